What follows belongs to an exercise in optimizing a design on an open flow for small area; a production flow would make more cautious choices.
Only simulation tests tie the RTL to the original design; equivalence was not proved.
Order is by start time. A run may have started before the one above it ended, and the first run may already hold edits.
Some runs may be left out. An edit can pass the tests and still lose a function that they never use.
In run 7 the design's own scripts or RTL, not TritonCTS, make the clock network.
The flow treats the clock pin as an ideal source. Dropping or thinning the clock tree relies on that and would not hold on a real chip.
Power figures rest on the tool's default switching activity, not on a simulated workload.

==> design/flow/design.v <==
module Clock (
    input start,
    input clk,
    output [11:0] clock_time
);
    reg [4:0] s;
    wire hz = s[4] & s[3];
    always @(posedge clk) begin
        if (~start)
            s <= 5'd24;
        else if (hz & s[0])
            s <= 5'd0;
        else
            s <= s + 5'd1;
    end
    assign clock_time = {7'd0, hz ? 5'd0 : s};
endmodule
module Parking(
    input start,
    input clk,
    input car_entered,
    input is_uni_car_entered,
    input car_exited,
    input is_uni_car_exited,
    output [15:0] uni_car_parked,
    output [15:0] parked_care,
    output [15:0] uni_vacated_space,
    output [15:0] vacated_space,
    output reg uni_is_vacated_space,
    output reg is_vacated_space,
    output [11:0] clock_time
);
    reg [8:0] u;
    reg [8:0] g;
    reg [8:0] cap_u;
    reg [8:0] cap_g;
    Clock clock (
        .clk(clk),
        .start(start),
        .clock_time(clock_time)
    );
    wire [4:0] t = clock_time[4:0];
    always @(*) begin
        if (t < 8) begin
            cap_u = 9'd0;   cap_g = 9'd0;
        end else if (t < 13) begin
            cap_u = 9'd500; cap_g = 9'd200;
        end else if (t < 14) begin
            cap_u = 9'd450; cap_g = 9'd250;
        end else if (t < 15) begin
            cap_u = 9'd400; cap_g = 9'd300;
        end else if (t < 16) begin
            cap_u = 9'd350; cap_g = 9'd350;
        end else begin
            cap_u = 9'd200; cap_g = 9'd500;
        end
    end
    wire [9:0] vac_u, vac_g;
    wire [9:0] bu, bg;
    assign bu[0] = 1'b0;
    assign bg[0] = 1'b0;
    genvar i;
    generate
        for (i = 0; i < 9; i = i + 1) begin : sub
            assign vac_u[i] = cap_u[i] ^ u[i] ^ bu[i];
            assign bu[i+1] = (~cap_u[i] & (u[i] | bu[i])) | (u[i] & bu[i]);
            assign vac_g[i] = cap_g[i] ^ g[i] ^ bg[i];
            assign bg[i+1] = (~cap_g[i] & (g[i] | bg[i])) | (g[i] & bg[i]);
        end
    endgenerate
    assign vac_u[9] = bu[9];
    assign vac_g[9] = bg[9];
    assign uni_vacated_space = {{6{vac_u[9]}}, vac_u};
    assign vacated_space = {{6{vac_g[9]}}, vac_g};
    assign uni_car_parked = {7'd0, u};
    assign parked_care = {7'd0, g};
    localparam [9:0] K = 10'd324;
    wire [9:0] ua = {1'b0, u};
    wire [9:0] ga = {1'b0, g};
    wire [9:0] s = ua ^ ga ^ K;
    wire [10:0] m = {(ua & ga) | (K & (ua | ga)), 1'b0};
    wire [10:0] c;
    assign c[0] = 1'b0;
    generate
        for (i = 0; i < 10; i = i + 1) begin : cmp
            assign c[i+1] = (s[i] & m[i]) | (c[i] & (s[i] | m[i]));
        end
    endgenerate
    wire over = c[10] | m[10];
    wire room = ~over;
    wire hz_u = ~(|vac_u[9:1]);
    wire hz_g = ~(|vac_g[9:1]);
    wire free_u = ~vac_u[9] & (~hz_u | vac_u[0]);
    wire free_g = ~vac_g[9] & (~hz_g | vac_g[0]);
    wire one_u = hz_u & vac_u[0];
    wire one_g = hz_g & vac_g[0];
    wire in_u = car_entered & is_uni_car_entered & room & uni_is_vacated_space & free_u;
    wire in_g = car_entered & ~is_uni_car_entered & room & is_vacated_space & free_g;
    wire out_u = ~car_entered & car_exited & is_uni_car_exited & (|u);
    wire out_g = ~car_entered & car_exited & ~is_uni_car_exited & (|g);
    wire [9:0] au, zu, ag, zg;
    assign au[0] = in_u;
    assign zu[0] = out_u;
    assign ag[0] = in_g;
    assign zg[0] = out_g;
    generate
        for (i = 0; i < 9; i = i + 1) begin : cnt
            assign au[i+1] = au[i] & u[i];
            assign zu[i+1] = zu[i] & ~u[i];
            assign ag[i+1] = ag[i] & g[i];
            assign zg[i+1] = zg[i] & ~g[i];
        end
    endgenerate
    always @(posedge clk) begin
        if (~start) begin
            u <= 9'd0;
            g <= 9'd0;
            uni_is_vacated_space <= 1'b1;
            is_vacated_space <= 1'b1;
        end else begin
            u <= u ^ (au[8:0] | zu[8:0]);
            g <= g ^ (ag[8:0] | zg[8:0]);
            if (in_u & one_u) uni_is_vacated_space <= 1'b0;
            else if (out_u) uni_is_vacated_space <= 1'b1;
            if (in_g & one_g) is_vacated_space <= 1'b0;
            else if (out_g) is_vacated_space <= 1'b1;
        end
    end
endmodule
==> design/flow/run.sh <==
#!/bin/bash
# synth_recipe.tcl (not shown) runs the flow's synth.tcl, then flattens the netlist and writes it again
# the make line also repeats each setting of config.mk as NAME=value (left out here)
make -C /OpenROAD-flow-scripts/flow DESIGN_CONFIG=/design/flow/config.mk WORK_HOME=/design/flow/orfs CLKGATE_MAP_FILE= SYNTH_SCRIPT=/design/flow/synth_recipe.tcl finish
==> design/flow/config.mk <==
export PLATFORM = sky130hd
export DESIGN_NAME = Parking
export DESIGN_NICKNAME = Parking
export VERILOG_FILES = /design/flow/design.v
export SDC_FILE = /design/flow/constraint.sdc
export NUM_CORES = 4
export LEC_CHECK = 0
export ABC_AREA = 1
export CAP_MARGIN = 20
export CORE_MARGIN = 2
export CORE_UTILIZATION = 40
export SLEW_MARGIN = 20
==> design/flow/constraint.sdc <==
create_clock -name core_clock -period 8.0 [get_ports {clk}]
set_input_delay 1.6000 -clock core_clock [delete_from_list [all_inputs] [get_ports {clk}]]
set_output_delay 1.6000 -clock core_clock [all_outputs]
set_load 0.01 [all_outputs]
==> reports/summary.txt, run 1 <==
STATUS
------------------------------------------------------------------------------------
Outcome ...............................................................  no timing/DRC/antenna violations

SYNTHESIS
------------------------------------------------------------------------------------
Post-synth cell types .................................................           36
Number of enable-type register cells in the synthesized netlist .......            0
Yosys top cell area share .............................................        0.199
Share of flip-flops with an asynchronous set or reset after synthesis .            0
Gate count of the mapped netlist ......................................          353
Dominant cells by area after synthesis ................................ dfxtp_1 20%, fa_1 13%, buf_4 10%
Primary flip-flop cell chosen by synthesis mapping ....................      dfxtp_1
Mean cell area of the mapped netlist ..................................    7.13 um^2
Sequential fraction of the synthesis area .............................        0.199
Synth Register Bits ...................................................           25
Synthesized area ......................................................    2520 um^2
Warning count from the yosys run ......................................            2
Yosys top cell by area ................................................      dfxtp_1

CTS
------------------------------------------------------------------------------------
CTS tree ..............................................................        built
Post-CTS Hold Fix Bufs ................................................            0
Clock buffer depth ....................................................            2
Clock transition at path regs .........................................      0.09 ns
Post-CTS repair timing setup buffer count .............................            0
CTS H-Tree Depth ......................................................            1
Clock Sinks ...........................................................           25
Number of cells upsized or downsized after cts ........................            0
Clock insertion delay at the later pin of the skew report .............      0.27 ns
Clock buffers created by TritonCTS ....................................            3
Clk Tree Root Cell ....................................................     clkbuf_8

TIMING
------------------------------------------------------------------------------------
Worst slew margin relative to its limit ...............................        0.462
Unrepaired setup endpoints after global routing .......................           no
Crit path time final ..................................................      7.36 ns
Maximum clock frequency ...............................................    0.136 GHz
Post-route setup TNS ..................................................         0 ns
Final cycle utilization of the critical path ..........................        0.921
Slew Limit Fails ......................................................            0
Final count of negative-setup-slack endpoints .........................            0
Tightest Pin Transition ...............................................     0.805 ns
Number of endpoints with negative hold slack in the final report ......            0
Setup Skew ............................................................   0.00535 ns

FLOORPLANNING
------------------------------------------------------------------------------------
Die footprint .........................................................    6940 um^2
Row cnt ...............................................................           28
Starting utilization of the core area .................................        0.420
Core outline area .....................................................    5990 um^2
Boundary pin count ....................................................           84
Die outline height ....................................................      83.3 um
Die W .................................................................      83.3 um

DETAILED ROUTING
------------------------------------------------------------------------------------
Count of vias placed by the detailed router ...........................         2251
Number of DRC violations after detailed routing .......................            0
Wire length reported by the detailed router ...........................      6170 um
DR vias/cell ..........................................................         4.73
Average wire per cell in the routed design ............................      13.0 um
First DRT Iteration DRCs ..............................................           68
Detailed-routing iteration count for the pre-antenna-repair pass ......            4
Post-route ant nets ...................................................            0

SETUP PATH
------------------------------------------------------------------------------------
Crit path max-delay family ............................................  adder cells
Worst setup path category ............................................. flip-flop to output pin
Most repeated library cell on the critical path .......................         fa_1
Maximum fanout encountered on the critical timing path ................            6
Register-to-register setup slack ......................................      1.70 ns
Max stage delay on crit path ..........................................      0.51 ns
Arrival time of the worst setup path ..................................      5.76 ns
Slowest cell on the critical path ..................................... clkdlybuf4s50_1
End of the worst register-to-register path ............................         g[5]
Critical path capture point type ......................................   output pin
Buffering stage count on the worst path with inverters included .......            6
Cells traversed along the worst timing path ........................... ha_1, nor2_1, nand2_1, nor2_1, inv_1, nor2_1, inv_1, nor2_1, inv_1, a211oi_1, fa_1, inv_1, fa_1, fa_1, fa_1, fa_1, fa_1, fa_1, inv_1, fa_1, clkdlybuf4s50_1
Worst R2R Start .......................................................   clock.s[3]
Kind of start point of the critical path ..............................    flip-flop
Required time of the worst setup path .................................      6.40 ns
Number of cells on the worst reg-to-reg path ..........................           31

PWR
------------------------------------------------------------------------------------
Largest voltage drop on the vdd net ...................................       176 uV
Net switching power figure ............................................       396 uW
Internal Pwr Total ....................................................       505 uW
Total power density per cell area .....................................  293 nW/um^2
Sequential cell fraction of total power ...............................        0.197
Clock group share of total power ......................................        0.088
Fraction of power consumed by combinational cells .....................        0.715
Share of total power consumed by net switching ........................        0.439
Static Leakage ........................................................      1.45 nW

GLOBAL ROUTING
------------------------------------------------------------------------------------
Via count of the first global-routing pass ............................         2114
Wire length of the first global-routing pass ..........................     10200 um
Antenna violations before repair ......................................            0
Overflow left after global routing ....................................            0
Largest net degree at the start of global routing .....................           20
All-Layer GR Usage ....................................................        0.180

FLOW RUN
------------------------------------------------------------------------------------
MaxCap Viol Count .....................................................            0

HOLD PATH
------------------------------------------------------------------------------------
Class of the tightest hold or removal check ........................... flip-flop to flip-flop
Number of stages on the worst hold path ...............................            1
Terminating pin of the worst hold path ................................   clock.s[0]
Hold path startpoint ..................................................   clock.s[0]

PLACED DESIGN
------------------------------------------------------------------------------------
Number of port buffers ................................................           62
Post-DP HPWL ..........................................................      4980 um
RD Place Congestion ...................................................        0.911
Placed cell count .....................................................          472

LAYOUT
------------------------------------------------------------------------------------
Total number of nets in the final design ..............................          437
Post-route non-filler standard cell count .............................          476
Diodes inserted .......................................................            0
Synthesis-to-layout area growth .......................................        21.9%
Share of final-layout standard cells stronger than drive strength 1 ...       0.0898
Utilization after layout ..............................................        0.512

-- power groups by stage --
stage	registers [mW]	logic [mW]	clock network (mW)
after floorplan	0.175	0.390	0
after global placement	0.181	0.645	0
after detailed placement	0.181	0.647	0
after CTS	0.178	0.651	0.0819
after global routing	0.183	0.712	0.0895
final	0.177	0.644	0.0789
-- layout by cell type, fill, tap and decap left out, types with 2 or more instances in the layout --
master           Yosys  routed
inv_1               68      68
nand2_1             65      65
clkdlybuf4s50_1      0      62
nor2_1              25      25
dfxtp_1             25      25
conb_1               1      21
a21oi_1             17      17
fa_1                16      16
ha_1                13      13
nand3_1             12      12
o21ai_0             11      11
nor3_1               8       8
nand2_2              8       8
inv_2                5       5
nand3_2              5       5
nand4_1              5       5
nor4_1               4       4
nor3_2               3       3
nand4_2              3       3
nor2_2               3       3
nor2_4               3       3
clkbuf_8             0       3
a211oi_1             2       2
o22ai_1              2       2
a311oi_1             2       2
-- layer usage --
metal | track usage | wire (um) | up-vias
li1 | - | - | 1148
met1 | 0.238 | 2830 | 1040
met2 | 0.309 | 3020 | 61
met3 | 0.0348 | 284 | 2
met4 | 0.0298 | 29 | 0
met5 | 0 | 0 | -
-- cells in the mapped netlist, types with 4 or more instances --
library cell	number
nand2_2	8
fa_1	16
o21ai_0	11
dfxtp_1	25
ha_1	13
nor3_1	8
nand4_1	5
nand2_1	65
buf_4	35
nand3_1	12
inv_1	68
a21oi_1	17
nor2_1	25
nand3_2	5
nor4_1	4
inv_2	5
-- layout make-up --
cell class              instances  area [um^2]
clock buffers                   4         45.0
flip-flops and latches         25          500
repair buffers                 62          621
multi-input cells             237         1540
fillers                       599         2920
well taps                      75         93.8
inverters                      73          274
-- worst max path at each step --
stage                     from           endpoint  slack (ns)  cells after the start
floorplan           clock.s[3]  vacated_space[10]        1.67                     22
global route        clock.s[3]   vacated_space[8]        0.21                     21
CTS                 clock.s[4]   vacated_space[8]        0.57                     21
detailed placement  clock.s[4]   vacated_space[8]        0.94                     21
finish              clock.s[3]   vacated_space[8]        0.64                     21
global placement    clock.s[4]   vacated_space[8]        1.01                     21
-- registers in the layout, indices dropped and copies added (netlist names) --
| register | cells |
|---|---|
| clock.s | 5 |
| g | 9 |
| is_vacated_space | 1 |
| u | 9 |
| uni_is_vacated_space | 1 |
-- cell families (layout without fill, tap and decap cells) --
| kind of cell | Yosys count | count (layout) | synth area share |
|---|---|---|---|
| DFF | 25 | 25 | 0.199 |
| AOI/OAI and AO/OA | 41 | 41 | 0.0969 |
| buffers and inverters | 111 | 139 | 0.221 |
| other | 1 | 21 | 0.00149 |
| and+or+nand+nor | 146 | 146 | 0.290 |
| adders and majority gates | 29 | 29 | 0.192 |
-- metrics by stage --
| stage | hold WS, ns | area, um^2 | power, mW | worst slack [ns] |
|---|---|---|---|---|
| 6_report | 0.496 | 3070 | 0.900 | 0.636 |
| 5_1_grt | 0.527 | 3070 | 0.985 | 0.215 |
| 4_1_cts | 0.493 | 3070 | 0.911 | 0.569 |
| 3_5_place_dp | 0.472 | 3020 | 0.828 | 0.936 |
| 3_3_place_gp | 0.454 | 3020 | 0.825 | 1.01 |
| 2_1_floorplan | 0.430 | 2590 | 0.566 | 1.67 |
==> run 2, diff against run 1 <==
==> design/flow/flow/run.sh (new file) <==
#!/bin/bash
# Standard layout with two changes: Yosys maps the adders to plain gates
# (no fa/ha cells), and each port gets a buf_1 buffer.
set -euo pipefail
export ADDER_MAP_FILE=
export BUFFER_PORTS_ARGS="-buffer_cell sky130_fd_sc_hd__buf_1"
bash standard.sh > standard.log 2>&1
==> design/flow/standard.sh (new file) <==
#!/bin/bash
# synth_recipe.tcl (not shown) runs the flow's synth.tcl, then flattens the netlist and writes it again
# the make line also repeats each setting of config.mk as NAME=value (left out here)
make -C /OpenROAD-flow-scripts/flow DESIGN_CONFIG=/design/flow/config.mk WORK_HOME=/design/flow/orfs CLKGATE_MAP_FILE= SYNTH_SCRIPT=/design/flow/synth_recipe.tcl "${@:-finish}"
removed: design/flow/run.sh
==> run 2 against run 1 <==
Net effect: synthesized cell count rose by 15%; design area fell by 18%; global-route usage rose by 1.8 points; die area fell by 4.7%; register-to-register slack improved by 3.3 ns; sequential power fell by about 10%; via count rose by 14%; hold slack improved by 0.039 ns; combinational power fell by about 50%; clock-buffer cell count did not move; largest power group unchanged.
==> reports/summary.txt, run 2 <==
STATUS
------------------------------------------------------------------------------------
Outcome ...............................................................  no timing/DRC/antenna violations

CTS
------------------------------------------------------------------------------------
Clock buffers created by TritonCTS ....................................            3   unchanged
CTS H-Tree Depth ......................................................            1   unchanged
CTS tree ..............................................................        built
Post-CTS repair timing setup buffer count .............................            0   unchanged
Clock Sinks ...........................................................           25   unchanged
Clock transition at path regs .........................................      0.09 ns   about the same
Post-CTS Hold Fix Bufs ................................................            0   unchanged
Clk Tree Root Cell ....................................................     clkbuf_8
Clock buffer depth ....................................................            2   unchanged
Clock insertion delay at the later pin of the skew report .............      0.27 ns   about the same
Number of cells upsized or downsized after cts ........................            0   unchanged

LAYOUT
------------------------------------------------------------------------------------
Top library cells by usage in the layout, fill and taps aside ......... 126 x nand2_1, 62 x buf_1, 45 x inv_1, 40 x nor2_1, 25 x dfxtp_1
Final-layout fill cell count ..........................................          645   +7.7%
Utilization after layout ..............................................        0.432   -0.0799
Share of final-layout standard cells stronger than drive strength 1 ...       0.0470   -0.0428
Storage element area ..................................................     500 um^2   unchanged
Post-route non-filler standard cell count .............................          522   +9.7%
Footprint of the multi-input gates ....................................    1490 um^2   -3.3%
Total number of nets in the final design ..............................          454   +3.9%
Most common cell after layout, fill and taps aside ....................      nand2_1
Diodes inserted .......................................................            0   unchanged
Synthesis-to-layout area growth .......................................        5.75%
Largest regs .......................................................... g (9), u (9), clock.s (5)

PWR
------------------------------------------------------------------------------------
Total power density per cell area .....................................  220 nW/um^2   -25%
Largest voltage drop on the vdd net ...................................       140 uV   -20%
Static Leakage ........................................................      1.28 nW   -12%

SETUP PATH
------------------------------------------------------------------------------------
Critical path capture point type ......................................   output pin
Arrival time of the worst setup path ..................................      2.73 ns   -3.03 ns
Kind of start point of the critical path ..............................    flip-flop
Max stage delay on crit path ..........................................      0.45 ns   -0.06 ns
Slowest cell on the critical path .....................................      dfxtp_1
Cells traversed along the worst timing path ........................... nand2_2, nor2_1, nand3_2, nand2_1, nand2_1, nand3_1, nand2_1, nand3_1, nand2_1, nand2_1, nand2_1, nand3_1, nand2_1, nand2_2, nand2_1, nand3_1, nand2_2, inv_2, buf_1
Maximum fanout encountered on the critical timing path ................            8   +2
Worst setup path category ............................................. flip-flop to output pin
Required time of the worst setup path .................................      6.40 ns   about the same
Most repeated library cell on the critical path .......................      nand2_1

SYNTHESIS
------------------------------------------------------------------------------------
Number of enable-type register cells in the synthesized netlist .......            0   unchanged
Yosys top cell area share .............................................        0.209   +0.0104
Commonest cells in the netlist ........................................ 126 x nand2_1, 45 x inv_1, 40 x nor2_1
Primary flip-flop cell chosen by synthesis mapping ....................      dfxtp_1
Gate count of the mapped netlist ......................................          407   +15%
Synthesized area ......................................................    2390 um^2   -5.0%
Synth Register Bits ...................................................           25   unchanged
Warning count from the yosys run ......................................            2   unchanged
Post-synth cell types .................................................           36   unchanged
Yosys top cell by area ................................................      dfxtp_1
Sequential fraction of the synthesis area .............................        0.209   +0.0104
Mean cell area of the mapped netlist ..................................    5.88 um^2   -18%
Dominant cells by area after synthesis ................................ dfxtp_1 21%, nand2_1 20%, buf_4 11%
Cell with the most instances after synthesis ..........................      nand2_1
Share of flip-flops with an asynchronous set or reset after synthesis .            0   unchanged

TIMING
------------------------------------------------------------------------------------
Tightest Pin Transition ...............................................     0.969 ns   +0.164 ns
Maximum clock frequency ...............................................    0.231 GHz   +70%
Crit path time final ..................................................      4.33 ns   -3.03 ns
Final cycle utilization of the critical path ..........................        0.542   -0.379
Final count of negative-setup-slack endpoints .........................            0   unchanged
Post-route setup TNS ..................................................         0 ns   unchanged
Unrepaired setup endpoints after global routing .......................           no
Setup Skew ............................................................   0.00193 ns   -0.00342 ns
Worst slew margin relative to its limit ...............................        0.354   -0.108
Slew Limit Fails ......................................................            0   unchanged
Number of endpoints with negative hold slack in the final report ......            0   unchanged

FLOORPLANNING
------------------------------------------------------------------------------------
Row cnt ...............................................................           28   unchanged
Die footprint .........................................................    6620 um^2   -4.7%
Core outline area .....................................................    5850 um^2   -2.3%
Die outline height ....................................................      81.3 um   -2.4%
Die W .................................................................      81.3 um   -2.4%
Boundary pin count ....................................................           84   unchanged
Starting utilization of the core area .................................        0.409   -0.0113

GLOBAL ROUTING
------------------------------------------------------------------------------------
Via count of the first global-routing pass ............................         2158   +2.1%
Antenna violations before repair ......................................            0   unchanged
Largest net degree at the start of global routing .....................           22   +10%
Overflow left after global routing ....................................            0   unchanged
All-Layer GR Usage ....................................................        0.198   +0.0182
Wire length of the first global-routing pass ..........................     10300 um   +0.95%

FLOW RUN
------------------------------------------------------------------------------------
MaxCap Viol Count .....................................................            0   unchanged

DETAILED ROUTING
------------------------------------------------------------------------------------
Average wire per cell in the routed design ............................      12.0 um   -7.3%
Number of DRC violations after detailed routing .......................            0   unchanged
Post-route ant nets ...................................................            0   unchanged
Wire length reported by the detailed router ...........................      6270 um   +1.6%
Detailed-routing iteration count for the pre-antenna-repair pass ......            4   unchanged
Count of vias placed by the detailed router ...........................         2576   +14%
DR vias/cell ..........................................................         4.93   +4.4%
First DRT Iteration DRCs ..............................................          125   +84%

PLACED DESIGN
------------------------------------------------------------------------------------
Number of port buffers ................................................           62   unchanged
RD Place Congestion ...................................................        0.876   -3.8%
Post-DP HPWL ..........................................................      5040 um   +1.3%
Placed cell count .....................................................          518   +9.7%

HOLD PATH
------------------------------------------------------------------------------------
Class of the tightest hold or removal check ........................... flip-flop to flip-flop

[run 2: critical path: cells and delay by family, from the launching register on]
kind	cells	cell delay, ns
DFF	1	0.45
and+or+nand+nor	17	1.74
buffers and inverters	2	0.27
[run 2: worst paths after layout]
| check | slack (ns) | cells past startpoint | end | start |
|---|---|---|---|---|
| max | 3.67 | 19 | uni_vacated_space[14] | clock.s[3] |
| min reg2reg | 0.54 | 1 | g[1] | g[1] |
| max reg2reg | 5.05 | 22 | g[5] | clock.s[3] |
| min | 0.54 | 1 | g[1] | g[1] |
[run 2: kinds of logic (layout without fill, tap and decap cells)]
family          Yosys count  in the layout  share of synthesized area
compound gates           52             52                      0.124
other cells               1             21                    0.00157
buf+inv                  92            112                      0.201
xor+xnor                 17             17                     0.0622
simple gates            220            220                      0.402
flops                    25             25                      0.209
[run 2: report_power, final]
group / total, mW / switching (mW) / internal (mW)
registers: 0.159 / 0.0235 / 0.135
clock network: 0.0780 / 0.0423 / 0.0357
logic: 0.319 / 0.214 / 0.106
[run 2: cell type report]
cell class,instances,share of cell area
multi-input combinational,310,0.587
inverter,46,0.0682
sequential,25,0.198
timing repair buffer,62,0.0920
clock buffer,4,0.0178
tap,75,0.0371
[run 2: per-stage QoR]
step	power (mW)	hold slack, ns	worst slack (ns)	area (um^2)
after floorplan	0.425	0.515	4.28	2470
after global placement	0.477	0.501	4.03	2480
after detailed placement	0.479	0.507	3.98	2480
after CTS	0.561	0.538	3.66	2530
after global routing	0.612	0.572	3.26	2530
final	0.556	0.536	3.67	2530
[run 2: layer usage]
layer / vias to the layer above / wire, um / GRT usage / share of wire
li1: 1324 / - / - / -
met1: 1166 / 3020 / 0.284 / 0.48
met2: 82 / 2820 / 0.317 / 0.45
met3: 4 / 379 / 0.0189 / 0.060
met4: 0 / 53 / 0.0492 / 0.0085
met5: - / 0 / 0 / 0
==> run 3, diff against run 2 <==
==> design/flow/flow/run.sh (replaced) <==
#!/bin/bash
# The standard layout, with these changes:
#  - synthesis is the standard flow's script, but ABC maps with an area script and
#    Yosys maps adders to plain gates (no fa/ha cells);
#  - each port gets a buf_1 buffer.
set -euo pipefail
work=$(pwd)
export ADDER_MAP_FILE=
make -C "$FLOW_HOME" DESIGN_CONFIG="$work/config.mk" WORK_HOME="$work/orfs" \
  CLKGATE_MAP_FILE= SYNTH_SCRIPT="$work/flow/my_synth.tcl" synth > synth.log 2>&1
export BUFFER_PORTS_ARGS="-buffer_cell sky130_fd_sc_hd__buf_1"
bash standard.sh > standard.log 2>&1
==> design/flow/flow/abc_map.script (new file) <==
strash
&get -n
&st
&dch -f
&nf -R 1000
&put
==> design/flow/flow/my_synth.tcl (new file) <==
# The standard flow's synthesis script (synth_recipe.tcl) with one change: ABC maps the
# logic with flow/abc_map.script, an area-oriented script.
set my_dir [file dirname [file normalize [info script]]]
proc abc {args} {
  global my_dir
  set i [lsearch -exact $args -script]
  if { $i >= 0 } {
    set args [lreplace $args $i [expr {$i + 1}] -script $my_dir/abc_map.script]
  }
  yosys abc {*}$args
}
source $my_dir/../synth_recipe.tcl
==> run 3 against run 2 <==
Net effect: design area shrank 7.6%; routed wire length shrank 15%; sequential share of layout area grew 1.6 points; setup slack lost 2.0 ns; register-to-register slack lost 2.9 ns; global-route usage shrank 1.8 points; non-clock buffer count is the same; synthesized cell count shrank 27%; total power grew 23%; critical path type unchanged; critical endpoint is now vacated_space[15]; largest cell class unchanged; largest power group unchanged.
==> reports/summary.txt, run 3 <==
GLOBAL ROUTING
------------------------------------------------------------------------------------
Wire length of the first global-routing pass ..........................      8850 um   -14%
All-Layer GR Usage ....................................................        0.180   -0.0177
Antenna violations before repair ......................................            0   unchanged
Overflow left after global routing ....................................            0   unchanged
Via count of the first global-routing pass ............................         1821   -16%
Largest net degree at the start of global routing .....................           24   +9.1%

FLOORPLANNING
------------------------------------------------------------------------------------
Starting utilization of the core area .................................        0.418   +0.00862
Die outline height ....................................................      77.5 um   -4.7%
Core outline area .....................................................    5170 um^2   -12%
Boundary pin count ....................................................           84   unchanged
Die W .................................................................      77.5 um   -4.7%
Row cnt ...............................................................           26   -7.1%
Die footprint .........................................................    6000 um^2   -9.3%

PLACED DESIGN
------------------------------------------------------------------------------------
RD Place Congestion ...................................................        0.774   -12%
Post-DP HPWL ..........................................................      4130 um   -18%
Number of port buffers ................................................           62   unchanged

DETAILED ROUTING
------------------------------------------------------------------------------------
Detailed-routing iteration count for the pre-antenna-repair pass ......            4   unchanged
Number of DRC violations after detailed routing .......................            0   unchanged
Wire length reported by the detailed router ...........................      5320 um   -15%
DR vias/cell ..........................................................         4.99   +1.0%
Count of vias placed by the detailed router ...........................         2084   -19%
Post-route ant nets ...................................................            0   unchanged
Average wire per cell in the routed design ............................      12.7 um   +5.9%
First DRT Iteration DRCs ..............................................           78   -38%

FLOW RUN
------------------------------------------------------------------------------------
MaxCap Viol Count .....................................................            0   unchanged

SETUP PATH
------------------------------------------------------------------------------------
Maximum fanout encountered on the critical timing path ................           10   +2
End of the worst register-to-register path ............................         g[8]
Critical path capture point type ......................................   output pin
Arrival time of the worst setup path ..................................      4.73 ns   +2.00 ns
Register-to-register setup slack ......................................      2.12 ns   -2.93 ns
Required time of the worst setup path .................................      6.40 ns   about the same
Kind of start point of the critical path ..............................    flip-flop
Number of cells on the worst reg-to-reg path ..........................           20   -9.1%
Worst R2R Start .......................................................   clock.s[4]
Worst setup path category ............................................. flip-flop to output pin

SYNTHESIS
------------------------------------------------------------------------------------
Synth Register Bits ...................................................           25   unchanged
Yosys top cell area share .............................................        0.232   +0.0225
Primary flip-flop cell chosen by synthesis mapping ....................      dfxtp_1
Number of enable-type register cells in the synthesized netlist .......            0   unchanged
Share of flip-flops with an asynchronous set or reset after synthesis .            0   unchanged
Yosys top cell by area ................................................      dfxtp_1
Sequential fraction of the synthesis area .............................        0.232   +0.0225
Synthesized area ......................................................    2160 um^2   -9.7%
Mean cell area of the mapped netlist ..................................    7.27 um^2   +24%
Dominant cells by area after synthesis ................................ dfxtp_1 23%, xnor2_1 13%, buf_4 12%
Post-synth cell types .................................................           35   -2.8%
Commonest cells in the netlist ........................................ 37 x nor2_1, 35 x buf_4, 31 x nand2_1, 31 x xnor2_1, 25 x dfxtp_1
Cell with the most instances after synthesis ..........................       nor2_1
Gate count of the mapped netlist ......................................          297   -27%
Warning count from the yosys run ......................................            2   unchanged

TIMING
------------------------------------------------------------------------------------
Final count of negative-setup-slack endpoints .........................            0   unchanged
Slew Limit Fails ......................................................            0   unchanged
Post-route setup TNS ..................................................         0 ns   unchanged
Unrepaired setup endpoints after global routing .......................           no
Number of endpoints with negative hold slack in the final report ......            0   unchanged
Worst slew margin relative to its limit ...............................        0.366   +0.0123
Worst hold-check slack ................................................     0.513 ns   -0.0230 ns
Final cycle utilization of the critical path ..........................        0.791   +0.249
Setup Skew ............................................................   0.00428 ns   +0.00235 ns
Crit path time final ..................................................      6.33 ns   +1.99 ns
Tightest Pin Transition ...............................................     0.951 ns   -0.0185 ns
Maximum clock frequency ...............................................    0.158 GHz   -31%

LAYOUT
------------------------------------------------------------------------------------
Synthesis-to-layout area growth .......................................        8.28%
Largest regs .......................................................... g (9), u (9), clock.s (5)
Share of final-layout standard cells stronger than drive strength 1 ...       0.0115   -0.0355
Utilization after layout ..............................................        0.452   +0.0197
Top library cells by usage in the layout, fill and taps aside ......... 62 x buf_1, 37 x nor2_1, 31 x nand2_1, 31 x xnor2_1, 25 x dfxtp_1
Total number of nets in the final design ..............................          355   -22%
Diodes inserted .......................................................            0   unchanged
Final-layout fill cell count ..........................................          565   -12%
Most common cell after layout, fill and taps aside ....................        buf_1

PWR
------------------------------------------------------------------------------------
Static Leakage ........................................................     0.890 nW   -31%
Largest voltage drop on the vdd net ...................................       101 uV   -28%
Total power density per cell area .....................................  291 nW/um^2   +33%

HOLD PATH
------------------------------------------------------------------------------------
Hold path startpoint ..................................................   clock.s[0]
Class of the tightest hold or removal check ........................... flip-flop to flip-flop
Terminating pin of the worst hold path ................................   clock.s[0]
Number of stages on the worst hold path ...............................            1   unchanged

CTS
------------------------------------------------------------------------------------
Clock buffer depth ....................................................            2   unchanged
Clk Tree Root Cell ....................................................     clkbuf_8
Post-CTS Hold Fix Bufs ................................................            0   unchanged
Number of cells upsized or downsized after cts ........................            0   unchanged
Post-CTS repair timing setup buffer count .............................            0   unchanged
CTS H-Tree Depth ......................................................            1   unchanged
Clock insertion delay at the later pin of the skew report .............      0.27 ns   about the same
CTS tree ..............................................................        built
Clock transition at path regs .........................................      0.09 ns   about the same
Clock Sinks ...........................................................           25   unchanged
Clock buffers created by TritonCTS ....................................            3   unchanged

STATUS
------------------------------------------------------------------------------------
Outcome ...............................................................  no timing/DRC/antenna violations

run 3: layout make-up:
cell class | instances | area (um^2) | share of cell area
well taps | 70 | 87.6 | 0.0375
flip-flops and latches | 25 | 500 | 0.214
multi-input cells | 249 | 1440 | 0.616
clock buffers | 3 | 41.3 | 0.0177
clock inverters | 1 | 5.00 | 0.00214
inverters | 8 | 30.0 | 0.0128
repair buffers | 62 | 233 | 0.0995
run 3: worst max path at each step:
stage	from	endpoint	slack, ns	cells past startpoint
floorplan	clock.s[4]	vacated_space[10]	2.15	14
global placement	clock.s[4]	vacated_space[10]	2.14	14
detailed placement	clock.s[4]	vacated_space[15]	2.02	14
CTS	clock.s[4]	vacated_space[14]	1.72	14
global route	clock.s[4]	vacated_space[15]	1.37	14
finish	clock.s[4]	vacated_space[15]	1.67	14
run 3: logic make-up (layout without fill, tap and decap cells):
kind of cell               after synthesis  in the layout  share of synthesized area
muxes                                    1              1                    0.00521
DFF                                     25             25                      0.232
and+or+nand+nor                        119            119                      0.261
adders and majority gates               12             12                     0.0556
buffers and inverters                   43             74                      0.136
xor gates and xnor gates                40             40                      0.162
AOI/OAI and AO/OA                       56             56                      0.147
other                                    1             21                    0.00174
run 3: through the flow:
stage	area, um^2	setup WS (ns)	total power, mW	instances
6_report	2340	1.67	0.681	418
3_5_place_dp	2290	2.02	0.606	414
4_1_cts	2340	1.72	0.687	418
5_1_grt	2340	1.37	0.741	418
3_3_place_gp	2290	2.14	0.604	414
2_1_floorplan	2230	2.15	0.521	317
run 3: report_power, final:
part / total, mW / switching (mW) / leakage (nW) / internal (mW)
Combinational: 0.422 / 0.261 / 0.660 / 0.161
Sequential: 0.182 / 0.0407 / 0.204 / 0.141
Clock: 0.0779 / 0.0431 / 0.0255 / 0.0349
run 3: metal layers:
| layer | up-vias | wire length (um) | GRT usage |
|---|---|---|---|
| met1 | 934 | 2480 | 0.247 |
| met2 | 71 | 2500 | 0.306 |
| met3 | 2 | 298 | 0.0163 |
| met5 | - | 0 | 0 |
| met4 | 0 | 34 | 0.0429 |
| li1 | 1077 | - | - |
run 3: critical path: stages (launching register included):
cell     delay, ns
dfxtp_1       0.40
nor2b_1       0.39
or2_0         0.26
nor2_1        0.10
nor2_1        0.32
a21oi_1       0.17
maj3_1        0.41
maj3_1        0.40
maj3_1        0.40
nand2_1       0.09
a21oi_1       0.10
maj3_1        0.37
maj3_1        0.38
maj3_1        0.49
buf_1         0.18
==> run 4, diff against run 3 <==
--- a/design/flow/design.v
+++ b/design/flow/design.v
@@ -2,17 +2,19 @@
     input start,
     input clk,
+    output [4:0] s,
     output [11:0] clock_time
 );
-    reg [4:0] s;
-    wire hz = s[4] & s[3];
+    reg [4:0] st;
+    assign s = st;
+    wire hz = st[4] & st[3];
     always @(posedge clk) begin
         if (~start)
-            s <= 5'd24;
-        else if (hz & s[0])
-            s <= 5'd0;
+            st <= 5'd24;
+        else if (hz & st[0])
+            st <= 5'd0;
         else
-            s <= s + 5'd1;
+            st <= st + 5'd1;
     end
-    assign clock_time = {7'd0, hz ? 5'd0 : s};
+    assign clock_time = {7'd0, st[4] & ~st[3], st[3] & ~st[4], st[2], st[1], st[0] & ~hz};
 endmodule
 module Parking(
@@ -35,23 +37,29 @@
     reg [8:0] cap_u;
     reg [8:0] cap_g;
+    wire [4:0] s;
     Clock clock (
         .clk(clk),
         .start(start),
+        .s(s),
         .clock_time(clock_time)
     );
-    wire [4:0] t = clock_time[4:0];
+    wire off = ~(s[4] ^ s[3]);
+    wire late = s[4] & ~s[3];
+    wire h13 = ~s[4] & s[3] & s[2] & ~s[1] & s[0];
+    wire h14 = ~s[4] & s[3] & s[2] & s[1] & ~s[0];
+    wire h15 = ~s[4] & s[3] & s[2] & s[1] & s[0];
     always @(*) begin
-        if (t < 8) begin
+        if (off) begin
             cap_u = 9'd0;   cap_g = 9'd0;
-        end else if (t < 13) begin
-            cap_u = 9'd500; cap_g = 9'd200;
-        end else if (t < 14) begin
+        end else if (late) begin
+            cap_u = 9'd200; cap_g = 9'd500;
+        end else if (h13) begin
             cap_u = 9'd450; cap_g = 9'd250;
-        end else if (t < 15) begin
+        end else if (h14) begin
             cap_u = 9'd400; cap_g = 9'd300;
-        end else if (t < 16) begin
+        end else if (h15) begin
             cap_u = 9'd350; cap_g = 9'd350;
         end else begin
-            cap_u = 9'd200; cap_g = 9'd500;
+            cap_u = 9'd500; cap_g = 9'd200;
         end
     end
@@ -78,5 +86,5 @@
     wire [9:0] ua = {1'b0, u};
     wire [9:0] ga = {1'b0, g};
-    wire [9:0] s = ua ^ ga ^ K;
+    wire [9:0] cs = ua ^ ga ^ K;
     wire [10:0] m = {(ua & ga) | (K & (ua | ga)), 1'b0};
     wire [10:0] c;
@@ -84,5 +92,5 @@
     generate
         for (i = 0; i < 10; i = i + 1) begin : cmp
-            assign c[i+1] = (s[i] & m[i]) | (c[i] & (s[i] | m[i]));
+            assign c[i+1] = (cs[i] & m[i]) | (c[i] & (cs[i] | m[i]));
         end
     endgenerate
==> run 4 against run 3 <==
Net effect: still clean on timing, DRC and antenna; register-to-register slack better by 0.13 ns; final cell count fell by 1.4%; first-iteration DRC count up 26%.
==> reports/summary.txt, run 4 <==
FLOORPLANNING
------------------------------------------------------------------------------------
Row cnt ...............................................................           26   unchanged
Die outline height ....................................................      77.4 um   -0.16%
Die footprint .........................................................    5980 um^2   -0.32%
Core outline area .....................................................    5140 um^2   -0.63%
Boundary pin count ....................................................           84   unchanged
Die W .................................................................      77.4 um   -0.16%
Starting utilization of the core area .................................        0.419   +0.00118

PLACED DESIGN
------------------------------------------------------------------------------------
Post-DP HPWL ..........................................................      4110 um   -0.56%
Number of port buffers ................................................           62   unchanged
RD Place Congestion ...................................................        0.766   -1.1%

DETAILED ROUTING
------------------------------------------------------------------------------------
First DRT Iteration DRCs ..............................................           98   +26%
Count of vias placed by the detailed router ...........................         2062   -1.1%
Post-route ant nets ...................................................            0   unchanged
DR vias/cell ..........................................................         5.00   +0.39%
Number of DRC violations after detailed routing .......................            0   unchanged
Average wire per cell in the routed design ............................      13.1 um   +3.4%
Detailed-routing iteration count for the pre-antenna-repair pass ......            4   unchanged
Wire length reported by the detailed router ...........................      5420 um   +1.9%

TIMING
------------------------------------------------------------------------------------
Tightest Pin Transition ...............................................     0.765 ns   -0.186 ns
Final count of negative-setup-slack endpoints .........................            0   unchanged
Post-route setup TNS ..................................................         0 ns   unchanged
Worst hold-check slack ................................................     0.545 ns   +0.0319 ns
Final cycle utilization of the critical path ..........................        0.783   -0.00776
Maximum clock frequency ...............................................    0.160 GHz   +0.99%
Crit path time final ..................................................      6.26 ns   -0.0621 ns
Unrepaired setup endpoints after global routing .......................           no
Slew Limit Fails ......................................................            0   unchanged
Worst slew margin relative to its limit ...............................        0.490   +0.124
Setup Skew ............................................................   0.00169 ns   -0.00259 ns
Number of endpoints with negative hold slack in the final report ......            0   unchanged

CTS
------------------------------------------------------------------------------------
Clock buffers created by TritonCTS ....................................            3   unchanged
CTS H-Tree Depth ......................................................            1   unchanged
Clk Tree Root Cell ....................................................     clkbuf_8
Clock buffer depth ....................................................            2   unchanged
Clock insertion delay at the later pin of the skew report .............      0.27 ns   about the same
Clock transition at path regs .........................................      0.09 ns   about the same
Post-CTS Hold Fix Bufs ................................................            0   unchanged
Clock Sinks ...........................................................           25   unchanged
Number of cells upsized or downsized after cts ........................            0   unchanged
Post-CTS repair timing setup buffer count .............................            0   unchanged
CTS tree ..............................................................        built

SETUP PATH
------------------------------------------------------------------------------------
Number of cells on the worst reg-to-reg path ..........................           23   +15%
Worst setup path category ............................................. flip-flop to output pin
Kind of start point of the critical path ..............................    flip-flop
End of the worst register-to-register path ............................         u[7]
Maximum fanout encountered on the critical timing path ................           10   unchanged
Arrival time of the worst setup path ..................................      4.66 ns   -0.07 ns
Required time of the worst setup path .................................      6.40 ns   about the same
Worst R2R Start .......................................................  clock.st[4]
Register-to-register setup slack ......................................      2.25 ns   +0.13 ns
Critical path capture point type ......................................   output pin

SYNTHESIS
------------------------------------------------------------------------------------
Fraction of the mapped netlist area in adder cells ....................       0.0465   -0.00911
Number of enable-type register cells in the synthesized netlist .......            0   unchanged
Dominant cells by area after synthesis ................................ dfxtp_1 23%, buf_4 13%, xnor2_1 11%
Mean cell area of the mapped netlist ..................................    7.34 um^2   +1.0%
Warning count from the yosys run ......................................            2   unchanged
Yosys top cell by area ................................................      dfxtp_1
Post-synth cell types .................................................           37   +5.7%
Gate count of the mapped netlist ......................................          293   -1.3%
Share of the synthesized area in compound gates (AO/OA/AOI/OAI) .......        0.161   +0.0145
Cell with the most instances after synthesis ..........................        buf_4
Area share of xor/xnor cells in the synthesized design ................        0.159   -0.00350
Multiplexer fraction of the synthesized cell area .....................      0.00523   +0.0000182
Share of flip-flops with an asynchronous set or reset after synthesis .            0   unchanged
Commonest cells in the netlist ........................................ 38 x buf_4, 31 x nand2_1, 27 x xnor2_1
Synth Register Bits ...................................................           25   unchanged
Simple-Gate Fraction of Synth Area ....................................        0.241   -0.0206
Synthesized area ......................................................    2150 um^2   -0.35%
Yosys top cell area share .............................................        0.233   +0.000808
Main combinational cell family by area after synthesis ................ simple AND/OR/NAND/NOR gates
Primary flip-flop cell chosen by synthesis mapping ....................      dfxtp_1
Sequential fraction of the synthesis area .............................        0.233   +0.000808

HOLD PATH
------------------------------------------------------------------------------------
Terminating pin of the worst hold path ................................ uni_is_vacated_space
Hold path startpoint .................................................. uni_is_vacated_space
Class of the tightest hold or removal check ........................... flip-flop to flip-flop
Number of stages on the worst hold path ...............................            2   +1

PWR
------------------------------------------------------------------------------------
Largest voltage drop on the vdd net ...................................      79.1 uV   -21%
Total power density per cell area .....................................  242 nW/um^2   -17%
Static Leakage ........................................................     0.868 nW   -2.5%

LAYOUT
------------------------------------------------------------------------------------
Share of final-layout standard cells stronger than drive strength 1 ...       0.0117   +0.000202
Most common cell after layout, fill and taps aside ....................        buf_1
Diodes inserted .......................................................            0   unchanged
Footprint of the multi-input gates ....................................    1400 um^2   -3.1%
Storage element area ..................................................     500 um^2   unchanged
Final-layout fill cell count ..........................................          595   +5.3%
Total number of nets in the final design ..............................          349   -1.7%
Top library cells by usage in the layout, fill and taps aside ......... 62 x buf_1, 31 x nand2_1, 27 x xnor2_1, 25 x dfxtp_1, 23 x nor2_1
Largest regs .......................................................... g (9), u (9), clock.st (5)
Synthesis-to-layout area growth .......................................        7.56%

GLOBAL ROUTING
------------------------------------------------------------------------------------
Overflow left after global routing ....................................            0   unchanged
Largest net degree at the start of global routing .....................           19   -21%
All-Layer GR Usage ....................................................        0.179   -0.00110
Antenna violations before repair ......................................            0   unchanged
Via count of the first global-routing pass ............................         1748   -4.0%
Wire length of the first global-routing pass ..........................      8710 um   -1.6%

STATUS
------------------------------------------------------------------------------------
Outcome ...............................................................  no timing/DRC/antenna violations

FLOW RUN
------------------------------------------------------------------------------------
MaxCap Viol Count .....................................................            0   unchanged

[run 4: logic make-up after synthesis]
group / Yosys count
xor gates and xnor gates: 39
DFF: 25
buffers and inverters: 50
other: 1
adders and majority gates: 10
muxes: 1
and+or+nand+nor: 109
AOI/OAI and AO/OA: 58
[run 4: power breakdown]
| part | total [mW] | internal [mW] | switching (mW) | leakage, nW |
|---|---|---|---|---|
| registers | 0.171 | 0.136 | 0.0347 | 0.204 |
| clock network | 0.0787 | 0.0357 | 0.0430 | 0.0228 |
| logic | 0.310 | 0.119 | 0.191 | 0.642 |
[run 4: critical path: stages, from the launching register on]
cell and delay [ns]:
dfxtp_1 0.39, nand2b_1 0.20, clkinv_1 0.26, nand3_1 0.32, o221ai_1 0.26, nor2_1 0.26
a21oi_1 0.17, o21a_1 0.19, a21oi_1 0.21, clkinv_1 0.10, maj3_1 0.36, maj3_1 0.39
maj3_1 0.41, nor2_1 0.11, nor2_1 0.06, a21oi_1 0.22, a21oi_1 0.29, buf_1 0.21
[run 4: how the worst max path moves through the flow]
| stage | endpoint | slack [ns] | from |
|---|---|---|---|
| final | uni_vacated_space[15] | 1.74 | clock.st[4] |
| after global routing | uni_vacated_space[15] | 1.35 | clock.st[4] |
| after CTS | uni_vacated_space[15] | 1.73 | clock.st[4] |
| after detailed placement | uni_vacated_space[15] | 2.11 | clock.st[4] |
| after global placement | uni_vacated_space[10] | 2.19 | clock.st[4] |
| after floorplan | uni_vacated_space[10] | 2.50 | clock.st[4] |
[run 4: final cells by class]
class	instances	area share
Sequential cell	25	0.216
Clock buffer	4	0.0195
Inverter	12	0.0195
Timing Repair Buffer	63	0.104
Multi-Input combinational cell	238	0.603
Tap cell	70	0.0378
[run 4: per-stage QoR]
stage	instance area (um^2)	power, mW	utilization	setup WS (ns)	instances
3_3_place_gp	2270	0.482	0.442	2.19	408
5_1_grt	2310	0.604	0.450	1.35	412
4_1_cts	2310	0.568	0.450	1.73	412
3_5_place_dp	2270	0.485	0.442	2.11	408
6_report	2310	0.560	0.450	1.74	412
2_1_floorplan	2230	0.424	-	2.50	313
[run 4: layer usage]
| layer | vias up | routed length (um) | track usage |
|---|---|---|---|
| met5 | - | 0 | 0 |
| met4 | 0 | 34 | 0.0429 |
| met3 | 2 | 229 | 0.0244 |
| met2 | 49 | 2590 | 0.302 |
| met1 | 937 | 2560 | 0.243 |
| li1 | 1074 | - | - |
==> run 5, diff against run 4 <==
--- a/design/flow/flow/run.sh
+++ b/design/flow/flow/run.sh
@@ -3,5 +3,6 @@
 #  - synthesis is the standard flow's script, but ABC maps with an area script and
 #    Yosys maps adders to plain gates (no fa/ha cells);
-#  - each port gets a buf_1 buffer.
+#  - each port gets a buf_1 buffer;
+#  - one tie cell drives all constant outputs.
 set -euo pipefail
 work=$(pwd)
@@ -10,3 +11,4 @@
   CLKGATE_MAP_FILE= SYNTH_SCRIPT="$work/flow/my_synth.tcl" synth > synth.log 2>&1
 export BUFFER_PORTS_ARGS="-buffer_cell sky130_fd_sc_hd__buf_1"
+export SKIP_REPAIR_TIE_FANOUT=1
 bash standard.sh > standard.log 2>&1
--- a/design/flow/config.mk
+++ b/design/flow/config.mk
@@ -10,3 +10,6 @@
 export CORE_MARGIN = 2
 export CORE_UTILIZATION = 40
+export CTS_BUF_LIST = sky130_fd_sc_hd__clkbuf_8
+export CTS_CLUSTER_DIAMETER = 500
+export CTS_CLUSTER_SIZE = 40
 export SLEW_MARGIN = 20
==> run 5 against run 4 <==
Net effect: non-clock buffer count did not move; register-to-register slack barely moved; global-route usage rose by 0.14 points; routed wire length fell by 1.2%; critical path depth did not move; total power fell by 0.15%; sequential power barely moved; sequential share of layout area rose by 0.71 points; die area did not move; setup slack improved by 0.0034 ns; final cell count fell by 4.9%; sequential cell count did not move; largest power group unchanged; highest routed layer unchanged.
==> reports/summary.txt, run 5 <==
STATUS
------------------------------------------------------------------------------------
Outcome ...............................................................  no timing/DRC/antenna violations

SETUP PATH
------------------------------------------------------------------------------------
Crit path max-delay family ............................................ compound AO/OA/AOI/OAI gates
Slowest cell on the critical path .....................................       maj3_1
Kind of start point of the critical path ..............................    flip-flop
Number of cells on the worst reg-to-reg path ..........................           23   unchanged
Worst R2R Start .......................................................  clock.st[4]
Required time of the worst setup path .................................      6.40 ns   about the same
Worst setup path category ............................................. flip-flop to output pin
Buffering stage count on the worst path with inverters included .......            3   unchanged
Register-to-register setup slack ......................................      2.24 ns   about the same
Max stage delay on crit path ..........................................      0.41 ns   about the same
Most repeated library cell on the critical path .......................      a21oi_1
Critical path capture point type ......................................   output pin
End of the worst register-to-register path ............................         u[7]
Maximum fanout encountered on the critical timing path ................           10   unchanged
Arrival time of the worst setup path ..................................      4.66 ns   about the same
Cells traversed along the worst timing path ........................... nand2b_1, clkinv_1, nand3_1, o221ai_1, nor2_1, a21oi_1, o21a_1, a21oi_1, clkinv_1, maj3_1, maj3_1, maj3_1, nor2_1, nor2_1, a21oi_1, a21oi_1, buf_1

SYNTHESIS
------------------------------------------------------------------------------------
Multiplexer fraction of the synthesized cell area .....................      0.00523   unchanged
Share of the synthesized area in compound gates (AO/OA/AOI/OAI) .......        0.161   unchanged
Gate count of the mapped netlist ......................................          293   unchanged
Yosys top cell area share .............................................        0.233   unchanged
Fraction of the mapped netlist area in adder cells ....................       0.0465   unchanged
Mean cell area of the mapped netlist ..................................    7.34 um^2   unchanged
Dominant cells by area after synthesis ................................ dfxtp_1 23%, buf_4 13%, xnor2_1 11%
Post-synth cell types .................................................           37   unchanged
Commonest cells in the netlist ........................................ 38 x buf_4, 31 x nand2_1, 27 x xnor2_1
Main combinational cell family by area after synthesis ................ simple AND/OR/NAND/NOR gates
Synth Register Bits ...................................................           25   unchanged
Primary flip-flop cell chosen by synthesis mapping ....................      dfxtp_1
Simple-Gate Fraction of Synth Area ....................................        0.241   unchanged
Share of flip-flops with an asynchronous set or reset after synthesis .            0   unchanged
Sequential fraction of the synthesis area .............................        0.233   unchanged
Synthesized area ......................................................    2150 um^2   unchanged
Area share of xor/xnor cells in the synthesized design ................        0.159   unchanged
Cell with the most instances after synthesis ..........................        buf_4
Yosys top cell by area ................................................      dfxtp_1
Number of enable-type register cells in the synthesized netlist .......            0   unchanged
Warning count from the yosys run ......................................            2   unchanged

TIMING
------------------------------------------------------------------------------------
Worst slew margin relative to its limit ...............................        0.501   +0.0107
Setup Skew ............................................................    0.0127 ns   +0.0110 ns
Maximum clock frequency ...............................................    0.160 GHz   about the same
Unrepaired setup endpoints after global routing .......................           no
Tightest Pin Transition ...............................................     0.749 ns   -0.0160 ns
Crit path time final ..................................................      6.26 ns   -0.00343 ns
Slew Limit Fails ......................................................            0   unchanged
Final cycle utilization of the critical path ..........................        0.782   about the same
Number of endpoints with negative hold slack in the final report ......            0   unchanged
Final count of negative-setup-slack endpoints .........................            0   unchanged
Post-route setup TNS ..................................................         0 ns   unchanged

LAYOUT
------------------------------------------------------------------------------------
Most common cell after layout, fill and taps aside ....................        buf_1
Top library cells by usage in the layout, fill and taps aside ......... 62 x buf_1, 31 x nand2_1, 27 x xnor2_1, 25 x dfxtp_1, 23 x nor2_1
Footprint of the multi-input gates ....................................    1320 um^2   -5.4%
Utilization after layout ..............................................        0.436   -0.0144
Storage element area ..................................................     500 um^2   unchanged
Synthesis-to-layout area growth .......................................        4.13%
Share of final-layout standard cells stronger than drive strength 1 ...       0.0155   +0.00383
Total number of nets in the final design ..............................          329   -5.7%
Largest regs .......................................................... g (9), u (9), clock.st (5)
Post-route cell area ..................................................    2240 um^2   -3.2%
Diodes inserted .......................................................            0   unchanged
Final-layout fill cell count ..........................................          577   -3.0%

FLOORPLANNING
------------------------------------------------------------------------------------
Die footprint .........................................................    5980 um^2   unchanged
Row cnt ...............................................................           26   unchanged
Core outline area .....................................................    5140 um^2   unchanged
Starting utilization of the core area .................................        0.419   unchanged
Die outline height ....................................................      77.4 um   unchanged
Boundary pin count ....................................................           84   unchanged
Die W .................................................................      77.4 um   unchanged

PLACED DESIGN
------------------------------------------------------------------------------------
Post-DP HPWL ..........................................................      4000 um   -2.8%
RD Place Congestion ...................................................        0.815   +6.4%
Number of port buffers ................................................           62   unchanged
Cell area after placement .............................................    2190 um^2   -3.3%

GLOBAL ROUTING
------------------------------------------------------------------------------------
Antenna violations before repair ......................................            0   unchanged
All-Layer GR Usage ....................................................        0.181   +0.00141
Wire length of the first global-routing pass ..........................      8850 um   +1.6%
Largest net degree at the start of global routing .....................           22   +3
Via count of the first global-routing pass ............................         1718   -1.7%
Overflow left after global routing ....................................            0   unchanged

CTS
------------------------------------------------------------------------------------
Clock buffers created by TritonCTS ....................................            3   unchanged
Clock transition at path regs .........................................      0.11 ns   +0.02 ns
Post-CTS repair timing setup buffer count .............................            0   unchanged
CTS H-Tree Depth ......................................................            1   unchanged
CTS tree ..............................................................        built
Post-CTS Hold Fix Bufs ................................................            0   unchanged
Clock insertion delay at the later pin of the skew report .............      0.28 ns   about the same
Clock buffer depth ....................................................            2   unchanged
Clock Sinks ...........................................................           25   unchanged
Clk Tree Root Cell ....................................................     clkbuf_8
Number of cells upsized or downsized after cts ........................            0   unchanged

DETAILED ROUTING
------------------------------------------------------------------------------------
Post-route ant nets ...................................................            0   unchanged
Count of vias placed by the detailed router ...........................         2035   -1.3%
Detailed-routing iteration count for the pre-antenna-repair pass ......            4   unchanged
First DRT Iteration DRCs ..............................................          138   +41%
Number of DRC violations after detailed routing .......................            0   unchanged
Average wire per cell in the routed design ............................      13.7 um   +3.9%
DR vias/cell ..........................................................         5.19   +3.7%
Wire length reported by the detailed router ...........................      5350 um   -1.2%

PWR
------------------------------------------------------------------------------------
Power consumption .....................................................       559 uW   -0.15%
Largest voltage drop on the vdd net ...................................       110 uV   +39%
Static Leakage ........................................................     0.806 nW   -7.2%
Total power density per cell area .....................................  249 nW/um^2   +3.1%

HOLD PATH
------------------------------------------------------------------------------------
Terminating pin of the worst hold path ................................ is_vacated_space
Hold path startpoint .................................................. is_vacated_space
Number of stages on the worst hold path ...............................            2   unchanged
Class of the tightest hold or removal check ........................... flip-flop to flip-flop

FLOW RUN
------------------------------------------------------------------------------------
MaxCap Viol Count .....................................................            0   unchanged

run 5: cell counts after synthesis:
No cell type changed its count.
run 5: logic make-up (layout without fill, tap and decap cells):
| kind of cell | after synthesis | in the layout |
|---|---|---|
| other | 1 | 1 |
| XOR/XNOR | 39 | 39 |
| AO/OA/AOI/OAI | 58 | 58 |
| adder cells (fa/ha/maj) | 10 | 10 |
| flip-flops | 25 | 25 |
| buffers and inverters | 50 | 79 |
| multiplexers | 1 | 1 |
| AND/OR/NAND/NOR | 109 | 109 |
run 5: cell type report:
| cell class | instances | share of cell area |
|---|---|---|
| repair buffers | 63 | 0.107 |
| clock buffers | 3 | 0.0184 |
| multi-input cells | 218 | 0.590 |
| inverters | 12 | 0.0201 |
| clock inverters | 1 | 0.00223 |
| flip-flops and latches | 25 | 0.223 |
| well taps | 70 | 0.0391 |
run 5: routing by layer:
layer | global-route usage | vias up | share of wire | wire [um]
met5 | 0 | - | 0 | 0
met4 | 0.0393 | 0 | 0.0050 | 27
met3 | 0.0291 | 4 | 0.054 | 288
met2 | 0.268 | 59 | 0.43 | 2310
met1 | 0.273 | 920 | 0.51 | 2720
li1 | - | 1052 | - | -
run 5: worst min-delay path: stages, from the launching register on:
cell     delay [ns]
dfxtp_1        0.36
o22ai_1        0.10
nand2_1        0.06
run 5: worst max path at each step:
stage	from	endpoint	slack, ns	cells after the start
after floorplan	clock.st[4]	uni_vacated_space[10]	2.50	17
after global placement	clock.st[4]	uni_vacated_space[9]	2.17	17
after detailed placement	clock.st[4]	uni_vacated_space[9]	2.07	17
after CTS	clock.st[4]	uni_vacated_space[9]	1.73	17
after global routing	clock.st[4]	uni_vacated_space[10]	1.30	17
final	clock.st[4]	uni_vacated_space[9]	1.74	17
run 5: per-stage QoR:
| step | instances | hold WS (ns) | setup slack [ns] |
|---|---|---|---|
| 2_1_floorplan | 293 | 0.499 | 2.50 |
| 3_3_place_gp | 388 | 0.517 | 2.17 |
| 3_5_place_dp | 388 | 0.516 | 2.07 |
| 4_1_cts | 392 | 0.542 | 1.73 |
| 5_1_grt | 392 | 0.599 | 1.30 |
| 6_report | 392 | 0.540 | 1.74 |
run 5: where the power goes:
part           internal, mW  leakage [nW]  total [mW]  switching (mW)
clock                0.0350        0.0255      0.0811          0.0461
combinational         0.119         0.577       0.308           0.189
sequential            0.136         0.204       0.170          0.0339
==> run 6, diff against run 5 <==
--- a/design/flow/flow/run.sh
+++ b/design/flow/flow/run.sh
@@ -1,5 +1,6 @@
 #!/bin/bash
 # The standard layout, with these changes:
-#  - synthesis is the standard flow's script, but ABC maps with an area script and
+#  - synthesis is the standard flow's script, but ABC first restructures the logic
+#    (&deepsyn, fixed seed and effort) and then maps it for area, and
 #    Yosys maps adders to plain gates (no fa/ha cells);
 #  - each port gets a buf_1 buffer;
==> design/flow/flow/abc_map.script (replaced) <==
strash
&get -n
&deepsyn -I 1 -J 200 -S 1
&put
strash
&get -n
&st
&dch -f
&nf -R 1000
&put
==> run 6 against run 5 <==
Net effect: still clean on timing, DRC and antenna; clock-buffer cell count stayed put; setup slack worse by 0.20 ns; register-to-register slack worse by 0.11 ns; routed wire length is 3.1% lower; non-clock buffer count is 1 lower; clock skew is 0.0082 ns lower; sequential power is 4% higher; hold slack worse by 0.021 ns; first-iteration DRC count is 22% lower; sequential share of layout area is 0.94 points higher; critical path type unchanged.
==> reports/summary.txt, run 6 <==
CTS
------------------------------------------------------------------------------------
Number of cells upsized or downsized after cts ........................            0   unchanged
Clock buffer depth ....................................................            2   unchanged
Clock transition at path regs .........................................      0.09 ns   -0.02 ns
Clock insertion delay at the later pin of the skew report .............      0.27 ns   about the same
Clock buffers created by TritonCTS ....................................            3   unchanged
Clk Tree Root Cell ....................................................     clkbuf_8
CTS H-Tree Depth ......................................................            1   unchanged
Post-CTS Hold Fix Bufs ................................................            0   unchanged
CTS tree ..............................................................        built
Post-CTS repair timing setup buffer count .............................            0   unchanged
Clock Sinks ...........................................................           25   unchanged

LAYOUT
------------------------------------------------------------------------------------
Synthesis-to-layout area growth .......................................        3.87%
Top library cells by usage in the layout, fill and taps aside ......... 62 x buf_1, 30 x nand2_1, 30 x o21ai_0, 25 x dfxtp_1, 23 x xnor2_1
Total number of nets in the final design ..............................          310   -5.8%
Utilization after layout ..............................................        0.427   -0.00943
Diodes inserted .......................................................            0   unchanged
Final-layout fill cell count ..........................................          538   -6.8%
Share of final-layout standard cells stronger than drive strength 1 ...      0.00990   -0.00563
Largest regs .......................................................... g (9), u (9), clock.st (5)
Most common cell after layout, fill and taps aside ....................        buf_1

HOLD PATH
------------------------------------------------------------------------------------
Number of stages on the worst hold path ...............................            2   unchanged
Class of the tightest hold or removal check ........................... flip-flop to flip-flop

PLACED DESIGN
------------------------------------------------------------------------------------
RD Place Congestion ...................................................        0.841   +3.3%
Post-DP HPWL ..........................................................      3940 um   -1.4%
Number of port buffers ................................................           62   unchanged

SETUP PATH
------------------------------------------------------------------------------------
Number of cells on the worst reg-to-reg path ..........................           21   -8.7%
Maximum fanout encountered on the critical timing path ................           10   unchanged
Required time of the worst setup path .................................      6.40 ns   about the same
Arrival time of the worst setup path ..................................      4.86 ns   +0.20 ns
Kind of start point of the critical path ..............................    flip-flop
Worst setup path category ............................................. flip-flop to output pin
Critical path capture point type ......................................   output pin

GLOBAL ROUTING
------------------------------------------------------------------------------------
Via count of the first global-routing pass ............................         1798   +4.7%
Largest net degree at the start of global routing .....................           23   +4.5%
Overflow left after global routing ....................................            0   unchanged
Antenna violations before repair ......................................            0   unchanged
All-Layer GR Usage ....................................................        0.187   +0.00612
Wire length of the first global-routing pass ..........................      8870 um   +0.24%

DETAILED ROUTING
------------------------------------------------------------------------------------
Top Metal Used ........................................................         met4
Count of vias placed by the detailed router ...........................         1939   -4.7%
Post-route ant nets ...................................................            0   unchanged
Detailed-routing iteration count for the pre-antenna-repair pass ......            4   unchanged
Number of DRC violations after detailed routing .......................            0   unchanged
First DRT Iteration DRCs ..............................................          107   -22%
Met3 WL post-DR .......................................................       278 um   -3.5%
DR vias/cell ..........................................................         5.20   +0.14%
Wire length reported by the detailed router ...........................      5190 um   -3.1%
M1 wire length ........................................................      2490 um   -8.7%
Wire length on met2 ...................................................      2400 um   +3.8%
Average wire per cell in the routed design ............................      13.9 um   +1.9%

FLOORPLANNING
------------------------------------------------------------------------------------
Row cnt ...............................................................           26   unchanged
Die footprint .........................................................    5770 um^2   -3.6%
Core outline area .....................................................    5040 um^2   -1.9%
Die outline height ....................................................      76.0 um   -1.8%
Boundary pin count ....................................................           84   unchanged
Die W .................................................................      76.0 um   -1.8%
Starting utilization of the core area .................................        0.411   -0.00803

SYNTHESIS
------------------------------------------------------------------------------------
Primary flip-flop cell chosen by synthesis mapping ....................      dfxtp_1
Yosys top cell area share .............................................        0.242   +0.00913
Yosys top cell by area ................................................      dfxtp_1
Synth Register Bits ...................................................           25   unchanged
Post-synth cell types .................................................           35   -5.4%
Sequential fraction of the synthesis area .............................        0.242   +0.00913
Commonest cells in the netlist ........................................ 38 x buf_4, 30 x nand2_1, 30 x o21ai_0
Mean cell area of the mapped netlist ..................................    7.53 um^2   +2.5%
Number of enable-type register cells in the synthesized netlist .......            0   unchanged
Dominant cells by area after synthesis ................................ dfxtp_1 24%, buf_4 14%, xnor2_1 9.7%
Synthesized area ......................................................    2070 um^2   -3.8%
Cell with the most instances after synthesis ..........................        buf_4
Share of flip-flops with an asynchronous set or reset after synthesis .            0   unchanged
Warning count from the yosys run ......................................            2   unchanged
Gate count of the mapped netlist ......................................          275   -6.1%

PWR
------------------------------------------------------------------------------------
Largest voltage drop on the vdd net ...................................       113 uV   +2.6%
Static Leakage ........................................................     0.742 nW   -7.9%
Total power density per cell area .....................................  302 nW/um^2   +21%

TIMING
------------------------------------------------------------------------------------
Post-route setup TNS ..................................................         0 ns   unchanged
Slew Limit Fails ......................................................            0   unchanged
Worst hold-check slack ................................................     0.519 ns   -0.0213 ns
Crit path time final ..................................................      6.46 ns   +0.198 ns
Final count of negative-setup-slack endpoints .........................            0   unchanged
Tightest Pin Transition ...............................................     0.980 ns   +0.231 ns
Setup Skew ............................................................   0.00457 ns   -0.00816 ns
Worst slew margin relative to its limit ...............................        0.338   -0.163
Unrepaired setup endpoints after global routing .......................           no
Maximum clock frequency ...............................................    0.155 GHz   -3.1%
Final cycle utilization of the critical path ..........................        0.807   +0.0248
Number of endpoints with negative hold slack in the final report ......            0   unchanged

FLOW RUN
------------------------------------------------------------------------------------
MaxCap Viol Count .....................................................            0   unchanged

STATUS
------------------------------------------------------------------------------------
Outcome ...............................................................  no timing/DRC/antenna violations

[run 6: final timing paths]
path	startpoint	endpoint	slack (ns)
max	clock.st[4]	uni_vacated_space[11]	1.54
min	clock.st[4]	clock.st[4]	0.52
max reg2reg	clock.st[4]	u[7]	2.13
min reg2reg	clock.st[4]	clock.st[4]	0.52
[run 6: final cells by class]
cell class                 count  area, um^2  share of cell area
clock buffer                   3        41.3              0.0192
sequential                    25         500               0.233
inverter                       7        26.3              0.0122
tap                           70        87.6              0.0407
timing repair buffer          62         233               0.108
multi-input combinational    205        1260               0.585
clock inverter                 1        3.75             0.00175
[run 6: routing by layer]
metal	track usage	up-vias
li1	-	988
met1	0.251	890
met2	0.310	59
met3	0.0321	2
met4	0.0509	0
met5	0	-
[run 6: worst max-delay path: stages, from the launching register on]
cell      delay, ns
dfxtp_1        0.34
nand2b_1       0.18
clkinv_1       0.18
nand3_1        0.27
nand2b_1       0.18
nor2_1         0.12
or2_0          0.27
maj3_1         0.39
maj3_1         0.41
maj3_1         0.40
maj3_1         0.38
maj3_1         0.41
maj3_1         0.41
maj3_1         0.48
buf_1          0.17
[run 6: cell families after synthesis]
kind of cell    count (synthesis)  synth area share
other cells                     1           0.00181
fa+ha+maj                      14            0.0677
compound gates                 64             0.173
simple gates                   90             0.213
flops                          25             0.242
xor+xnor                       36             0.152
buf+inv                        45             0.150
[run 6: where the power goes]
group / switching (mW) / internal, mW / leakage (nW)
Clock: 0.0414 / 0.0344 / 0.0269
Sequential: 0.0369 / 0.139 / 0.204
Combinational: 0.240 / 0.158 / 0.511
[run 6: metrics by stage]
stage	setup WS [ns]	power [mW]	instance area [um^2]	instances
after floorplan	2.06	0.496	2070	275
after CTS	1.56	0.656	2150	373
after global placement	2.00	0.574	2110	369
after detailed placement	1.88	0.576	2110	369
final	1.54	0.650	2150	373
after global routing	1.32	0.705	2150	373
==> run 7, diff against run 6 <==
--- a/design/flow/flow/run.sh
+++ b/design/flow/flow/run.sh
@@ -5,5 +5,6 @@
 #    Yosys maps adders to plain gates (no fa/ha cells);
 #  - each port gets a buf_1 buffer;
-#  - one tie cell drives all constant outputs.
+#  - one tie cell drives all constant outputs;
+#  - the clock tree is one clkbuf_16 (flow/cts.tcl) instead of ORFS's CTS.
 set -euo pipefail
 work=$(pwd)
@@ -13,3 +14,8 @@
 export BUFFER_PORTS_ARGS="-buffer_cell sky130_fd_sc_hd__buf_1"
 export SKIP_REPAIR_TIE_FANOUT=1
+bash standard.sh place > place.log 2>&1
+export RESULTS="$work/orfs/results/sky130hd/Parking/base"
+openroad -no_init -exit flow/cts.tcl > cts.log 2>&1
+cp "$RESULTS/4_1_cts.odb" "$RESULTS/4_cts.odb"
+touch "$RESULTS/4_cts.sdc"
 bash standard.sh > standard.log 2>&1
==> design/flow/flow/cts.tcl (new file) <==
# Clock tree in place of ORFS's CTS step: the design has only 25 flip-flops,
# so one clkbuf_16, placed at the centre of the flip-flops, drives all their
# clock pins and the clock port drives only that buffer. Every flip-flop's
# clock passes through the same buffer, so none is skewed against another.
set results $::env(RESULTS)
set platform $::env(FLOW_HOME)/platforms/sky130hd
read_liberty $platform/lib/sky130_fd_sc_hd__tt_025C_1v80.lib
read_db $results/3_place.odb
read_sdc $results/3_place.sdc
source $platform/setRC.tcl

set block [ord::get_db_block]
set net [$block findNet clk]
set master [[ord::get_db] findMaster sky130_fd_sc_hd__clkbuf_16]
set inst [odb::dbInst_create $block $master clkbuf_0_clk]
set leaf [odb::dbNet_create $block clknet_0_clk]
$leaf setSigType CLOCK
set xs 0
set ys 0
set n 0
foreach it [$net getITerms] {
  set box [[$it getInst] getBBox]
  set xs [expr {$xs + ([$box xMin] + [$box xMax]) / 2}]
  set ys [expr {$ys + ([$box yMin] + [$box yMax]) / 2}]
  incr n
  $it disconnect
  $it connect $leaf
}
[$inst findITerm A] connect $net
[$inst findITerm X] connect $leaf
$inst setLocation [expr {$xs / $n}] [expr {$ys / $n}]
$inst setPlacementStatus PLACED
global_connect
detailed_placement
check_placement -verbose

set_propagated_clock [all_clocks]
estimate_parasitics -placement
report_clock_skew
report_worst_slack -max
report_worst_slack -min
write_db $results/4_1_cts.odb
write_sdc -no_timestamp $results/4_cts.sdc
--- a/design/flow/config.mk
+++ b/design/flow/config.mk
@@ -10,6 +10,3 @@
 export CORE_MARGIN = 2
 export CORE_UTILIZATION = 40
-export CTS_BUF_LIST = sky130_fd_sc_hd__clkbuf_8
-export CTS_CLUSTER_DIAMETER = 500
-export CTS_CLUSTER_SIZE = 40
 export SLEW_MARGIN = 20
==> run 7 against run 6 <==
Net effect: sequential cell count is the same; design area down 0.93%; fmax grew 1.8%; clock power is 24% lower; critical path depth unchanged; clock skew increased by 0.0036 ns; via count is 1.3% lower; critical path type unchanged; critical endpoint unchanged; largest cell class unchanged.
==> reports/summary.txt, run 7 <==
SYNTHESIS
------------------------------------------------------------------------------------
Number of enable-type register cells in the synthesized netlist .......            0   unchanged
Synthesized area ......................................................    2070 um^2   unchanged
Cell with the most instances after synthesis ..........................        buf_4
Mean cell area of the mapped netlist ..................................    7.53 um^2   unchanged
Yosys top cell by area ................................................      dfxtp_1
Dominant cells by area after synthesis ................................ dfxtp_1 24%, buf_4 14%, xnor2_1 9.7%
Synth Register Bits ...................................................           25   unchanged
Commonest cells in the netlist ........................................ 38 x buf_4, 30 x nand2_1, 30 x o21ai_0
Warning count from the yosys run ......................................            2   unchanged
Sequential fraction of the synthesis area .............................        0.242   unchanged
Yosys top cell area share .............................................        0.242   unchanged
Gate count of the mapped netlist ......................................          275   unchanged
Primary flip-flop cell chosen by synthesis mapping ....................      dfxtp_1
Share of flip-flops with an asynchronous set or reset after synthesis .            0   unchanged
Post-synth cell types .................................................           35   unchanged

FLOORPLANNING
------------------------------------------------------------------------------------
Boundary pin count ....................................................           84   unchanged
Die footprint .........................................................    5770 um^2   unchanged
Row cnt ...............................................................           26   unchanged
Die outline height ....................................................      76.0 um   unchanged
Core outline area .....................................................    5040 um^2   unchanged
Die W .................................................................      76.0 um   unchanged
Starting utilization of the core area .................................        0.411   unchanged

LAYOUT
------------------------------------------------------------------------------------
Synthesis-to-layout area growth .......................................        2.90%
Utilization after layout ..............................................        0.423   -0.00397
Top library cells by usage in the layout, fill and taps aside ......... 62 x buf_1, 30 x nand2_1, 30 x o21ai_0, 25 x dfxtp_1, 23 x xnor2_1
Share of final-layout standard cells stronger than drive strength 1 ...      0.00333   -0.00657
Largest regs .......................................................... g (9), u (9), clock.st (5)
Post-route non-filler standard cell count .............................          370   -0.80%
Diodes inserted .......................................................            0   unchanged
Total number of nets in the final design ..............................          308   -0.65%
Most common cell after layout, fill and taps aside ....................        buf_1

DETAILED ROUTING
------------------------------------------------------------------------------------
Average wire per cell in the routed design ............................      13.8 um   -0.72%
DR vias/cell ..........................................................         5.17   -0.49%
Post-route ant nets ...................................................            0   unchanged
Wire length reported by the detailed router ...........................      5110 um   -1.5%
Detailed-routing iteration count for the pre-antenna-repair pass ......            5   +1
Number of DRC violations after detailed routing .......................            0   unchanged
First DRT Iteration DRCs ..............................................          114   +6.5%
Count of vias placed by the detailed router ...........................         1914   -1.3%

GLOBAL ROUTING
------------------------------------------------------------------------------------
Largest net degree at the start of global routing .....................           26   +13%
Antenna violations before repair ......................................            0   unchanged
Via count of the first global-routing pass ............................         1756   -2.3%
Layer with the highest usage after global routing .....................         met2
Met3 GRT Util .........................................................       0.0167   -0.0155
Overflow left after global routing ....................................            0   unchanged
Met1 usage ............................................................        0.253   +0.00221
Wire length of the first global-routing pass ..........................      8760 um   -1.2%
All-Layer GR Usage ....................................................        0.178   -0.00829
Global-route track usage on met2 ......................................        0.302   -0.00804

TIMING
------------------------------------------------------------------------------------
Worst slew margin relative to its limit ...............................        0.369   +0.0316
Slew Limit Fails ......................................................            0   unchanged
Final count of negative-setup-slack endpoints .........................            0   unchanged
Post-route worst setup slack ..........................................      1.66 ns   +0.116 ns
Final cycle utilization of the critical path ..........................        0.793   -0.0145
Number of endpoints with negative hold slack in the final report ......            0   unchanged
Setup Skew ............................................................   0.00815 ns   +0.00358 ns
Crit path time final ..................................................      6.34 ns   -0.116 ns
Unrepaired setup endpoints after global routing .......................           no
Maximum clock frequency ...............................................    0.158 GHz   +1.8%
Tightest Pin Transition ...............................................     0.946 ns   -0.0340 ns
Post-route setup TNS ..................................................         0 ns   unchanged

SETUP PATH
------------------------------------------------------------------------------------
Maximum fanout encountered on the critical timing path ................           10   unchanged
Required time of the worst setup path .................................      6.40 ns   about the same
Arrival time of the worst setup path ..................................      4.74 ns   -0.12 ns
Number of cells on the worst reg-to-reg path ..........................           21   unchanged
Worst setup path category ............................................. flip-flop to output pin
Kind of start point of the critical path ..............................    flip-flop
Critical path capture point type ......................................   output pin

PWR
------------------------------------------------------------------------------------
Static Leakage ........................................................     0.727 nW   -2.0%
Total power density per cell area .....................................  296 nW/um^2   -2.0%
Power consumption .....................................................       631 uW   -3.0%
Largest voltage drop on the vdd net ...................................       131 uV   +17%

HOLD PATH
------------------------------------------------------------------------------------
Class of the tightest hold or removal check ........................... flip-flop to flip-flop
Number of stages on the worst hold path ...............................            2   unchanged

CTS
------------------------------------------------------------------------------------
Clock insertion delay at the later pin of the skew report .............      0.17 ns   -0.10 ns
Clock transition at path regs .........................................      0.10 ns   about the same

PLACED DESIGN
------------------------------------------------------------------------------------
Number of port buffers ................................................           62   unchanged
Post-DP HPWL ..........................................................      3940 um   unchanged
Placed cell count .....................................................          369   unchanged
RD Place Congestion ...................................................        0.841   unchanged
Post-placement worst setup slack ......................................      1.88 ns   unchanged

FLOW RUN
------------------------------------------------------------------------------------
MaxCap Viol Count .....................................................            0   unchanged

STATUS
------------------------------------------------------------------------------------
Outcome ...............................................................  no timing/DRC/antenna violations

-- run 7: through the flow --
step	instance area, um^2	hold slack [ns]
after floorplan	2070	0.473
after global placement	2110	0.499
after detailed placement	2110	0.506
after global routing	2130	0.553
final	2130	0.519
-- run 7: logic make-up after synthesis --
group,count (synthesis),synth area share
DFF,25,0.242
xor gates and xnor gates,36,0.152
adders and majority gates,14,0.0677
AOI/OAI and AO/OA,64,0.173
and+or+nand+nor,90,0.213
buffers and inverters,45,0.150
other,1,0.00181
-- run 7: final timing paths --
path / end / from / slack (ns)
setup / recovery: uni_vacated_space[11] / clock.st[4] / 1.66
hold / removal: clock.st[4] / clock.st[4] / 0.52
setup reg to reg: u[7] / clock.st[4] / 2.15
hold reg to reg: clock.st[4] / clock.st[4] / 0.52
-- run 7: cell type report --
cell class	count	area [um^2]
buffer	1	25.0
fill	536	2910
inverter	7	26.3
multi-input combinational	205	1260
sequential	25	500
tap	70	87.6
timing repair buffer	62	233
-- run 7: critical path, cell delays in order (launching register included) --
cell and delay (ns):
dfxtp_1 0.34, nand2b_1 0.18, clkinv_1 0.18, nand3_1 0.27, nand2b_1 0.18, nor2_1 0.11, or2_0 0.27, maj3_1 0.39
maj3_1 0.41, maj3_1 0.40, maj3_1 0.38, maj3_1 0.41, maj3_1 0.41, maj3_1 0.48, buf_1 0.17
-- run 7: report_power, final --
part	leakage, nW	total [mW]	internal (mW)	switching (mW)
Sequential	0.204	0.176	0.139	0.0366
Clock	0.0123	0.0573	0.0231	0.0342
Combinational	0.511	0.398	0.158	0.240
Total	0.727	0.631	0.321	0.310
-- run 7: routing by layer --
metal  vias to the layer above  wire length (um)
met2                        65              2380
li1                        979                 -
met3                         2               266
met5                         -                 0
met4                         0                23
met1                       868              2440

port drivers added, routing unchanged:
In the flow no input, the clock included, has a driving cell. The finished layouts below were timed again as built, in two steps.
Step 1 sets driving cells, clkbuf_16 on the clock port and buf_2 on the other inputs (assumed; they add their load-dependent delay and slew).
Step 2 also shifts input and output timing later by t, the mid clock arrival at the registers, as if the neighbouring blocks saw the same clock.
a / b / c = ideal / step 1 / step 2; a / b = the first two.
run	t, ns	slack for setup (ns)	latest minus earliest clock arrival (ns)
run 1	0.299	0.636 / 0.607 / 0.907	0.005 / 0.005
run 2	0.301	3.666 / 3.635 / 3.936	0.002 / 0.002
run 3	0.296	1.675 / 1.647 / 1.943	0.004 / 0.004
run 4	0.297	1.737 / 1.708 / 2.005	0.002 / 0.001
run 5	0.302	1.740 / 1.714 / 2.016	0.012 / 0.013
run 6	0.293	1.542 / 1.514 / 1.807	0.005 / 0.004
run 7	0.195	1.658 / 1.625 / 1.820	0.008 / 0.008
After both steps every run listed still meets setup and hold.
